Background: an optimization exercise with open tools, aiming at small area. Do not read the settings as production practice.
Only simulation tests tie the RTL to the original design; equivalence was not proved.
Runs are listed by start time; runs that overlapped did not see each other's results, and the first one shown may already differ from the original design.
The series may have gaps, and a smaller design here may also do less where the tests do not look.
Power figures rest on the tool's default switching activity, not on a simulated workload.

`design.v`:
```
`timescale 1ns / 1ps
module fifo_top(
input clk, rst, en, clr, push_in, pop_in,
input [7:0] din,
output [7:0] dout,
output empty, full,
output ge4, ge8, ge14
);
reg [7:0] mem [0:15];
reg [3:0] idx;
reg       e;
assign empty = e;
assign full  = ~e & (~en | (idx == 4'd15));  
wire push = push_in & ~full;
wire pop  = pop_in  & ~e;
assign dout = mem[idx];
always @(posedge clk, posedge rst)
begin
if (rst)
  begin
  idx <= 4'd15;
  e   <= 1'b1;
  end
else if (clr)
  begin
  idx <= 4'd15;
  e   <= 1'b1;
  end
else if (push & ~pop)
  begin
  idx <= idx + 4'd1;
  e   <= 1'b0;
  end
else if (pop & ~push)
  begin
  idx <= idx - 4'd1;
  e   <= (idx == 4'd0);
  end
end
integer i;
always @(posedge clk)
begin
if (push)
  begin
  mem[0] <= din;
  for (i = 1; i < 16; i = i + 1)
    mem[i] <= mem[i-1];
  end
end
assign ge4  = ~e & (idx >= 4'd3);
assign ge8  = ~e & (idx >= 4'd7);
assign ge14 = ~e & (idx >= 4'd13);
endmodule
module all_mod(
input clk, rst, wr, rd,
input rx,
input [2:0] addr,
input [7:0] din,
output tx,
output [7:0] dout
    );
reg [7:0] lcr;
wire dlab = lcr[7];
wire [1:0] wls = lcr[1:0];
wire stb = lcr[2];
wire pen = lcr[3];
wire eps = lcr[4];
wire sticky_parity = lcr[5];
wire set_break = lcr[6];
wire a0 = (addr == 3'd0);
wire a1 = (addr == 3'd1);
reg [7:0] dlsb, dmsb;
wire [15:0] dl = {dmsb, dlsb};
always @(posedge clk, posedge rst)
  if (rst) dlsb <= 8'h00;
  else if (wr & a0 & dlab) dlsb <= din;
always @(posedge clk, posedge rst)
  if (rst) dmsb <= 8'h00;
  else if (wr & a1 & dlab) dmsb <= din;
reg update_baud;
reg [15:0] baud_cnt;
reg baud_pulse;
always @(posedge clk, posedge rst)
  if (rst) update_baud <= 1'b0;
  else     update_baud <= wr & dlab & (a0 | a1);
always @(posedge clk, posedge rst)
  if (rst) baud_cnt <= 16'h0;
  else if (update_baud || baud_cnt == 16'h0000) baud_cnt <= dl;
  else baud_cnt <= baud_cnt - 16'd1;
always @(posedge clk, posedge rst)
  if (rst) baud_pulse <= 1'b0;
  else     baud_pulse <= |dl & ~|baud_cnt;
reg [3:0] ier;
always @(posedge clk, posedge rst)
  if (rst) ier <= 4'h0;
  else if (wr & a1 & ~dlab) ier <= din[3:0];
reg [1:0] rx_trigger;
reg       fcr_ena, fcr_tx_rst, fcr_rx_rst;
wire      wr_fcr = wr & (addr == 3'd2);
always @(posedge clk, posedge rst)
  if (rst)
    begin
    rx_trigger <= 2'b00;
    fcr_ena    <= 1'b0;
    end
  else if (wr_fcr)
    begin
    rx_trigger <= din[7:6];
    fcr_ena    <= din[0];
    end
always @(posedge clk, posedge rst)
  if (rst)
    begin
    fcr_tx_rst <= 1'b0;
    fcr_rx_rst <= 1'b0;
    end
  else
    begin
    fcr_tx_rst <= wr_fcr & din[2];
    fcr_rx_rst <= wr_fcr & din[1];
    end
always @(posedge clk, posedge rst)
  if (rst) lcr <= 8'h00;
  else if (wr & (addr == 3'd3)) lcr <= din;
reg [4:0] mcr;
always @(posedge clk, posedge rst)
  if (rst) mcr <= 5'h00;
  else if (wr & (addr == 3'd4)) mcr <= din[4:0];
wire loop = mcr[4];
reg [7:0] scr;
always @(posedge clk, posedge rst)
  if (rst) scr <= 8'h00;
  else if (wr & (addr == 3'd7)) scr <= din;
wire tx_fifo_push = wr & a0 & ~dlab;
wire rx_fifo_pop  = rd & a0 & ~dlab;
reg  tx_pop;
wire [7:0] tx_fifo_out, rx_fifo_out;
wire tx_fifo_empty, rx_fifo_empty, rx_fifo_full;
wire rx_ge4, rx_ge8, rx_ge14;
reg  rx_push;
reg  [7:0] rsr;
fifo_top tx_fifo_inst (
    .clk (clk), .rst (rst), .en (fcr_ena), .clr (fcr_tx_rst),
    .push_in (tx_fifo_push), .pop_in (tx_pop), .din (din),
    .dout (tx_fifo_out), .empty (tx_fifo_empty), .full (),
    .ge4 (), .ge8 (), .ge14 ()
);
fifo_top rx_fifo_inst (
    .clk (clk), .rst (rst), .en (fcr_ena), .clr (fcr_rx_rst),
    .push_in (rx_push), .pop_in (rx_fifo_pop), .din (rsr),
    .dout (rx_fifo_out), .empty (rx_fifo_empty), .full (rx_fifo_full),
    .ge4 (rx_ge4), .ge8 (rx_ge8), .ge14 (rx_ge14)
);
wire rx_oe = rx_push & rx_fifo_full;
reg rx_thre;
always @*
  if (~fcr_ena) rx_thre = ~rx_fifo_empty;
  else
    case (rx_trigger)
    2'b00:   rx_thre = ~rx_fifo_empty;
    2'b01:   rx_thre = rx_ge4;
    2'b10:   rx_thre = rx_ge8;
    default: rx_thre = rx_ge14;
    endcase
localparam [1:0] T_IDLE = 2'd0, T_START = 2'd1, T_SEND = 2'd2, T_PARITY = 2'd3;
reg [1:0] tstate;
reg [4:0] tcount;
reg [2:0] tbitcnt;
reg [7:0] tsr;
reg       parity_out;
reg       tx_q;
wire thre = tx_fifo_empty;
wire tcz  = (tcount == 5'd0);
wire [4:0] stop_count = ~stb ? 5'd15 : (wls == 2'b00) ? 5'd23 : 5'd31;
wire sreg_empty = ~(tstate == T_START) & ~(tstate == T_SEND);
wire tpar = ^tsr[4:0] ^ (tsr[5] & |tbitcnt[1:0]) ^ (tsr[6] & tbitcnt[1])
            ^ (tsr[7] & &tbitcnt[1:0]);
reg tx_data;
always @*
  case (tstate)
  T_IDLE:   tx_data = 1'b1;
  T_START:  tx_data = 1'b0;
  T_SEND:   tx_data = tsr[0];
  default:  tx_data = parity_out;
  endcase
wire tload = baud_pulse & (tstate == T_IDLE) & ~thre & tcz;
always @(posedge clk, posedge rst)
  if (rst) tx_pop <= 1'b0;
  else     tx_pop <= tload;
always @(posedge clk)
  if (tload) tsr <= tx_fifo_out;
  else if (baud_pulse & (tstate == T_SEND) & tcz & (tbitcnt != 3'd0)) tsr <= tsr >> 1;
always @(posedge clk)
  if (baud_pulse & (tstate == T_START))
    parity_out <= sticky_parity ? ~eps : (tpar ^ ~eps);
always @(posedge clk, posedge rst)
  if (rst)
    begin
    tstate  <= T_IDLE;
    tcount  <= 5'd15;
    tbitcnt <= 3'd0;
    end
  else if (baud_pulse)
    case (tstate)
    T_IDLE:
      if (~thre)
        begin
        if (~tcz) tcount <= tcount - 5'd1;
        else
          begin
          tcount  <= 5'd15;
          tstate  <= T_START;
          tbitcnt <= {1'b1, wls};
          end
        end
    T_START:
      if (~tcz) tcount <= tcount - 5'd1;
      else
        begin
        tcount <= 5'd15;
        tstate <= T_SEND;
        end
    T_SEND:
      if (~tcz) tcount <= tcount - 5'd1;
      else if (tbitcnt != 3'd0)
        begin
        tcount  <= 5'd15;
        tbitcnt <= tbitcnt - 3'd1;
        end
      else if (pen)
        begin
        tcount <= 5'd15;
        tstate <= T_PARITY;
        end
      else
        begin
        tcount <= stop_count;
        tstate <= T_IDLE;
        end
    default:
      if (~tcz) tcount <= tcount - 5'd1;
      else
        begin
        tcount <= stop_count;
        tstate <= T_IDLE;
        end
    endcase
always @(posedge clk, posedge rst)
  if (rst) tx_q <= 1'b1;
  else     tx_q <= tx_data & ~set_break;
assign tx = loop | tx_q;
wire rx_in = loop ? tx_q : rx;
localparam [2:0] R_IDLE = 3'd0, R_START = 3'd1, R_READ = 3'd2, R_PARITY = 3'd3, R_STOP = 3'd4;
reg [2:0] rstate;
reg [3:0] rcount;
reg [2:0] rbitcnt;
reg       rx_reg;
reg       par_bit, pe, fe, bi;
always @(posedge clk, posedge rst)
  if (rst) rx_reg <= 1'b1;
  else     rx_reg <= rx_in;
wire r7 = (rcount == 4'd7);
wire r0 = (rcount == 4'd0);
always @(posedge clk)
  if (baud_pulse)
    rcount <= (rstate == R_IDLE) ? 4'd15 : rcount - 4'd1;
always @(posedge clk, posedge rst)
  if (rst) rstate <= R_IDLE;
  else if (baud_pulse)
    case (rstate)
    R_IDLE:   if (~rx_reg) rstate <= R_START;
    R_START:  if (r7 & rx_in) rstate <= R_IDLE;
              else if (r0) rstate <= R_READ;
    R_READ:   if (r0 & (rbitcnt == 3'd0)) rstate <= pen ? R_PARITY : R_STOP;
    R_PARITY: if (r0) rstate <= R_STOP;
    default:  if (r0) rstate <= R_IDLE;
    endcase
always @(posedge clk)
  if (baud_pulse & r0)
    begin
    if (rstate == R_START) rbitcnt <= {1'b1, wls};
    else if (rstate == R_READ) rbitcnt <= rbitcnt - 3'd1;
    end
always @(posedge clk, posedge rst)
  if (rst) rsr <= 8'h00;
  else if (baud_pulse & (rstate == R_READ) & r7)
    case (wls)
    2'b00: rsr <= {3'b000, rx_in, rsr[4:1]};
    2'b01: rsr <= {2'b00 , rx_in, rsr[5:1]};
    2'b10: rsr <= {1'b0  , rx_in, rsr[6:1]};
    2'b11: rsr <= {        rx_in, rsr[7:1]};
    endcase
always @(posedge clk)
  if (baud_pulse & (rstate == R_READ) & r0 & (rbitcnt == 3'd0))
    begin
    pe      <= 1'b0;
    par_bit <= 1'b0;
    end
  else if (baud_pulse & (rstate == R_PARITY) & r7)
    begin
    par_bit <= rx_in;
    pe      <= sticky_parity ? (rx_in ^ ~eps) : ~(^{rx_in, rsr, eps});
    end
wire stop_sample = baud_pulse & (rstate == R_STOP) & r7;
always @(posedge clk, posedge rst)
  if (rst) rx_push <= 1'b0;
  else     rx_push <= stop_sample;
always @(posedge clk)
  begin
  fe <= ~rx_in;
  bi <= ~rx_in & ~|rsr & ~par_bit;
  end
wire read_lsr = rd & (addr == 3'd5);
reg oe_s, pe_s, fe_s, bi_s;
always @(posedge clk, posedge rst)
  if (rst)
    begin
    oe_s <= 1'b0;
    pe_s <= 1'b0;
    fe_s <= 1'b0;
    bi_s <= 1'b0;
    end
  else
    begin
    oe_s <= (oe_s & ~read_lsr) | rx_oe;
    pe_s <= (pe_s & ~read_lsr) | (rx_push & pe);
    fe_s <= (fe_s & ~read_lsr) | (rx_push & fe);
    bi_s <= (bi_s & ~read_lsr) | (rx_push & bi);
    end
wire temt = thre & sreg_empty;
wire [7:0] lsr = {1'b0, temt, thre, bi_s, fe_s, pe_s, oe_s, ~rx_fifo_empty};
reg [3:0] iir_id;
always @*
  if (ier[2] & (oe_s | pe_s | fe_s | bi_s)) iir_id = 4'b0110;
  else if (ier[0] & rx_thre)                iir_id = 4'b0100;
  else if (ier[1] & thre)                   iir_id = 4'b0010;
  else                                      iir_id = 4'b0001;
reg [7:0] dout_r;
always @(posedge clk, posedge rst)
  if (rst) dout_r <= 8'h00;
  else if (rd)
    case (addr)
    3'd0: dout_r <= dlab ? dlsb : (rx_fifo_empty ? 8'h00 : rx_fifo_out);
    3'd1: dout_r <= dlab ? dmsb : {4'h0, ier};
    3'd2: dout_r <= {fcr_ena, fcr_ena, 2'b00, iir_id};
    3'd3: dout_r <= lcr;
    3'd4: dout_r <= {3'b000, mcr};
    3'd5: dout_r <= lsr;
    3'd6: dout_r <= 8'h00;
    default: dout_r <= scr;
    endcase
assign dout = dout_r;
endmodule
```
`run.sh`:
```
#!/bin/bash
# synth_recipe.tcl (not shown) runs the flow's synth.tcl, then flattens the netlist and writes it again
# the make line also repeats each setting of config.mk as NAME=value (left out here)
make -C /OpenROAD-flow-scripts/flow DESIGN_CONFIG=/design/flow/config.mk WORK_HOME=/design/flow/orfs CLKGATE_MAP_FILE= SYNTH_SCRIPT=/design/flow/synth_recipe.tcl finish
```
`config.mk`:
```
export PLATFORM = sky130hd
export DESIGN_NAME = all_mod
export DESIGN_NICKNAME = all_mod
export VERILOG_FILES = /design/flow/design.v
export SDC_FILE = /design/flow/constraint.sdc
export NUM_CORES = 4
export LEC_CHECK = 0
export CAP_MARGIN = 20
export CORE_MARGIN = 2
export CORE_UTILIZATION = 40
export PLACE_DENSITY = 0.6
export SLEW_MARGIN = 20
```
`constraint.sdc`:
```
create_clock -name core_clock -period 10.0 [get_ports {clk}]
set_input_delay 2.0000 -clock core_clock [delete_from_list [all_inputs] [get_ports {clk}]]
set_output_delay 2.0000 -clock core_clock [all_outputs]
set_load 0.01 [all_outputs]
```
==> results of run 1 <==
## layer usage
metal | vias to the layer above | track usage
met5 | - | 0
met3 | 58 | 0.02672
met4 | 0 | 0.04515
met2 | 304 | 0.2636
li1 | 4892 | -
met1 | 5388 | 0.2676
## kinds of logic (layout without fill, tap and decap cells)
| kind of cell | count (synthesis) | in the layout |
|---|---|---|
| compound gates | 315 | 315 |
| mux | 70 | 70 |
| flops | 387 | 387 |
| xor+xnor | 38 | 38 |
| buf+inv | 111 | 153 |
| fa+ha+maj | 28 | 28 |
| simple gates | 331 | 331 |
| other cells | 0 | 2 |
## path summary, 6_finish.rpt
check / start / end / slack (ns) / depth (start not counted)
max reg2reg: tx_fifo_inst.idx[2] / tsr[0] / 6.83 / 5
min in group asynchronous: rst / tcount[4] / 1.92 / 2
max in group asynchronous: rst / rsr[0] / 6.83 / 3
min: tx_fifo_inst.mem[9][4] / tx_fifo_inst.mem[10][4] / 0.44 / 0
min reg2reg: tx_fifo_inst.mem[9][4] / tx_fifo_inst.mem[10][4] / 0.44 / 0
max: addr[1] / tx_fifo_inst.idx[2] / 4.82 / 8
## where the power goes
part           switching, mW  internal, mW
Sequential             0.161          1.84
Clock                  0.619         0.905
Combinational          0.596         0.383
## per-stage QoR
stage                     area [sq um]    util  worst slack [ns]  power (mW)
after global placement           17470  0.4258             4.134       2.996
final                            18830  0.4590             4.825       4.503
after global routing             18820  0.4589             4.536       4.719
after CTS                        18810  0.4585             4.567       4.533
after detailed placement         17470  0.4258             3.965       3.005
after floorplan                  16720       -             3.534       2.675
## cell type report
class	count	area [sq um]	share of cell area
sequential	387	11050	0.5867
multi-input combinational	782	5258	0.2792
clock buffer	57	1146	0.06087
tap	532	665.6	0.03535
timing repair buffer	40	364.1	0.01934
clock inverter	17	195.2	0.01037
inverter	39	148.9	0.007908
antenna	2	5.005	0.0002658
## layout by cell type (no fill, tap or decap), drive strengths merged, types with 17 or more instances in the layout
| cell | netlist | layout |
|---|---|---|
| o22ai | 17 | 17 |
| nor2 | 70 | 70 |
| nand2b | 19 | 19 |
| nand3 | 46 | 46 |
| clkbuf | 48 | 57 |
| nor3 | 23 | 23 |
| nand2 | 101 | 101 |
| mux2 | 57 | 57 |
| o21ai | 62 | 62 |
| a22oi | 30 | 30 |
| edfxtp | 272 | 272 |
| clkdlybuf4s50 | 0 | 24 |
| dfrtp | 95 | 95 |
| a21oi | 68 | 68 |
| xnor2 | 32 | 32 |
| inv | 39 | 41 |
| ha | 27 | 27 |
==> out/results.tsv, run 1 <==
metric	value	unit
outcome	timing/DRC/antenna clean	
xor-xnor portion of the synthesized cell area	0.01991	
number of synthesized flops with an enable pin	272	
Root Buffer	sky130_fd_sc_hd__clkbuf_16	
hold bufs inserted after CTS	0	
detailed-route via count	10640	
DR WL/cell	20.55	um
# placed instances	1780	
detailed-route wire length on metal 1	18150	um
routed vias/inst	5.734	
initial antenna violation count	1	
CTS-repair resized insts	0	
wire length of the first global-routing pass	60770	um
maximum buffer depth of the clock tree	3	
crit path launch type	input pin	
Pre-Repair DR Iteration Count	7	
Worst Skew	0.01837	ns
Num CTS Buffers	40	
leakage power summed over all cells	6.626	nW
Die Ht	208.4	um
largest cells by area after synthesis	sky130_fd_sc_hd__edfxtp_1, sky130_fd_sc_hd__dfrtp_1, sky130_fd_sc_hd__mux2_2, sky130_fd_sc_hd__dfstp_2, sky130_fd_sc_hd__nand2_1	
Synth Area in Adders	0.02081	
slowest stage delay, CP	0.91	ns
highest clock frequency the design can meet	0.1932	GHz
Peak supply drop	0.0001531	V
critical path data arrival time	5.64	ns
growth of design area from synthesis to finish	12.63	%
Worst setup EP type	flip-flop	
sequential area share after synthesis	0.6608	
met3 WL	2193	um
Final Net Count	1333	
routability congestion estimate from global placement	0.8831	
count of standard-cell rows	74	
Avg Synthesized Cell Area	13.06	sq um
core region area	41020	sq um
largest net degree at the start of global routing	90	
layout cells sized above 1	0.1172	
cells along the critical path	clkdlybuf4s50_1, or3_1, nor2_1, o21a_4, buf_6, mux2i_1, xnor2_1, nand2b_1	
maximum fanout encountered on the critical timing path	89	
total buffers and inverters traversed by the critical path	2	
fill cell total of the finished layout	3618	
endpoints failing hold	0	
Slowest-stage cell, CP	sky130_fd_sc_hd__clkdlybuf4s50_1	
post-synth cell types	77	
most frequently used flop master after synthesis	sky130_fd_sc_hd__edfxtp_1	
worst relative slew slack	0.3116	
Worst Max-Slew Pin Slew	1.033	ns
most frequent cell after synthesis	sky130_fd_sc_hd__edfxtp_1	
Overflow after GRT	0	
number of remaining DRC errors	0	
minimum hold slack	0.4412	ns
share of the synthesized area in the top cell type	0.4886	
Tmin final	5.175	ns
post-detailed-routing wire length	38140	um
combinational family with the most area after synthesis	compound AO/OA/AOI/OAI gates	
post-route clock period utilization	0.5175	
total global routing track utilization	0.1761	
met2 WL post-DR	17060	um
I/O pin total	25	
number of global-route vias before repair	10340	
DRC marker count from the first detailed-route iteration	1085	
ranking of synthesized cells by instance count	sky130_fd_sc_hd__edfxtp_1, sky130_fd_sc_hd__nand2_1, sky130_fd_sc_hd__dfrtp_1	
clock tree from TritonCTS	yes	
H-tree levels	2	
number of I/O port buffers	24	
post-synthesis register bit count	387	
Worst-Skew Late Latency	0.54	ns
unrepaired setup endpoints after global routing	no	
Die Area	43440	sq um
Critical Setup Path Class	in2reg	
required time of the critical path	10.46	ns
Highest Signal Layer	met4	
number of max-slew violations in the final report	0	
count of max-cap constraint violations	0	
final setup vio count	0	
Die X-Extent	208.4	um
power density cells	239.2	nW/um^2
share of synthesized registers carrying an async set or reset	0.2868	
syn nets	1323	
largest registers ranked by flip-flop count	rx_fifo_inst.mem (128), tx_fifo_inst.mem (128), baud_cnt (16)	
Setup TNS	0	ns
share of synthesized area spent on multiplexers	0.04716	
compound-gate portion of the synthesized area	0.1292	
family with the most delay on the worst path	buffers and inverters	
post-synthesis cell area	16720	sq um
gate count after technology mapping	1280	
clock-pin slew reported for the worst setup and hold paths after clock tree synthesis	0.06	ns
cell type contributing the most total cell area after synthesis	sky130_fd_sc_hd__edfxtp_1	
Clock Sinks	387	
effective utilization at floorplan	0.4075	
post-synthesis share of cell area spent on and, or, nand and nor gates	0.09603	
worst min-delay path class	reg2reg	
yosys synthesis warning count	3	
post-route ant nets	0	
Post-CTS Setup Repair Bufs	0	
half-perimeter wire length of the detailed placement result	23920	um
Cell Count, Final, Fillers Out	1856	
==> run 2, diff against run 1 <==
--- a/config.mk
+++ b/config.mk
@@ -8,5 +8,6 @@
 export CAP_MARGIN = 20
 export CORE_MARGIN = 2
 export CORE_UTILIZATION = 40
+export CTS_BUF_LIST = sky130_fd_sc_hd__clkbuf_4
 export PLACE_DENSITY = 0.6
 export SLEW_MARGIN = 20
==> out/results.tsv, run 2 <==
metric	value	unit	change
post-synthesis cell area	16720	sq um	unchanged
layout cells sized above 1	0.1771		was 0.1172
H-tree levels	3		was 2
Die Ht	208.4	um	unchanged
Pre-Repair DR Iteration Count	7		unchanged
required time of the critical path	10.71	ns	was 10.46 ns
post-synthesis share of cell area spent on and, or, nand and nor gates	0.09603		unchanged
hold bufs inserted after CTS	0		unchanged
maximum buffer depth of the clock tree	3		unchanged
count of standard-cell rows	74		unchanged
clock-pin slew reported for the worst setup and hold paths after clock tree synthesis	0.07	ns	was 0.06 ns
number of synthesized flops with an enable pin	272		unchanged
Root Buffer	sky130_fd_sc_hd__clkbuf_4		was sky130_fd_sc_hd__clkbuf_16
Worst Max-Slew Pin Slew	1.030	ns	was 1.033 ns
total global routing track utilization	0.1812		was 0.1761
wire length of the first global-routing pass	61900	um	was 60770 um
Clock Sinks	387		unchanged
compound-gate portion of the synthesized area	0.1292		unchanged
minimum hold slack	0.4212	ns	was 0.4412 ns
Tmin final	5.095	ns	was 5.175 ns
DRC marker count from the first detailed-route iteration	1042		was 1085
number of I/O port buffers	24		unchanged
Critical Setup Path Class	in2reg		unchanged
highest clock frequency the design can meet	0.1963	GHz	was 0.1932 GHz
post-detailed-routing wire length	38840	um	was 38140 um
most frequently used flop master after synthesis	sky130_fd_sc_hd__edfxtp_1		unchanged
Post-CTS Setup Repair Bufs	0		unchanged
sequential area share after synthesis	0.6608		unchanged
post-synthesis register bit count	387		unchanged
syn nets	1323		unchanged
combinational family with the most area after synthesis	compound AO/OA/AOI/OAI gates		unchanged
xor-xnor portion of the synthesized cell area	0.01991		unchanged
worst min-delay path class	reg2reg		unchanged
P_sw	1.393	mW	was 1.375 mW
largest cells by area after synthesis	sky130_fd_sc_hd__edfxtp_1, sky130_fd_sc_hd__dfrtp_1, sky130_fd_sc_hd__mux2_2, sky130_fd_sc_hd__dfstp_2, sky130_fd_sc_hd__nand2_1		unchanged
final setup vio count	0		unchanged
routability congestion estimate from global placement	0.8831		unchanged
proportion of power drawn by combinational gates	0.227		was 0.217
Die Area	43440	sq um	unchanged
number of remaining DRC errors	0		unchanged
placed standard-cell area	17470	sq um	unchanged
Final Net Count	1393		was 1333
half-perimeter wire length of the detailed placement result	23920	um	unchanged
ranking of synthesized cells by instance count	sky130_fd_sc_hd__edfxtp_1, sky130_fd_sc_hd__nand2_1, sky130_fd_sc_hd__dfrtp_1		unchanged
clock tree from TritonCTS	yes		unchanged
post-route clock period utilization	0.5095		was 0.5175
post-layout util	0.4565		was 0.4590
number of global-route vias before repair	10890		was 10340
leading cell types in the layout, fill and taps excluded	sky130_fd_sc_hd__edfxtp_1, sky130_fd_sc_hd__clkbuf_4, sky130_fd_sc_hd__nand2_1		was sky130_fd_sc_hd__edfxtp_1, sky130_fd_sc_hd__nand2_1, sky130_fd_sc_hd__dfrtp_1
I/O pin total	25		unchanged
routed vias/inst	5.639		was 5.734
Worst Skew	0.05521	ns	was 0.01837 ns
worst relative slew slack	0.3131		was 0.3116
share of synthesized registers carrying an async set or reset	0.2868		unchanged
outcome	timing/DRC/antenna clean		unchanged
Overflow after GRT	0		unchanged
final critical-path setup slack	4.905	ns	was 4.825 ns
dpl ws	3.965	ns	unchanged
leakage power summed over all cells	6.716	nW	was 6.626 nW
Cell Count, Final, Fillers Out	1957		was 1856
share of the synthesized area in the top cell type	0.4886		unchanged
detailed-route via count	11040		was 10640
yosys synthesis warning count	3		unchanged
Power Total	4.293	mW	was 4.503 mW
final std cell area, no fill	18720	sq um	was 18830 sq um
Synth Area in Adders	0.02081		unchanged
Die X-Extent	208.4	um	unchanged
core region area	41020	sq um	unchanged
power share of the sequential group	0.466		was 0.444
crit path launch type	input pin		unchanged
gate count after technology mapping	1280		unchanged
most frequent cell after synthesis	sky130_fd_sc_hd__edfxtp_1		unchanged
most frequent standard cell in the layout excluding fill and tap cells	sky130_fd_sc_hd__edfxtp_1		unchanged
Peak supply drop	0.0001272	V	was 0.0001531 V
effective utilization at floorplan	0.4075		unchanged
CTS-repair resized insts	0		unchanged
maximum fanout encountered on the critical timing path	48		was 89
Avg Synthesized Cell Area	13.06	sq um	unchanged
endpoints failing hold	0		unchanged
post-synth cell types	77		unchanged
critical path data arrival time	5.81	ns	was 5.64 ns
largest net degree at the start of global routing	90		unchanged
number of max-slew violations in the final report	0		unchanged
# placed instances	1780		unchanged
post-route ant nets	0		unchanged
unrepaired setup endpoints after global routing	no		unchanged
portion of total power attributed to the clock network	0.307		was 0.338
largest registers ranked by flip-flop count	rx_fifo_inst.mem (128), tx_fifo_inst.mem (128), baud_cnt (16)		unchanged
growth of design area from synthesis to finish	12.01	%	was 12.63%
cell type contributing the most total cell area after synthesis	sky130_fd_sc_hd__edfxtp_1		unchanged
Pint	2.900	mW	was 3.128 mW
Worst setup EP type	flip-flop		unchanged
DR WL/cell	19.85	um	was 20.55 um
count of max-cap constraint violations	0		unchanged
Setup TNS	0	ns	unchanged
power density cells	229.3	nW/um^2	was 239.2 nW/um^2
proportion of total power due to net switching	0.3245		was 0.3054
share of synthesized area spent on multiplexers	0.04716		unchanged
Worst-Skew Late Latency	0.80	ns	was 0.54 ns
initial antenna violation count	2		was 1
Num CTS Buffers	99		was 40
[run 2: layout make-up]
class,count,area (sq um)
clock inverter,25,101.3
timing repair buffer,41,380.4
clock buffer,149,1119
inverter,39,148.9
fill,3700,22290
sequential,387,11050
tap,532,665.6
antenna,2,5.005
multi-input combinational,782,5258
[run 2: worst max-delay path, stage by stage]
cell and delay (ns):
sky130_fd_sc_hd__clkdlybuf4s50_1 0.90, sky130_fd_sc_hd__or3_1 0.67, sky130_fd_sc_hd__nor2_1 0.26, sky130_fd_sc_hd__o21a_4 0.57
sky130_fd_sc_hd__buf_4 0.58, sky130_fd_sc_hd__buf_12 0.33, sky130_fd_sc_hd__mux2i_1 0.26, sky130_fd_sc_hd__xnor2_1 0.14
sky130_fd_sc_hd__nand2b_1 0.07
[run 2: cells by family (layout without fill, tap and decap cells)]
| logic type | Yosys count | in the layout |
|---|---|---|
| DFF | 387 | 387 |
| other | 0 | 2 |
| xor gates and xnor gates | 38 | 38 |
| buffers and inverters | 111 | 254 |
| AOI/OAI and AO/OA | 315 | 315 |
| and+or+nand+nor | 331 | 331 |
| adders and majority gates | 28 | 28 |
| muxes | 70 | 70 |
[run 2: power groups by stage]
| stage | Sequential (mW) | Combinational, mW | Clock [mW] |
|---|---|---|---|
| 2_1_floorplan | 1.95 | 0.728 | 0 |
| 4_1_cts | 2.00 | 0.975 | 1.36 |
| 6_report | 2.00 | 0.975 | 1.32 |
| 5_1_grt | 2.02 | 1.08 | 1.44 |
| 3_3_place_gp | 2.03 | 0.966 | 0 |
| 3_5_place_dp | 2.03 | 0.973 | 0 |
[run 2: worst paths after layout]
kind                                              start                       to  slack [ns]  cells past startpoint
worst max register to register                   lcr[7]      tx_fifo_inst.idx[2]        6.81                      8
worst max-delay path                            addr[1]      tx_fifo_inst.idx[2]        4.91                      9
worst min-delay path            tx_fifo_inst.mem[10][4]  tx_fifo_inst.mem[11][4]        0.42                      0
min in group asynchronous                           rst               tbitcnt[0]        1.68                      2
max in group asynchronous                           rst                   rsr[4]        7.03                      3
worst min register to register  tx_fifo_inst.mem[10][4]  tx_fifo_inst.mem[11][4]        0.42                      0
[run 2: per-layer routing]
layer | wire (um) | vias to the layer above | GRT usage | part of all wire
met5 | 0 | - | 0 | 0
met4 | 817 | 0 | 0.06648 | 0.021
met3 | 2431 | 59 | 0.03457 | 0.063
met2 | 17220 | 363 | 0.2658 | 0.44
met1 | 18370 | 5513 | 0.2672 | 0.47
li1 | - | 5100 | - | -
==> run 3, diff against run 2 <==
--- a/design.v
+++ b/design.v
@@ -1,55 +1,9 @@
 `timescale 1ns / 1ps
-module fifo_top(
-input clk, rst, en, clr, push_in, pop_in,
-input [7:0] din,
-output [7:0] dout,
-output empty, full,
-output ge4, ge8, ge14
+module aoi222(
+input a1, a2, b1, b2, c1, c2,
+output y
 );
-reg [7:0] mem [0:15];
-reg [3:0] idx;
-reg       e;
-assign empty = e;
-assign full  = ~e & (~en | (idx == 4'd15));  
-wire push = push_in & ~full;
-wire pop  = pop_in  & ~e;
-assign dout = mem[idx];
-always @(posedge clk, posedge rst)
-begin
-if (rst)
-  begin
-  idx <= 4'd15;
-  e   <= 1'b1;
-  end
-else if (clr)
-  begin
-  idx <= 4'd15;
-  e   <= 1'b1;
-  end
-else if (push & ~pop)
-  begin
-  idx <= idx + 4'd1;
-  e   <= 1'b0;
-  end
-else if (pop & ~push)
-  begin
-  idx <= idx - 4'd1;
-  e   <= (idx == 4'd0);
-  end
-end
-integer i;
-always @(posedge clk)
-begin
-if (push)
-  begin
-  mem[0] <= din;
-  for (i = 1; i < 16; i = i + 1)
-    mem[i] <= mem[i-1];
-  end
-end
-assign ge4  = ~e & (idx >= 4'd3);
-assign ge8  = ~e & (idx >= 4'd7);
-assign ge14 = ~e & (idx >= 4'd13);
+assign y = ~((a1 & a2) | (b1 & b2) | (c1 & c2));
 endmodule
 module all_mod(
 input clk, rst, wr, rd,
@@ -71,12 +25,11 @@
 wire a1 = (addr == 3'd1);
 reg [7:0] dlsb, dmsb;
 wire [15:0] dl = {dmsb, dlsb};
-always @(posedge clk, posedge rst)
-  if (rst) dlsb <= 8'h00;
-  else if (wr & a0 & dlab) dlsb <= din;
-always @(posedge clk, posedge rst)
-  if (rst) dmsb <= 8'h00;
-  else if (wr & a1 & dlab) dmsb <= din;
+wire [7:0] din_c = rst ? 8'h00 : din;
+always @(posedge clk)
+  if (rst | (wr & a0 & dlab)) dlsb <= din_c;
+always @(posedge clk)
+  if (rst | (wr & a1 & dlab)) dmsb <= din_c;
 reg update_baud;
 reg [15:0] baud_cnt;
 reg baud_pulse;
@@ -91,22 +44,16 @@
   if (rst) baud_pulse <= 1'b0;
   else     baud_pulse <= |dl & ~|baud_cnt;
 reg [3:0] ier;
-always @(posedge clk, posedge rst)
-  if (rst) ier <= 4'h0;
-  else if (wr & a1 & ~dlab) ier <= din[3:0];
+always @(posedge clk)
+  if (rst | (wr & a1 & ~dlab)) ier <= din_c[3:0];
 reg [1:0] rx_trigger;
 reg       fcr_ena, fcr_tx_rst, fcr_rx_rst;
 wire      wr_fcr = wr & (addr == 3'd2);
-always @(posedge clk, posedge rst)
-  if (rst)
-    begin
-    rx_trigger <= 2'b00;
-    fcr_ena    <= 1'b0;
-    end
-  else if (wr_fcr)
+always @(posedge clk)
+  if (rst | wr_fcr)
     begin
-    rx_trigger <= din[7:6];
-    fcr_ena    <= din[0];
+    rx_trigger <= din_c[7:6];
+    fcr_ena    <= din_c[0];
     end
 always @(posedge clk, posedge rst)
   if (rst)
@@ -119,38 +66,141 @@
     fcr_tx_rst <= wr_fcr & din[2];
     fcr_rx_rst <= wr_fcr & din[1];
     end
-always @(posedge clk, posedge rst)
-  if (rst) lcr <= 8'h00;
-  else if (wr & (addr == 3'd3)) lcr <= din;
+always @(posedge clk)
+  if (rst | (wr & (addr == 3'd3))) lcr <= din_c;
 reg [4:0] mcr;
-always @(posedge clk, posedge rst)
-  if (rst) mcr <= 5'h00;
-  else if (wr & (addr == 3'd4)) mcr <= din[4:0];
+always @(posedge clk)
+  if (rst | (wr & (addr == 3'd4))) mcr <= din_c[4:0];
 wire loop = mcr[4];
 reg [7:0] scr;
-always @(posedge clk, posedge rst)
-  if (rst) scr <= 8'h00;
-  else if (wr & (addr == 3'd7)) scr <= din;
+always @(posedge clk)
+  if (rst | (wr & (addr == 3'd7))) scr <= din_c;
 wire tx_fifo_push = wr & a0 & ~dlab;
 wire rx_fifo_pop  = rd & a0 & ~dlab;
 reg  tx_pop;
-wire [7:0] tx_fifo_out, rx_fifo_out;
-wire tx_fifo_empty, rx_fifo_empty, rx_fifo_full;
-wire rx_ge4, rx_ge8, rx_ge14;
 reg  rx_push;
 reg  [7:0] rsr;
-fifo_top tx_fifo_inst (
-    .clk (clk), .rst (rst), .en (fcr_ena), .clr (fcr_tx_rst),
-    .push_in (tx_fifo_push), .pop_in (tx_pop), .din (din),
-    .dout (tx_fifo_out), .empty (tx_fifo_empty), .full (),
-    .ge4 (), .ge8 (), .ge14 ()
-);
-fifo_top rx_fifo_inst (
-    .clk (clk), .rst (rst), .en (fcr_ena), .clr (fcr_rx_rst),
-    .push_in (rx_push), .pop_in (rx_fifo_pop), .din (rsr),
-    .dout (rx_fifo_out), .empty (rx_fifo_empty), .full (rx_fifo_full),
-    .ge4 (rx_ge4), .ge8 (rx_ge8), .ge14 (rx_ge14)
-);
+integer i;
+reg [7:0] txf_mem [0:15];
+reg [3:0] txf_idx;
+reg       txf_e;
+wire      txf_full = ~txf_e & (~fcr_ena | (txf_idx == 4'd15));
+wire      txf_push = tx_fifo_push & ~txf_full;
+wire      txf_pop  = tx_pop & ~txf_e;
+always @(posedge clk, posedge rst)
+  if (rst)
+    begin
+    txf_idx <= 4'd15;
+    txf_e   <= 1'b1;
+    end
+  else if (fcr_tx_rst)
+    begin
+    txf_idx <= 4'd15;
+    txf_e   <= 1'b1;
+    end
+  else if (txf_push & ~txf_pop)
+    begin
+    txf_idx <= txf_idx + 4'd1;
+    txf_e   <= 1'b0;
+    end
+  else if (txf_pop & ~txf_push)
+    begin
+    txf_idx <= txf_idx - 4'd1;
+    txf_e   <= (txf_idx == 4'd0);
+    end
+always @(posedge clk)
+  if (txf_push)
+    begin
+    txf_mem[0] <= din;
+    for (i = 1; i < 16; i = i + 1)
+      txf_mem[i] <= txf_mem[i-1];
+    end
+wire [15:0] txf_sel;
+wire [7:0]  txf_out;
+genvar txf_k, txf_b;
+generate
+  for (txf_k = 0; txf_k < 16; txf_k = txf_k + 1) begin : txf_dec
+    assign txf_sel[txf_k] = ~txf_e & (txf_idx == txf_k);
+  end
+  for (txf_b = 0; txf_b < 8; txf_b = txf_b + 1) begin : txf_rd
+    wire [4:0] n;
+    aoi222 u0 (.a1(txf_sel[0]),  .a2(txf_mem[0][txf_b]),  .b1(txf_sel[1]),  .b2(txf_mem[1][txf_b]),
+               .c1(txf_sel[2]),  .c2(txf_mem[2][txf_b]),  .y(n[0]));
+    aoi222 u1 (.a1(txf_sel[3]),  .a2(txf_mem[3][txf_b]),  .b1(txf_sel[4]),  .b2(txf_mem[4][txf_b]),
+               .c1(txf_sel[5]),  .c2(txf_mem[5][txf_b]),  .y(n[1]));
+    aoi222 u2 (.a1(txf_sel[6]),  .a2(txf_mem[6][txf_b]),  .b1(txf_sel[7]),  .b2(txf_mem[7][txf_b]),
+               .c1(txf_sel[8]),  .c2(txf_mem[8][txf_b]),  .y(n[2]));
+    aoi222 u3 (.a1(txf_sel[9]),  .a2(txf_mem[9][txf_b]),  .b1(txf_sel[10]), .b2(txf_mem[10][txf_b]),
+               .c1(txf_sel[11]), .c2(txf_mem[11][txf_b]), .y(n[3]));
+    aoi222 u4 (.a1(txf_sel[12]), .a2(txf_mem[12][txf_b]), .b1(txf_sel[13]), .b2(txf_mem[13][txf_b]),
+               .c1(txf_sel[14]), .c2(txf_mem[14][txf_b]), .y(n[4]));
+    assign txf_out[txf_b] = ~&n | (txf_sel[15] & txf_mem[15][txf_b]);
+  end
+endgenerate
+reg [7:0] rxf_mem [0:15];
+reg [3:0] rxf_idx;
+reg       rxf_e;
+wire      rxf_full = ~rxf_e & (~fcr_ena | (rxf_idx == 4'd15));
+wire      rxf_push = rx_push & ~rxf_full;
+wire      rxf_pop  = rx_fifo_pop & ~rxf_e;
+always @(posedge clk, posedge rst)
+  if (rst)
+    begin
+    rxf_idx <= 4'd15;
+    rxf_e   <= 1'b1;
+    end
+  else if (fcr_rx_rst)
+    begin
+    rxf_idx <= 4'd15;
+    rxf_e   <= 1'b1;
+    end
+  else if (rxf_push & ~rxf_pop)
+    begin
+    rxf_idx <= rxf_idx + 4'd1;
+    rxf_e   <= 1'b0;
+    end
+  else if (rxf_pop & ~rxf_push)
+    begin
+    rxf_idx <= rxf_idx - 4'd1;
+    rxf_e   <= (rxf_idx == 4'd0);
+    end
+always @(posedge clk)
+  if (rxf_push)
+    begin
+    rxf_mem[0] <= rsr;
+    for (i = 1; i < 16; i = i + 1)
+      rxf_mem[i] <= rxf_mem[i-1];
+    end
+wire [15:0] rxf_sel;
+wire [7:0]  rxf_out;
+genvar rxf_k, rxf_b;
+generate
+  for (rxf_k = 0; rxf_k < 16; rxf_k = rxf_k + 1) begin : rxf_dec
+    assign rxf_sel[rxf_k] = ~rxf_e & (rxf_idx == rxf_k);
+  end
+  for (rxf_b = 0; rxf_b < 8; rxf_b = rxf_b + 1) begin : rxf_rd
+    wire [4:0] n;
+    aoi222 u0 (.a1(rxf_sel[0]),  .a2(rxf_mem[0][rxf_b]),  .b1(rxf_sel[1]),  .b2(rxf_mem[1][rxf_b]),
+               .c1(rxf_sel[2]),  .c2(rxf_mem[2][rxf_b]),  .y(n[0]));
+    aoi222 u1 (.a1(rxf_sel[3]),  .a2(rxf_mem[3][rxf_b]),  .b1(rxf_sel[4]),  .b2(rxf_mem[4][rxf_b]),
+               .c1(rxf_sel[5]),  .c2(rxf_mem[5][rxf_b]),  .y(n[1]));
+    aoi222 u2 (.a1(rxf_sel[6]),  .a2(rxf_mem[6][rxf_b]),  .b1(rxf_sel[7]),  .b2(rxf_mem[7][rxf_b]),
+               .c1(rxf_sel[8]),  .c2(rxf_mem[8][rxf_b]),  .y(n[2]));
+    aoi222 u3 (.a1(rxf_sel[9]),  .a2(rxf_mem[9][rxf_b]),  .b1(rxf_sel[10]), .b2(rxf_mem[10][rxf_b]),
+               .c1(rxf_sel[11]), .c2(rxf_mem[11][rxf_b]), .y(n[3]));
+    aoi222 u4 (.a1(rxf_sel[12]), .a2(rxf_mem[12][rxf_b]), .b1(rxf_sel[13]), .b2(rxf_mem[13][rxf_b]),
+               .c1(rxf_sel[14]), .c2(rxf_mem[14][rxf_b]), .y(n[4]));
+    assign rxf_out[rxf_b] = ~&n | (rxf_sel[15] & rxf_mem[15][rxf_b]);
+  end
+endgenerate
+wire tx_fifo_empty = txf_e;
+wire rx_fifo_empty = rxf_e;
+wire rx_fifo_full  = rxf_full;
+wire [7:0] tx_fifo_out = txf_out;
+wire [7:0] rx_fifo_out = rxf_out;
+wire rx_ge4  = ~rxf_e & (rxf_idx >= 4'd3);
+wire rx_ge8  = ~rxf_e & (rxf_idx >= 4'd7);
+wire rx_ge14 = ~rxf_e & (rxf_idx >= 4'd13);
 wire rx_oe = rx_push & rx_fifo_full;
 reg rx_thre;
 always @*
@@ -191,6 +241,9 @@
   if (tload) tsr <= tx_fifo_out;
   else if (baud_pulse & (tstate == T_SEND) & tcz & (tbitcnt != 3'd0)) tsr <= tsr >> 1;
 always @(posedge clk)
+  if (tload) tbitcnt <= {1'b1, wls};
+  else if (baud_pulse & (tstate == T_SEND) & tcz & (tbitcnt != 3'd0)) tbitcnt <= tbitcnt - 3'd1;
+always @(posedge clk)
   if (baud_pulse & (tstate == T_START))
     parity_out <= sticky_parity ? ~eps : (tpar ^ ~eps);
 always @(posedge clk, posedge rst)
@@ -198,7 +251,6 @@
     begin
     tstate  <= T_IDLE;
     tcount  <= 5'd15;
-    tbitcnt <= 3'd0;
     end
   else if (baud_pulse)
     case (tstate)
@@ -210,7 +262,6 @@
           begin
           tcount  <= 5'd15;
           tstate  <= T_START;
-          tbitcnt <= {1'b1, wls};
           end
         end
     T_START:
@@ -223,10 +274,7 @@
     T_SEND:
       if (~tcz) tcount <= tcount - 5'd1;
       else if (tbitcnt != 3'd0)
-        begin
         tcount  <= 5'd15;
-        tbitcnt <= tbitcnt - 3'd1;
-        end
       else if (pen)
         begin
         tcount <= 5'd15;
@@ -281,7 +329,7 @@
     if (rstate == R_START) rbitcnt <= {1'b1, wls};
     else if (rstate == R_READ) rbitcnt <= rbitcnt - 3'd1;
     end
-always @(posedge clk, posedge rst)
+always @(posedge clk)
   if (rst) rsr <= 8'h00;
   else if (baud_pulse & (rstate == R_READ) & r7)
     case (wls)
@@ -340,7 +388,7 @@
   if (rst) dout_r <= 8'h00;
   else if (rd)
     case (addr)
-    3'd0: dout_r <= dlab ? dlsb : (rx_fifo_empty ? 8'h00 : rx_fifo_out);
+    3'd0: dout_r <= dlab ? dlsb : rx_fifo_out;
     3'd1: dout_r <= dlab ? dmsb : {4'h0, ier};
     3'd2: dout_r <= {fcr_ena, fcr_ena, 2'b00, iir_id};
     3'd3: dout_r <= lcr;
--- a/config.mk
+++ b/config.mk
@@ -7,7 +7,8 @@
 export LEC_CHECK = 0
 export CAP_MARGIN = 20
 export CORE_MARGIN = 2
-export CORE_UTILIZATION = 40
-export CTS_BUF_LIST = sky130_fd_sc_hd__clkbuf_4
-export PLACE_DENSITY = 0.6
+export CORE_UTILIZATION = 65
+export PLACE_DENSITY = 0.8
 export SLEW_MARGIN = 20
+export SYNTH_HIERARCHICAL = 1
+export SYNTH_MINIMUM_KEEP_SIZE = 0
==> out/results.tsv, run 3 <==
metric	value	unit	change
worst relative slew slack	0.2670		was 0.3131
Die Area	25410	sq um	was 43440 sq um
hold bufs inserted after CTS	0		unchanged
routed vias/inst	6.752		was 5.639
gate count after technology mapping	1080		was 1280
power density cells	211.8	nW/um^2	was 229.3 nW/um^2
I/O pin total	25		unchanged
most frequently used flop master after synthesis	sky130_fd_sc_hd__edfxtp_1		unchanged
detailed-route via count	9926		was 11040
final critical-path setup slack	5.013	ns	was 4.905 ns
total global routing track utilization	0.2733		was 0.1812
initial antenna violation count	0		was 2
post-route clock period utilization	0.4987		was 0.5095
Critical Setup Path Class	in2reg		unchanged
effective utilization at floorplan	0.6650		was 0.4075
Overflow after GRT	0		unchanged
worst min-delay path class	reg2reg		unchanged
post-synthesis register bit count	387		unchanged
family with the most delay on the worst path	buffers and inverters		unchanged
syn nets	1123		was 1323
CTS-repair resized insts	0		unchanged
final std cell area, no fill	17560	sq um	was 18720 sq um
startpoint of the lowest-slack register-to-register path	rxf_idx[0]		was lcr[7]
number of global-route vias before repair	9576		was 10890
outcome	timing/DRC/antenna clean		unchanged
count of max-cap constraint violations	0		unchanged
post-detailed-routing wire length	34540	um	was 38840 um
number of synthesized flops with an enable pin	318		was 272
post-synth cell types	73		was 77
met3 WL	3122	um	was 2431 um
# placed instances	1398		was 1780
highest clock frequency the design can meet	0.2005	GHz	was 0.1963 GHz
placed standard-cell area	16280	sq um	was 17470 sq um
Critical R2R Capture	dout_r[2]		was tx_fifo_inst.idx[2]
ranking of synthesized cells by instance count	sky130_fd_sc_hd__edfxtp_1, sky130_fd_sc_hd__a222oi_1, sky130_fd_sc_hd__nand2_1		was sky130_fd_sc_hd__edfxtp_1, sky130_fd_sc_hd__nand2_1, sky130_fd_sc_hd__dfrtp_1
sequential area share after synthesis	0.7153		was 0.6608
cells along the critical path	clkdlybuf4s50_1, or3_1, nor4_4, buf_4, buf_6, a21oi_1, a21oi_1, o21ai_0		was clkdlybuf4s50_1, or3_1, nor2_1, o21a_4, buf_4, buf_12, mux2i_1, xnor2_1, nand2b_1
Worst setup EP type	flip-flop		unchanged
core region area	23610	sq um	was 41020 sq um
routability congestion estimate from global placement	0.9714		was 0.8831
post-route ant nets	0		unchanged
Final Net Count	1163		was 1393
DR WL/cell	23.50	um	was 19.85 um
clock-pin slew reported for the worst setup and hold paths after clock tree synthesis	0.06	ns	was 0.07 ns
Num CTS Buffers	39		was 99
slowest stage delay, CP	0.81	ns	was 0.90 ns
number of remaining DRC errors	0		unchanged
leakage power summed over all cells	6.056	nW	was 6.716 nW
hold path depth	1		was 0
cell type contributing the most total cell area after synthesis	sky130_fd_sc_hd__edfxtp_1		unchanged
growth of design area from synthesis to finish	11.85	%	was 12.01%
post-layout util	0.7437		was 0.4565
leading cell types in the layout, fill and taps excluded	sky130_fd_sc_hd__edfxtp_1, sky130_fd_sc_hd__a222oi_1, sky130_fd_sc_hd__nand2_1		was sky130_fd_sc_hd__edfxtp_1, sky130_fd_sc_hd__clkbuf_4, sky130_fd_sc_hd__nand2_1
H-tree levels	2		was 3
DRC marker count from the first detailed-route iteration	1567		was 1042
dpl ws	4.225	ns	was 3.965 ns
Worst Skew	0.01850	ns	was 0.05521 ns
wire length of the first global-routing pass	53830	um	was 61900 um
most frequent cell after synthesis	sky130_fd_sc_hd__edfxtp_1		unchanged
Highest Signal Layer	met4		unchanged
post-synthesis cell area	15700	sq um	was 16720 sq um
total buffers and inverters traversed by the critical path	3		unchanged
Root Buffer	sky130_fd_sc_hd__clkbuf_16		was sky130_fd_sc_hd__clkbuf_4
detailed-route wire length on metal 1	14120	um	was 18370 um
Avg Synthesized Cell Area	14.54	sq um	was 13.06 sq um
fill cell total of the finished layout	1438		was 3700
most frequent standard cell in the layout excluding fill and tap cells	sky130_fd_sc_hd__edfxtp_1		unchanged
yosys synthesis warning count	11		was 3
maximum fanout encountered on the critical timing path	100		was 48
crit path launch type	input pin		unchanged
share of synthesized registers carrying an async set or reset	0.1447		was 0.2868
Die Ht	159.4	um	was 208.4 um
final setup vio count	0		unchanged
number of max-slew violations in the final report	0		unchanged
largest cells by area after synthesis	sky130_fd_sc_hd__edfxtp_1, sky130_fd_sc_hd__dfrtp_1, sky130_fd_sc_hd__a222oi_1, sky130_fd_sc_hd__dfstp_2, sky130_fd_sc_hd__ha_1		was sky130_fd_sc_hd__edfxtp_1, sky130_fd_sc_hd__dfrtp_1, sky130_fd_sc_hd__mux2_2, sky130_fd_sc_hd__dfstp_2, sky130_fd_sc_hd__nand2_1
Cell Count, Final, Fillers Out	1470		was 1957
Worst Reg2Reg Path Length in Cells	9		was 8
Post-CTS Setup Repair Bufs	0		unchanged
Power Total	3.720	mW	was 4.293 mW
met2 WL post-DR	16230	um	was 17220 um
Endpoint, Worst Hold	tx_q		was tx_fifo_inst.mem[11][4]
Pre-Repair DR Iteration Count	7		unchanged
startpoint of the worst hold path	lcr[6]		was tx_fifo_inst.mem[10][4]
maximum buffer depth of the clock tree	3		unchanged
unrepaired setup endpoints after global routing	no		unchanged
share of the synthesized area in the top cell type	0.6082		was 0.4886
number of I/O port buffers	24		unchanged
Peak supply drop	0.0001683	V	was 0.0001272 V
Worst-Skew Late Latency	0.53	ns	was 0.80 ns
largest registers ranked by flip-flop count	rxf_mem (128), txf_mem (128), baud_cnt (16)		was rx_fifo_inst.mem (128), tx_fifo_inst.mem (128), baud_cnt (16)
critical path data arrival time	5.44	ns	was 5.81 ns
Tmin final	4.987	ns	was 5.095 ns
endpoints failing hold	0		unchanged
Slowest-stage cell, CP	sky130_fd_sc_hd__clkdlybuf4s50_1		unchanged
clock tree from TritonCTS	yes		unchanged
count of standard-cell rows	56		was 74
layout cells sized above 1	0.07993		was 0.1771
Worst Max-Slew Pin Slew	1.091	ns	was 1.030 ns
most common cell type on the critical path	sky130_fd_sc_hd__a21oi_1		
Clock Sinks	387		unchanged
minimum hold slack	0.4000	ns	was 0.4212 ns
flop-to-flop setup slack	6.25	ns	was 6.81 ns
Die X-Extent	159.4	um	was 208.4 um
Setup TNS	0	ns	unchanged
half-perimeter wire length of the detailed placement result	22710	um	was 23920 um
antenna cell count	0		was 2
required time of the critical path	10.46	ns	was 10.71 ns
largest net degree at the start of global routing	101		was 90
-- run 3: cell count changes after synthesis, moves of 12 or more --
cell and delta:
sky130_fd_sc_hd__a222oi_1 +66, sky130_fd_sc_hd__and3_1 +14, sky130_fd_sc_hd__mux2_2 -41, sky130_fd_sc_hd__edfxtp_1 +46, sky130_fd_sc_hd__inv_1 +12, sky130_fd_sc_hd__clkbuf_1 -24
sky130_fd_sc_hd__a21oi_1 -30, sky130_fd_sc_hd__nand3_1 -26, sky130_fd_sc_hd__a22oi_1 -28, sky130_fd_sc_hd__nand2_1 -27, sky130_fd_sc_hd__dfrtp_1 -55, sky130_fd_sc_hd__o21ai_1 -16
sky130_fd_sc_hd__mux2_1 -15, sky130_fd_sc_hd__o22ai_1 -13
-- run 3: power breakdown --
part	internal (mW)	switching (mW)	total, mW
clock network	0.844	0.588	1.43
registers	1.82	0.0847	1.90
logic	0.151	0.236	0.387
total	2.81	0.909	3.72
-- run 3: metal layers --
metal,vias up,GRT usage
li1,4376,-
met5,-,0
met2,565,0.4318
met4,0,0.08554
met1,4905,0.3981
met3,80,0.04402
-- run 3: kinds of logic (layout without fill, tap and decap cells) --
logic type / after synthesis / in the layout / share of synthesized area
flip-flops: 387 / 387 / 0.7153
AND/OR/NAND/NOR: 295 / 295 / 0.09746
AO/OA/AOI/OAI: 246 / 246 / 0.1192
buffers and inverters: 77 / 148 / 0.01897
XOR/XNOR: 39 / 39 / 0.02175
adder cells (fa/ha/maj): 27 / 27 / 0.02152
multiplexers: 9 / 9 / 0.005817
-- run 3: how the worst max path moves through the flow --
| stage | start | endpoint | slack (ns) | cells past startpoint |
|---|---|---|---|---|
| detailed placement | addr[2] | txf_idx[1] | 4.22 | 8 |
| floorplan | rxf_idx[0] | rxf_idx[2] | 2.19 | 8 |
| global route | addr[2] | txf_idx[1] | 4.79 | 8 |
| finish | addr[2] | txf_idx[1] | 5.01 | 8 |
| CTS | addr[2] | txf_idx[1] | 4.81 | 8 |
| global placement | addr[2] | txf_idx[1] | 4.31 | 8 |
-- run 3: area by class of cell --
class | instances | area (sq um) | share of cell area
tap | 319 | 399.1 | 0.02273
sequential | 387 | 11230 | 0.6395
clock buffer | 60 | 1146 | 0.06526
clock inverter | 12 | 118.9 | 0.006768
multi-input combinational | 616 | 4198 | 0.2390
timing repair buffer | 31 | 300.3 | 0.01710
inverter | 45 | 168.9 | 0.009618
-- run 3: Yosys stat by module (local to each module, per instance) --
module   cells  cell area, sq um
all_mod   1000             14900
aoi222       1             10.01
==> run 4, diff against run 3 <==
==> flow/run.sh (new file) <==
#!/bin/bash
set -euo pipefail
export CTS_ARGS="-sink_clustering_enable -repair_clock_nets -dont_use_dummy_load -buf_list sky130_fd_sc_hd__clkbuf_8 -sink_clustering_size 16 -sink_clustering_max_diameter 50"
export BUFFER_PORTS_ARGS="-buffer_cell sky130_fd_sc_hd__buf_1"
bash standard.sh > flow.log 2>&1
==> standard.sh (new file) <==
#!/bin/bash
# synth_recipe.tcl (not shown) runs the flow's synth.tcl, then flattens the netlist and writes it again
# the make line also repeats each setting of config.mk as NAME=value (left out here)
make -C /OpenROAD-flow-scripts/flow DESIGN_CONFIG=/design/flow/config.mk WORK_HOME=/design/flow/orfs CLKGATE_MAP_FILE= SYNTH_SCRIPT=/design/flow/synth_recipe.tcl "${@:-finish}"
removed: run.sh
==> out/results.tsv, run 4 <==
metric	value	unit	change
post-detailed-routing wire length	33460	um	was 34540 um
most frequent standard cell in the layout excluding fill and tap cells	sky130_fd_sc_hd__edfxtp_1		unchanged
number of remaining DRC errors	0		unchanged
detailed-route via count	9645		was 9926
Die Ht	159.4	um	unchanged
post-route clock period utilization	0.4435		was 0.4987
family with the most delay on the worst path	buffers and inverters		unchanged
Clock Sinks	387		unchanged
layout cells sized above 1	0.06535		was 0.07993
Post-CTS Setup Repair Bufs	0		unchanged
count of standard-cell rows	56		unchanged
post-layout util	0.7049		was 0.7437
initial antenna violation count	0		unchanged
Final Net Count	1162		was 1163
unrepaired setup endpoints after global routing	no		unchanged
Worst-Skew Late Latency	0.56	ns	was 0.53 ns
routability congestion estimate from global placement	0.9310		was 0.9714
Peak supply drop	0.0001136	V	was 0.0001683 V
effective utilization at floorplan	0.6650		unchanged
gate count after technology mapping	1080		unchanged
Setup TNS	0	ns	unchanged
CTS-repair resized insts	0		unchanged
total global routing track utilization	0.2644		was 0.2733
endpoints failing hold	0		unchanged
Num CTS Buffers	35		was 39
total buffers and inverters traversed by the critical path	3		unchanged
core region area	23610	sq um	unchanged
routed vias/inst	6.717		was 6.752
leading cell types in the layout, fill and taps excluded	sky130_fd_sc_hd__edfxtp_1, sky130_fd_sc_hd__a222oi_1, sky130_fd_sc_hd__nand2_1		unchanged
Slowest-stage cell, CP	sky130_fd_sc_hd__buf_6		was sky130_fd_sc_hd__clkdlybuf4s50_1
clock tree from TritonCTS	yes		unchanged
largest registers ranked by flip-flop count	rxf_mem (128), txf_mem (128), baud_cnt (16)		unchanged
number of global-route vias before repair	9217		was 9576
largest cells by area after synthesis	sky130_fd_sc_hd__edfxtp_1, sky130_fd_sc_hd__dfrtp_1, sky130_fd_sc_hd__a222oi_1, sky130_fd_sc_hd__dfstp_2, sky130_fd_sc_hd__ha_1		unchanged
antenna cell count	0		unchanged
slowest stage delay, CP	0.70	ns	was 0.81 ns
most frequently used flop master after synthesis	sky130_fd_sc_hd__edfxtp_1		unchanged
wire length of the first global-routing pass	51950	um	was 53830 um
minimum hold slack	0.4011	ns	was 0.4000 ns
critical path data arrival time	4.93	ns	was 5.44 ns
Worst Skew	0.06443	ns	was 0.01850 ns
half-perimeter wire length of the detailed placement result	22700	um	was 22710 um
placed standard-cell area	16150	sq um	was 16280 sq um
worst relative slew slack	0.2112		was 0.2670
Tmin final	4.435	ns	was 4.987 ns
flop-to-flop setup slack	6.33	ns	was 6.25 ns
most frequent cell after synthesis	sky130_fd_sc_hd__edfxtp_1		unchanged
cells along the critical path	buf_1, or3_1, nor4_4, buf_4, buf_6, o21ai_0, a21oi_1, o21ai_0		was clkdlybuf4s50_1, or3_1, nor4_4, buf_4, buf_6, a21oi_1, a21oi_1, o21ai_0
number of max-slew violations in the final report	0		unchanged
sequential area share after synthesis	0.7153		unchanged
leakage power summed over all cells	5.635	nW	was 6.056 nW
I/O pin total	25		unchanged
maximum fanout encountered on the critical timing path	95		was 100
Overflow after GRT	0		unchanged
crit path launch type	input pin		unchanged
post-synth cell types	73		unchanged
number of synthesized flops with an enable pin	318		unchanged
most common cell type on the critical path	sky130_fd_sc_hd__o21ai_0		was sky130_fd_sc_hd__a21oi_1
highest clock frequency the design can meet	0.2255	GHz	was 0.2005 GHz
Root Buffer	sky130_fd_sc_hd__clkbuf_8		was sky130_fd_sc_hd__clkbuf_16
Worst Max-Slew Pin Slew	1.153	ns	was 1.091 ns
syn nets	1123		unchanged
Pre-Repair DR Iteration Count	9		was 7
share of the synthesized area in the top cell type	0.6082		unchanged
Avg Synthesized Cell Area	14.54	sq um	unchanged
ranking of synthesized cells by instance count	sky130_fd_sc_hd__edfxtp_1, sky130_fd_sc_hd__a222oi_1, sky130_fd_sc_hd__nand2_1		unchanged
post-route ant nets	0		unchanged
growth of design area from synthesis to finish	6.001	%	was 11.85%
final std cell area, no fill	16640	sq um	was 17560 sq um
DR WL/cell	23.30	um	was 23.50 um
clock-pin slew reported for the worst setup and hold paths after clock tree synthesis	0.09	ns	was 0.06 ns
share of synthesized registers carrying an async set or reset	0.1447		unchanged
outcome	timing/DRC/antenna clean		unchanged
Die Area	25410	sq um	unchanged
power density cells	184.1	nW/um^2	was 211.8 nW/um^2
cell type contributing the most total cell area after synthesis	sky130_fd_sc_hd__edfxtp_1		unchanged
largest net degree at the start of global routing	96		was 101
DRC marker count from the first detailed-route iteration	1597		was 1567
Die X-Extent	159.4	um	unchanged
fill cell total of the finished layout	1553		was 1438
post-synthesis register bit count	387		unchanged
final setup vio count	0		unchanged
count of max-cap constraint violations	0		unchanged
maximum buffer depth of the clock tree	3		unchanged
H-tree levels	2		unchanged
Worst setup EP type	flip-flop		unchanged
worst min-delay path class	reg2reg		unchanged
number of I/O port buffers	24		unchanged
hold bufs inserted after CTS	0		unchanged
required time of the critical path	10.49	ns	was 10.46 ns
yosys synthesis warning count	11		unchanged
Critical Setup Path Class	in2reg		unchanged
post-synthesis cell area	15700	sq um	unchanged
run 4: Yosys stat by module (local to each module, per instance):
module | flip-flops and latches | times used
all_mod | 387 | 1
aoi222 | 0 | 80
run 4: path summary, 6_finish.rpt:
kind,startpoint,endpoint,depth (start not counted)
setup reg to reg,rxf_idx[0],dout_r[4],9
hold reg to reg,lcr[6],tx_q,1
hold / removal,lcr[6],tx_q,1
setup / recovery,addr[0],txf_idx[1],8
max in group asynchronous,rst,txf_idx[3],3
min in group asynchronous,rst,rx_push,2
run 4: layout make-up:
| class | count | area, sq um | area share |
|---|---|---|---|
| clock buffers | 35 | 481.7 | 0.02894 |
| inverters | 45 | 168.9 | 0.01015 |
| repair buffers | 34 | 166.4 | 0.009998 |
| flip-flops and latches | 387 | 11230 | 0.6748 |
| multi-input cells | 616 | 4197 | 0.2521 |
| well taps | 319 | 399.1 | 0.02398 |
run 4: routing by layer:
layer / wire, um / track usage / vias up
li1: - / - / 4328
met4: 839 / 0.08306 / 0
met2: 15520 / 0.4087 / 554
met1: 13840 / 0.3898 / 4703
met5: 0 / 0 / -
met3: 3258 / 0.04845 / 60
run 4: cell families after synthesis:
| group | after synthesis | synth area share |
|---|---|---|
| muxes | 9 | 0.005817 |
| AOI/OAI and AO/OA | 246 | 0.1192 |
| buffers and inverters | 77 | 0.01897 |
| adders and majority gates | 27 | 0.02152 |
| DFF | 387 | 0.7153 |
| and+or+nand+nor | 295 | 0.09746 |
| xor gates and xnor gates | 39 | 0.02175 |
run 4: report_power, final:
part           switching, mW  internal [mW]  leakage [nW]
Combinational          0.234          0.141          1.71
Clock                  0.476          0.314         0.252
Sequential            0.0844           1.81          3.67
run 4: metrics by stage:
| stage | worst slack, ns | power, mW | instances |
|---|---|---|---|
| after floorplan | 2.186 | 2.159 | 1080 |
| after global placement | 4.745 | 2.285 | 1400 |
| after detailed placement | 4.676 | 2.299 | 1400 |
| after CTS | 5.304 | 3.065 | 1435 |
| after global routing | 5.274 | 3.174 | 1436 |
| final | 5.565 | 3.064 | 1436 |
==> run 5, diff against run 4 <==
==> flow/run.sh (replaced) <==
#!/bin/bash
set -euo pipefail
scr=$PWD/scripts_abc_area
rm -rf "$scr"
cp -r "$FLOW_HOME/scripts" "$scr"
cp flow/abc_area.script "$scr/abc_speed.script"
bash standard.sh SCRIPTS_DIR="$scr" synth > flow_synth.log 2>&1
export CTS_ARGS="-sink_clustering_enable -repair_clock_nets -dont_use_dummy_load -buf_list sky130_fd_sc_hd__clkbuf_16 -sink_clustering_size 30 -sink_clustering_max_diameter 60"
export BUFFER_PORTS_ARGS="-buffer_cell sky130_fd_sc_hd__buf_1"
bash standard.sh > flow.log 2>&1
==> flow/abc_area.script (new file) <==
&get -n
&st
&dc2
&dch -f
&nf -a
&st
&dc2
&dch -f
&nf -a
&put
==> out/results.tsv, run 5 <==
metric	value	unit	change
outcome	timing/DRC/antenna clean		unchanged
Worst Reg2Reg Path Length in Cells	10		was 9
Peak supply drop	0.0001604	V	was 0.0001136 V
post-synthesis register bit count	387		unchanged
ranking of synthesized cells by instance count	sky130_fd_sc_hd__edfxtp_1, sky130_fd_sc_hd__a222oi_1, sky130_fd_sc_hd__nand2_1		unchanged
Critical Setup Path Class	in2reg		unchanged
number of I/O port buffers	24		unchanged
startpoint of the worst hold path	rxf_mem[2][4]		was lcr[6]
hold bufs inserted after CTS	0		unchanged
number of max-slew violations in the final report	0		unchanged
DRC marker count from the first detailed-route iteration	1824		was 1597
most frequent cell after synthesis	sky130_fd_sc_hd__edfxtp_1		unchanged
Overflow after GRT	0		unchanged
largest net degree at the start of global routing	89		was 96
Avg Synthesized Cell Area	14.93	sq um	was 14.54 sq um
detailed-route via count	9613		was 9645
H-tree levels	1		was 2
effective utilization at floorplan	0.6565		was 0.6650
endpoints failing hold	0		unchanged
Tmin final	5.308	ns	was 4.435 ns
I/O pin total	25		unchanged
Clock Sinks	387		unchanged
Endpoint, Worst Hold	rxf_mem[3][4]		was tx_q
Num CTS Buffers	24		was 35
maximum buffer depth of the clock tree	3		unchanged
Worst Skew	0.05517	ns	was 0.06443 ns
wire length of the first global-routing pass	50650	um	was 51950 um
startpoint of the lowest-slack register-to-register path	txf_idx[0]		was rxf_idx[0]
highest clock frequency the design can meet	0.1884	GHz	was 0.2255 GHz
growth of design area from synthesis to finish	7.735	%	was 6.001%
critical path data arrival time	5.75	ns	was 4.93 ns
antenna cell count	0		unchanged
number of remaining DRC errors	0		unchanged
post-route clock period utilization	0.5308		was 0.4435
crit path launch type	input pin		unchanged
leakage power summed over all cells	5.424	nW	was 5.635 nW
Die Area	24810	sq um	was 25410 sq um
Worst-Skew Late Latency	0.55	ns	was 0.56 ns
clock-pin slew reported for the worst setup and hold paths after clock tree synthesis	0.10	ns	was 0.09 ns
post-route ant nets	0		unchanged
post-synth cell types	55		was 73
Power Total	3.143	mW	was 3.064 mW
total global routing track utilization	0.2697		was 0.2644
required time of the critical path	10.44	ns	was 10.49 ns
largest registers ranked by flip-flop count	rxf_mem (128), txf_mem (128), baud_cnt (16)		unchanged
Worst Max-Slew Pin Slew	1.111	ns	was 1.153 ns
routability congestion estimate from global placement	0.8969		was 0.9310
worst min-delay path class	reg2reg		unchanged
worst relative slew slack	0.2513		was 0.2112
core region area	23330	sq um	was 23610 sq um
largest cells by area after synthesis	sky130_fd_sc_hd__edfxtp_1, sky130_fd_sc_hd__dfrtp_1, sky130_fd_sc_hd__a222oi_1, sky130_fd_sc_hd__dfstp_2, sky130_fd_sc_hd__ha_1		unchanged
post-synthesis cell area	15320	sq um	was 15700 sq um
routed vias/inst	6.862		was 6.717
Pre-Repair DR Iteration Count	11		was 9
Worst setup EP type	flip-flop		unchanged
hold path depth	0		was 1
Setup TNS	0	ns	unchanged
flop-to-flop setup slack	5.80	ns	was 6.33 ns
Critical R2R Capture	txf_idx[3]		was dout_r[4]
most frequently used flop master after synthesis	sky130_fd_sc_hd__edfxtp_1		unchanged
Die Ht	157.5	um	was 159.4 um
gate count after technology mapping	1026		was 1080
Die X-Extent	157.5	um	was 159.4 um
initial antenna violation count	0		unchanged
number of synthesized flops with an enable pin	318		unchanged
power density cells	190.4	nW/um^2	was 184.1 nW/um^2
number of global-route vias before repair	8888		was 9217
yosys synthesis warning count	11		unchanged
count of standard-cell rows	56		unchanged
Post-CTS Setup Repair Bufs	0		unchanged
maximum fanout encountered on the critical timing path	70		was 95
layout cells sized above 1	0.04991		was 0.06535
final setup vio count	0		unchanged
unrepaired setup endpoints after global routing	no		unchanged
DR WL/cell	23.64	um	was 23.30 um
sequential area share after synthesis	0.7332		was 0.7153
Final Net Count	1127		was 1162
clock tree from TritonCTS	yes		unchanged
syn nets	1069		was 1123
share of synthesized registers carrying an async set or reset	0.1447		unchanged
Root Buffer	sky130_fd_sc_hd__clkbuf_16		was sky130_fd_sc_hd__clkbuf_8
most frequent standard cell in the layout excluding fill and tap cells	sky130_fd_sc_hd__edfxtp_1		unchanged
post-detailed-routing wire length	33120	um	was 33460 um
share of the synthesized area in the top cell type	0.6234		was 0.6082
CTS-repair resized insts	0		unchanged
half-perimeter wire length of the detailed placement result	22600	um	was 22700 um
cell type contributing the most total cell area after synthesis	sky130_fd_sc_hd__edfxtp_1		unchanged
count of max-cap constraint violations	0		unchanged
leading cell types in the layout, fill and taps excluded	sky130_fd_sc_hd__edfxtp_1, sky130_fd_sc_hd__a222oi_1, sky130_fd_sc_hd__nand2_1		unchanged
-- run 5: cell types whose count changed after synthesis, sizes merged, moves of 7 or more --
| cell | change |
|---|---|
| and2 | -11 |
| nand2b | -10 |
| clkbuf | -25 |
| buf | -7 |
| xnor2 | -13 |
| nor2 | +13 |
| inv | -45 |
| a21oi | +16 |
| clkinv | +38 |
| a211oi | -7 |
-- run 5: stage by stage --
step	setup slack [ns]	hold WS [ns]	std cells	cell area (sq um)	utilization
final	4.692	0.4285	1401	16500	0.7073
after global routing	4.311	0.4301	1401	16500	0.7073
after CTS	4.727	0.4261	1401	16490	0.7068
after detailed placement	4.174	0.4325	1377	15890	0.6810
after global placement	4.282	0.4263	1377	15890	0.6808
after floorplan	1.078	0.3614	1026	15320	-
-- run 5: metal layers --
layer | global-route usage | up-vias | part of all wire
li1 | - | 4257 | -
met1 | 0.4225 | 4751 | 0.42
met2 | 0.4065 | 562 | 0.45
met3 | 0.04846 | 43 | 0.11
met4 | 0.04978 | 0 | 0.018
met5 | 0 | - | 0
-- run 5: cell type report --
class	instances	area, sq um
Clock buffer	24	600.6
Fill cell	1513	6829
Timing Repair Buffer	32	150.1
Multi-Input combinational cell	601	3978
Tap cell	319	399.1
Sequential cell	387	11230
Inverter	38	145.1
-- run 5: per-module statistics from Yosys, one instance, submodules excluded --
module	area (sq um)	flip-flops and latches
all_mod	14520	387
aoi222	10.01	0
-- run 5: critical path, stage by stage --
cell                     delay, ns
sky130_fd_sc_hd__buf_1        0.25
sky130_fd_sc_hd__or3_1        0.67
sky130_fd_sc_hd__nor3_4       0.25
sky130_fd_sc_hd__buf_4        0.61
sky130_fd_sc_hd__buf_4        0.80
sky130_fd_sc_hd__nor2_1       0.16
sky130_fd_sc_hd__nor3_1       0.46
sky130_fd_sc_hd__nor3_1       0.10
sky130_fd_sc_hd__or3b_1       0.36
-- run 5: power breakdown --
group	internal (mW)	leakage (nW)	switching [mW]
Sequential	1.81	3.76	0.0866
Clock	0.425	0.296	0.474
Combinational	0.127	1.37	0.218
Total	2.36	5.42	0.778
-- run 5: worst max-delay path by stage --
stage             from          to  slack [ns]  cells after the start
2_1_floorplan  addr[2]  txf_idx[2]        1.08                      6
4_1_cts        addr[2]  txf_idx[3]        4.73                      9
3_3_place_gp   addr[2]  txf_idx[3]        4.28                      9
5_1_grt        addr[2]  txf_idx[3]        4.31                      9
3_5_place_dp   addr[2]  txf_idx[3]        4.17                      9
6_report       addr[2]  txf_idx[3]        4.69                      9
-- run 5: logic make-up (layout without fill, tap and decap cells) --
family	after synthesis	count (layout)	synth area share
DFF	387	387	0.7332
and+or+nand+nor	281	281	0.08928
AOI/OAI and AO/OA	255	255	0.1232
buffers and inverters	38	94	0.009312
adders and majority gates	27	27	0.02205
xor gates and xnor gates	27	27	0.01544
muxes	11	11	0.007596
==> run 6, diff against run 5 <==
==> flow/run.sh (replaced) <==
#!/bin/bash
set -euo pipefail
scr=$PWD/scripts_abc_area
rm -rf "$scr"
cp -r "$FLOW_HOME/scripts" "$scr"
cp flow/abc_area.script "$scr/abc_speed.script"
bash standard.sh SCRIPTS_DIR="$scr" synth > flow_synth.log 2>&1
export CTS_ARGS="-sink_clustering_enable -repair_clock_nets -dont_use_dummy_load -buf_list sky130_fd_sc_hd__clkbuf_8 -sink_clustering_size 18 -sink_clustering_max_diameter 50"
export BUFFER_PORTS_ARGS="-buffer_cell sky130_fd_sc_hd__buf_1"
bash standard.sh > flow.log 2>&1
==> out/results.tsv, run 6 <==
metric	value	unit	change
post-synth cell types	55		unchanged
Worst Reg2Reg Path Length in Cells	10		unchanged
most frequent standard cell in the layout excluding fill and tap cells	sky130_fd_sc_hd__edfxtp_1		unchanged
ranking of synthesized cells by instance count	sky130_fd_sc_hd__edfxtp_1, sky130_fd_sc_hd__a222oi_1, sky130_fd_sc_hd__nand2_1		unchanged
Post-CTS Setup Repair Bufs	0		unchanged
antenna cell count	0		unchanged
post-layout util	0.7014		was 0.7073
hold bufs inserted after CTS	0		unchanged
endpoints failing hold	0		unchanged
Overflow after GRT	0		unchanged
Pint	2.245	mW	was 2.365 mW
CTS-repair resized insts	0		unchanged
largest registers ranked by flip-flop count	rxf_mem (128), txf_mem (128), baud_cnt (16)		unchanged
placed standard-cell area	15890	sq um	unchanged
required time of the critical path	10.43	ns	was 10.44 ns
total global routing track utilization	0.2723		was 0.2697
number of global-route vias before repair	8931		was 8888
# placed instances	1377		unchanged
Slowest-stage cell, CP	sky130_fd_sc_hd__buf_4		unchanged
unrepaired setup endpoints after global routing	no		unchanged
post-synthesis cell area	15320	sq um	unchanged
Worst Skew	0.07571	ns	was 0.05517 ns
worst relative slew slack	0.2233		was 0.2513
Critical Setup Path Class	in2reg		unchanged
post-route clock period utilization	0.5330		was 0.5308
critical path data arrival time	5.76	ns	was 5.75 ns
outcome	timing/DRC/antenna clean		unchanged
number of I/O port buffers	24		unchanged
Worst-Skew Late Latency	0.56	ns	was 0.55 ns
DRC marker count from the first detailed-route iteration	1483		was 1824
flop-to-flop setup slack	5.78	ns	was 5.80 ns
leakage power summed over all cells	5.371	nW	was 5.424 nW
number of synthesized flops with an enable pin	318		unchanged
Pre-Repair DR Iteration Count	9		was 11
most frequently used flop master after synthesis	sky130_fd_sc_hd__edfxtp_1		unchanged
maximum fanout encountered on the critical timing path	70		unchanged
half-perimeter wire length of the detailed placement result	22600	um	unchanged
post-synthesis register bit count	387		unchanged
growth of design area from synthesis to finish	6.837	%	was 7.735%
proportion of total power due to net switching	0.2561		was 0.2476
yosys synthesis warning count	11		unchanged
Root Buffer	sky130_fd_sc_hd__clkbuf_8		was sky130_fd_sc_hd__clkbuf_16
clock-pin slew reported for the worst setup and hold paths after clock tree synthesis	0.08	ns	was 0.10 ns
leading cell types in the layout, fill and taps excluded	sky130_fd_sc_hd__edfxtp_1, sky130_fd_sc_hd__a222oi_1, sky130_fd_sc_hd__nand2_1		unchanged
crit path launch	addr[2]		unchanged
Die X-Extent	157.5	um	unchanged
crit path launch type	input pin		unchanged
DR WL/cell	23.41	um	was 23.64 um
power share of the sequential group	0.629		was 0.604
proportion of power drawn by combinational gates	0.114		was 0.110
syn nets	1069		unchanged
worst min-delay path class	reg2reg		unchanged
power density cells	184.4	nW/um^2	was 190.4 nW/um^2
final setup vio count	0		unchanged
cells along the critical path	buf_1, or3_1, nor3_4, buf_4, buf_4, nor2_1, nor3_1, nor3_1, or3b_1		unchanged
core region area	23330	sq um	unchanged
layout cells sized above 1	0.05769		was 0.04991
capture point of the critical path	txf_idx[3]		unchanged
maximum buffer depth of the clock tree	3		unchanged
Die Area	24810	sq um	unchanged
startpoint of the lowest-slack register-to-register path	txf_idx[0]		unchanged
Avg Synthesized Cell Area	14.93	sq um	unchanged
highest clock frequency the design can meet	0.1876	GHz	was 0.1884 GHz
share of synthesized registers carrying an async set or reset	0.1447		unchanged
fill cell total of the finished layout	1555		was 1513
most frequent cell after synthesis	sky130_fd_sc_hd__edfxtp_1		unchanged
Final Net Count	1137		was 1127
final std cell area, no fill	16370	sq um	was 16500 sq um
routability congestion estimate from global placement	0.8969		unchanged
post-route ant nets	0		unchanged
routed vias/inst	6.791		was 6.862
wire length of the first global-routing pass	50900	um	was 50650 um
Worst setup EP type	flip-flop		unchanged
largest cells by area after synthesis	sky130_fd_sc_hd__edfxtp_1, sky130_fd_sc_hd__dfrtp_1, sky130_fd_sc_hd__a222oi_1, sky130_fd_sc_hd__dfstp_2, sky130_fd_sc_hd__ha_1		unchanged
portion of total power attributed to the clock network	0.257		was 0.286
Tmin final	5.330	ns	was 5.308 ns
Setup TNS	0	ns	unchanged
total stage count of the critical path	9		unchanged
effective utilization at floorplan	0.6565		unchanged
Clock Sinks	387		unchanged
largest net degree at the start of global routing	89		unchanged
Worst Max-Slew Pin Slew	1.153	ns	was 1.111 ns
family with the most delay on the worst path	simple AND/OR/NAND/NOR gates		unchanged
P_sw	0.7729	mW	was 0.7780 mW
multi-input gate area in the final layout	3973	sq um	was 3978 sq um
cell type contributing the most total cell area after synthesis	sky130_fd_sc_hd__edfxtp_1		unchanged
number of remaining DRC errors	0		unchanged
Die Ht	157.5	um	unchanged
count of max-cap constraint violations	0		unchanged
I/O pin total	25		unchanged
Peak supply drop	0.0001432	V	was 0.0001604 V
gate count after technology mapping	1026		unchanged
sequential area share after synthesis	0.7332		unchanged
initial antenna violation count	0		unchanged
slowest stage delay, CP	0.80	ns	about the same
post-detailed-routing wire length	33030	um	was 33120 um
H-tree levels	2		was 1
sequential cell area in the final layout	11230	sq um	unchanged
detailed-route via count	9582		was 9613
count of standard-cell rows	56		unchanged
share of the synthesized area in the top cell type	0.6234		unchanged
number of max-slew violations in the final report	0		unchanged
Critical R2R Capture	txf_idx[3]		unchanged
Num CTS Buffers	34		was 24
Cell Count, Final, Fillers Out	1411		was 1401
total buffers and inverters traversed by the critical path	3		unchanged
clock tree from TritonCTS	yes		unchanged
minimum hold slack	0.3991	ns	was 0.4285 ns
==> run 6: power groups by stage <==
stage	clock, mW	combinational (mW)	sequential, mW
after floorplan	0	0.233	1.91
after global placement	0	0.327	1.93
after detailed placement	0	0.338	1.93
after CTS	0.784	0.339	1.90
after global routing	0.841	0.379	1.91
final	0.774	0.345	1.90
==> run 6: cells by family after synthesis <==
group,share of synthesized area
flip-flops,0.7332
AND/OR/NAND/NOR,0.08928
AO/OA/AOI/OAI,0.1232
buffers and inverters,0.009312
XOR/XNOR,0.01544
adder cells (fa/ha/maj),0.02205
multiplexers,0.007596
==> run 6: cell type report <==
cell class | instances | share of cell area
inverters | 38 | 0.008868
repair buffers | 32 | 0.009174
flip-flops and latches | 387 | 0.6862
multi-input cells | 601 | 0.2427
clock buffers | 34 | 0.02859
well taps | 319 | 0.02439
==> run 6: routing by layer <==
layer	global-route usage	wire length (um)	up-vias
met5	0	0	-
met4	0.05801	505	0
met3	0.06195	3476	52
met2	0.4024	14820	538
met1	0.4216	14220	4724
li1	-	-	4268
==> run 6: metrics by stage <==
stage | setup WS (ns) | power, mW
6_report | 4.670 | 3.018
3_3_place_gp | 4.282 | 2.254
5_1_grt | 4.329 | 3.128
4_1_cts | 4.718 | 3.020
3_5_place_dp | 4.174 | 2.269
2_1_floorplan | 1.078 | 2.141
==> run 6: how the worst min path moves through the flow <==
stage / from / to / slack, ns / cells past startpoint
final: rxf_mem[10][6] / rxf_mem[11][6] / 0.40 / 0
after global routing: rxf_mem[10][6] / rxf_mem[11][6] / 0.42 / 0
after CTS: txf_mem[7][2] / txf_mem[8][2] / 0.42 / 0
after detailed placement: txf_mem[1][1] / txf_mem[2][1] / 0.43 / 0
after global placement: txf_mem[12][5] / txf_mem[13][5] / 0.43 / 0
after floorplan: lcr[6] / tx_q / 0.36 / 1
==> run 6: worst register-to-register path, delay by kind of cell, from the launching register on <==
family | cells | cell delay, ns
flip-flops | 1 | 0.60
adder cells (fa/ha/maj) | 1 | 0.18
AND/OR/NAND/NOR | 7 | 2.40
buffers and inverters | 2 | 0.92
==> run 6: modules after synthesis, one instance, submodules excluded <==
module   area [sq um]  copies in the design  cells  flip-flops and latches
aoi222          10.01                    80      1                       0
all_mod         14520                     1    946                     387
==> run 7, diff against run 6 <==
==> flow/run.sh (replaced) <==
#!/bin/bash
set -euo pipefail
scr=$PWD/scripts_abc_area
rm -rf "$scr"
cp -r "$FLOW_HOME/scripts" "$scr"
cp flow/abc_area.script "$scr/abc_speed.script"
bash standard.sh SCRIPTS_DIR="$scr" synth > flow_synth.log 2>&1
export CTS_ARGS="-sink_clustering_enable -repair_clock_nets -dont_use_dummy_load -buf_list sky130_fd_sc_hd__clkbuf_8 -sink_clustering_size 20 -sink_clustering_max_diameter 100"
export BUFFER_PORTS_ARGS="-buffer_cell sky130_fd_sc_hd__buf_1"
bash standard.sh > flow.log 2>&1
==> out/results.tsv, run 7 <==
metric	value	unit	change
outcome	timing/DRC/antenna clean		unchanged
Root Buffer	sky130_fd_sc_hd__clkbuf_8		unchanged
count of max-cap constraint violations	0		unchanged
Tmin final	5.237	ns	was 5.330 ns
final std cell area, no fill	16220	sq um	was 16370 sq um
hold bufs inserted after CTS	0		unchanged
post-route clock period utilization	0.5237		was 0.5330
multi-input gate area in the final layout	3978	sq um	was 3973 sq um
post-route ant nets	0		unchanged
final setup vio count	0		unchanged
ranking of synthesized cells by instance count	sky130_fd_sc_hd__edfxtp_1, sky130_fd_sc_hd__a222oi_1, sky130_fd_sc_hd__nand2_1		unchanged
cells along the critical path	buf_1, or3_1, nor3_4, buf_4, buf_4, nor2_1, nor3_1, nor3_1, or3b_1		unchanged
number of global-route vias before repair	8880		was 8931
most frequent standard cell in the layout excluding fill and tap cells	sky130_fd_sc_hd__edfxtp_1		unchanged
routability congestion estimate from global placement	0.8969		unchanged
I/O pin total	25		unchanged
share of synthesized area spent on multiplexers	0.007596		unchanged
clock tree from TritonCTS	yes		unchanged
post-detailed-routing wire length	32780	um	was 33030 um
share of synthesized registers carrying an async set or reset	0.1447		unchanged
Num CTS Buffers	23		was 34
sequential area share after synthesis	0.7332		unchanged
DRC marker count from the first detailed-route iteration	1604		was 1483
required time of the critical path	10.52	ns	was 10.43 ns
number of remaining DRC errors	0		unchanged
leakage power summed over all cells	5.293	nW	was 5.371 nW
Pre-Repair DR Iteration Count	9		unchanged
Die Area	24810	sq um	unchanged
Setup TNS	0	ns	unchanged
largest cells by area after synthesis	sky130_fd_sc_hd__edfxtp_1, sky130_fd_sc_hd__dfrtp_1, sky130_fd_sc_hd__a222oi_1, sky130_fd_sc_hd__dfstp_2, sky130_fd_sc_hd__ha_1		unchanged
highest clock frequency the design can meet	0.1909	GHz	was 0.1876 GHz
xor-xnor portion of the synthesized cell area	0.01544		unchanged
number of I/O port buffers	24		unchanged
total global routing track utilization	0.2681		was 0.2723
proportion of total power due to net switching	0.2572		was 0.2561
leading cell types in the layout, fill and taps excluded	sky130_fd_sc_hd__edfxtp_1, sky130_fd_sc_hd__a222oi_1, sky130_fd_sc_hd__nand2_1		unchanged
slowest stage delay, CP	0.80	ns	about the same
most frequent cell after synthesis	sky130_fd_sc_hd__edfxtp_1		unchanged
worst relative slew slack	0.2115		was 0.2233
# placed instances	1377		unchanged
detailed-route via count	9444		was 9582
Peak supply drop	0.0001642	V	was 0.0001432 V
core region area	23330	sq um	unchanged
fill cell total of the finished layout	1564		was 1555
placed standard-cell area	15890	sq um	unchanged
Worst-Skew Late Latency	0.59	ns	was 0.56 ns
sequential cell area in the final layout	11230	sq um	unchanged
Post-CTS Setup Repair Bufs	0		unchanged
total buffers and inverters traversed by the critical path	3		unchanged
power density cells	178.2	nW/um^2	was 184.4 nW/um^2
Worst setup EP type	flip-flop		unchanged
H-tree levels	1		was 2
endpoints failing hold	0		unchanged
largest registers ranked by flip-flop count	rxf_mem (128), txf_mem (128), baud_cnt (16)		unchanged
DR WL/cell	23.41	um	about the same
proportion of power drawn by combinational gates	0.119		was 0.114
worst min-delay path class	reg2reg		unchanged
portion of total power attributed to the clock network	0.224		was 0.257
minimum hold slack	0.3921	ns	was 0.3991 ns
yosys synthesis warning count	11		unchanged
post-synthesis share of cell area spent on and, or, nand and nor gates	0.08928		unchanged
number of synthesized flops with an enable pin	318		unchanged
power share of the sequential group	0.657		was 0.629
routed vias/inst	6.746		was 6.791
share of the synthesized area in the top cell type	0.6234		unchanged
post-synthesis cell area	15320	sq um	unchanged
growth of design area from synthesis to finish	5.881	%	was 6.837%
Overflow after GRT	0		unchanged
compound-gate portion of the synthesized area	0.1232		unchanged
cell type contributing the most total cell area after synthesis	sky130_fd_sc_hd__edfxtp_1		unchanged
Avg Synthesized Cell Area	14.93	sq um	unchanged
P_sw	0.7434	mW	was 0.7729 mW
CTS-repair resized insts	0		unchanged
initial antenna violation count	0		unchanged
count of standard-cell rows	56		unchanged
clock-pin slew reported for the worst setup and hold paths after clock tree synthesis	0.12	ns	was 0.08 ns
wire length of the first global-routing pass	50370	um	was 50900 um
maximum buffer depth of the clock tree	3		unchanged
Slowest-stage cell, CP	sky130_fd_sc_hd__buf_4		unchanged
post-synthesis register bit count	387		unchanged
combinational family with the most area after synthesis	compound AO/OA/AOI/OAI gates		unchanged
number of max-slew violations in the final report	0		unchanged
Die Ht	157.5	um	unchanged
maximum fanout encountered on the critical timing path	70		unchanged
Worst Skew	0.05600	ns	was 0.07571 ns
Pint	2.147	mW	was 2.245 mW
critical path data arrival time	5.76	ns	about the same
effective utilization at floorplan	0.6565		unchanged
Die X-Extent	157.5	um	unchanged
antenna cell count	0		unchanged
post-synth cell types	55		unchanged
layout cells sized above 1	0.04903		was 0.05769
Final Net Count	1126		was 1137
half-perimeter wire length of the detailed placement result	22600	um	unchanged
syn nets	1069		unchanged
family with the most delay on the worst path	simple AND/OR/NAND/NOR gates		unchanged
largest net degree at the start of global routing	89		unchanged
Critical Setup Path Class	in2reg		unchanged
gate count after technology mapping	1026		unchanged
Worst Max-Slew Pin Slew	1.170	ns	was 1.153 ns
most frequently used flop master after synthesis	sky130_fd_sc_hd__edfxtp_1		unchanged
Clock Sinks	387		unchanged
Cell Count, Final, Fillers Out	1400		was 1411
crit path launch type	input pin		unchanged
Synth Area in Adders	0.02205		unchanged
unrepaired setup endpoints after global routing	no		unchanged
## run 7: cell counts after synthesis
No cell type changed its count.
## run 7: cell type report
| class | count | area share |
|---|---|---|
| flip-flops and latches | 387 | 0.6924 |
| multi-input cells | 601 | 0.2452 |
| well taps | 319 | 0.02461 |
| clock buffers | 23 | 0.01952 |
| repair buffers | 32 | 0.009257 |
| inverters | 38 | 0.008949 |
## run 7: per-module statistics from Yosys (local to each module, per instance)
module | cell area [sq um] | copies in the design | cells inside
all_mod | 14520 | 1 | 946
aoi222 | 10.01 | 80 | 1
## run 7: cells by family after synthesis
family	Yosys count
AO/OA/AOI/OAI	255
XOR/XNOR	27
adder cells (fa/ha/maj)	27
buffers and inverters	38
flip-flops	387
multiplexers	11
AND/OR/NAND/NOR	281
## run 7: worst paths after layout
path                       slack, ns     startpoint             to  depth (start not counted)
max                             4.76        addr[2]     txf_idx[3]                          9
min                             0.39  txf_mem[2][3]  txf_mem[3][3]                          0
max reg2reg                     5.81     txf_idx[1]     txf_idx[3]                         10
min reg2reg                     0.39  txf_mem[2][3]  txf_mem[3][3]                          0
max in group asynchronous       7.50            rst      tstate[1]                          4
min in group asynchronous       1.54            rst      dout_r[6]                          3
## run 7: per-layer routing
metal	vias to the layer above	wire, um	GRT usage
li1	4235	-	-
met1	4626	13980	0.4177
met5	-	0	0
met3	48	3430	0.05094
met4	0	618	0.05498
met2	535	14740	0.4020
## run 7: per-stage QoR
step	setup slack (ns)	util	total power [mW]
global placement	4.282	0.6808	2.254
finish	4.763	0.6951	2.891
floorplan	1.078	-	2.141
detailed placement	4.174	0.6810	2.269
global route	4.407	0.6951	2.997
CTS	4.810	0.6946	2.896
## run 7: power by group through the flow
stage	clock [mW]	combinational [mW]	sequential [mW]
finish	0.648	0.344	1.90
floorplan	0	0.233	1.91
detailed placement	0	0.338	1.93
global route	0.710	0.378	1.91
CTS	0.661	0.339	1.90
global placement	0	0.327	1.93
==> run 8, diff against run 7 <==
--- a/design.v
+++ b/design.v
@@ -33,9 +33,8 @@
 reg update_baud;
 reg [15:0] baud_cnt;
 reg baud_pulse;
-always @(posedge clk, posedge rst)
-  if (rst) update_baud <= 1'b0;
-  else     update_baud <= wr & dlab & (a0 | a1);
+always @(posedge clk)
+  update_baud <= wr & dlab & (a0 | a1);
 always @(posedge clk, posedge rst)
   if (rst) baud_cnt <= 16'h0;
   else if (update_baud || baud_cnt == 16'h0000) baud_cnt <= dl;
@@ -82,31 +81,33 @@
 reg  [7:0] rsr;
 integer i;
 reg [7:0] txf_mem [0:15];
-reg [3:0] txf_idx;
-reg       txf_e;
+reg [3:0] txf_nidx;    
+reg       txf_ne;      
+wire [3:0] txf_idx = ~txf_nidx;
+wire      txf_e   = ~txf_ne;
 wire      txf_full = ~txf_e & (~fcr_ena | (txf_idx == 4'd15));
 wire      txf_push = tx_fifo_push & ~txf_full;
 wire      txf_pop  = tx_pop & ~txf_e;
 always @(posedge clk, posedge rst)
   if (rst)
     begin
-    txf_idx <= 4'd15;
-    txf_e   <= 1'b1;
+    txf_nidx <= 4'd0;
+    txf_ne   <= 1'b0;
     end
   else if (fcr_tx_rst)
     begin
-    txf_idx <= 4'd15;
-    txf_e   <= 1'b1;
+    txf_nidx <= 4'd0;
+    txf_ne   <= 1'b0;
     end
   else if (txf_push & ~txf_pop)
     begin
-    txf_idx <= txf_idx + 4'd1;
-    txf_e   <= 1'b0;
+    txf_nidx <= txf_nidx - 4'd1;
+    txf_ne   <= 1'b1;
     end
   else if (txf_pop & ~txf_push)
     begin
-    txf_idx <= txf_idx - 4'd1;
-    txf_e   <= (txf_idx == 4'd0);
+    txf_nidx <= txf_nidx + 4'd1;
+    txf_ne   <= (txf_idx != 4'd0);
     end
 always @(posedge clk)
   if (txf_push)
@@ -138,31 +139,33 @@
   end
 endgenerate
 reg [7:0] rxf_mem [0:15];
-reg [3:0] rxf_idx;
-reg       rxf_e;
+reg [3:0] rxf_nidx;    
+reg       rxf_ne;      
+wire [3:0] rxf_idx = ~rxf_nidx;
+wire      rxf_e   = ~rxf_ne;
 wire      rxf_full = ~rxf_e & (~fcr_ena | (rxf_idx == 4'd15));
 wire      rxf_push = rx_push & ~rxf_full;
 wire      rxf_pop  = rx_fifo_pop & ~rxf_e;
 always @(posedge clk, posedge rst)
   if (rst)
     begin
-    rxf_idx <= 4'd15;
-    rxf_e   <= 1'b1;
+    rxf_nidx <= 4'd0;
+    rxf_ne   <= 1'b0;
     end
   else if (fcr_rx_rst)
     begin
-    rxf_idx <= 4'd15;
-    rxf_e   <= 1'b1;
+    rxf_nidx <= 4'd0;
+    rxf_ne   <= 1'b0;
     end
   else if (rxf_push & ~rxf_pop)
     begin
-    rxf_idx <= rxf_idx + 4'd1;
-    rxf_e   <= 1'b0;
+    rxf_nidx <= rxf_nidx - 4'd1;
+    rxf_ne   <= 1'b1;
     end
   else if (rxf_pop & ~rxf_push)
     begin
-    rxf_idx <= rxf_idx - 4'd1;
-    rxf_e   <= (rxf_idx == 4'd0);
+    rxf_nidx <= rxf_nidx + 4'd1;
+    rxf_ne   <= (rxf_idx != 4'd0);
     end
 always @(posedge clk)
   if (rxf_push)
@@ -214,7 +217,8 @@
     endcase
 localparam [1:0] T_IDLE = 2'd0, T_START = 2'd1, T_SEND = 2'd2, T_PARITY = 2'd3;
 reg [1:0] tstate;
-reg [4:0] tcount;
+reg [4:0] tcn;    
+wire [4:0] tcount = ~tcn;
 reg [2:0] tbitcnt;
 reg [7:0] tsr;
 reg       parity_out;
@@ -234,9 +238,8 @@
   default:  tx_data = parity_out;
   endcase
 wire tload = baud_pulse & (tstate == T_IDLE) & ~thre & tcz;
-always @(posedge clk, posedge rst)
-  if (rst) tx_pop <= 1'b0;
-  else     tx_pop <= tload;
+always @(posedge clk)
+  tx_pop <= tload;
 always @(posedge clk)
   if (tload) tsr <= tx_fifo_out;
   else if (baud_pulse & (tstate == T_SEND) & tcz & (tbitcnt != 3'd0)) tsr <= tsr >> 1;
@@ -250,46 +253,46 @@
   if (rst)
     begin
     tstate  <= T_IDLE;
-    tcount  <= 5'd15;
+    tcn  <= ~(5'd15);
     end
   else if (baud_pulse)
     case (tstate)
     T_IDLE:
       if (~thre)
         begin
-        if (~tcz) tcount <= tcount - 5'd1;
+        if (~tcz) tcn <= ~(tcount - 5'd1);
         else
           begin
-          tcount  <= 5'd15;
+          tcn  <= ~(5'd15);
           tstate  <= T_START;
           end
         end
     T_START:
-      if (~tcz) tcount <= tcount - 5'd1;
+      if (~tcz) tcn <= ~(tcount - 5'd1);
       else
         begin
-        tcount <= 5'd15;
+        tcn <= ~(5'd15);
         tstate <= T_SEND;
         end
     T_SEND:
-      if (~tcz) tcount <= tcount - 5'd1;
+      if (~tcz) tcn <= ~(tcount - 5'd1);
       else if (tbitcnt != 3'd0)
-        tcount  <= 5'd15;
+        tcn  <= ~(5'd15);
       else if (pen)
         begin
-        tcount <= 5'd15;
+        tcn <= ~(5'd15);
         tstate <= T_PARITY;
         end
       else
         begin
-        tcount <= stop_count;
+        tcn <= ~(stop_count);
         tstate <= T_IDLE;
         end
     default:
-      if (~tcz) tcount <= tcount - 5'd1;
+      if (~tcz) tcn <= ~(tcount - 5'd1);
       else
         begin
-        tcount <= stop_count;
+        tcn <= ~(stop_count);
         tstate <= T_IDLE;
         end
     endcase
@@ -350,9 +353,8 @@
     pe      <= sticky_parity ? (rx_in ^ ~eps) : ~(^{rx_in, rsr, eps});
     end
 wire stop_sample = baud_pulse & (rstate == R_STOP) & r7;
-always @(posedge clk, posedge rst)
-  if (rst) rx_push <= 1'b0;
-  else     rx_push <= stop_sample;
+always @(posedge clk)
+  rx_push <= stop_sample;
 always @(posedge clk)
   begin
   fe <= ~rx_in;
@@ -384,7 +386,7 @@
   else if (ier[1] & thre)                   iir_id = 4'b0010;
   else                                      iir_id = 4'b0001;
 reg [7:0] dout_r;
-always @(posedge clk, posedge rst)
+always @(posedge clk)
   if (rst) dout_r <= 8'h00;
   else if (rd)
     case (addr)
==> out/results.tsv, run 8 <==
metric	value	unit	change
Num CTS Buffers	23		unchanged
post-synth cell types	55		unchanged
most frequently used flop master after synthesis	sky130_fd_sc_hd__edfxtp_1		unchanged
count of max-cap constraint violations	0		unchanged
power density cells	185.3	nW/um^2	was 178.2 nW/um^2
layout cells sized above 1	0.03952		was 0.04903
count of standard-cell rows	56		unchanged
clock tree from TritonCTS	yes		unchanged
number of global-route vias before repair	8682		was 8880
half-perimeter wire length of the detailed placement result	21580	um	was 22600 um
DR WL/cell	22.57	um	was 23.41 um
unrepaired setup endpoints after global routing	no		unchanged
Clock Sinks	387		unchanged
endpoints failing hold	0		unchanged
clock-pin slew reported for the worst setup and hold paths after clock tree synthesis	0.12	ns	about the same
gate count after technology mapping	1027		was 1026
worst min-delay path class	reg2reg		unchanged
share of the synthesized area in the top cell type	0.6257		was 0.6234
leakage power summed over all cells	5.291	nW	was 5.293 nW
leading cell types in the layout, fill and taps excluded	sky130_fd_sc_hd__edfxtp_1, sky130_fd_sc_hd__a222oi_1, sky130_fd_sc_hd__nand2_1		unchanged
total global routing track utilization	0.2569		was 0.2681
dpl ws	5.143	ns	was 4.174 ns
CTS-repair resized insts	0		unchanged
maximum buffer depth of the clock tree	3		unchanged
antenna cell count	0		unchanged
largest net degree at the start of global routing	89		unchanged
Post-CTS Setup Repair Bufs	0		unchanged
growth of design area from synthesis to finish	6.059	%	was 5.881%
most frequent cell after synthesis	sky130_fd_sc_hd__edfxtp_1		unchanged
effective utilization at floorplan	0.6560		was 0.6565
Pre-Repair DR Iteration Count	9		unchanged
largest cells by area after synthesis	sky130_fd_sc_hd__edfxtp_1, sky130_fd_sc_hd__dfrtp_1, sky130_fd_sc_hd__a222oi_1, sky130_fd_sc_hd__dfxtp_1, sky130_fd_sc_hd__a21oi_1		was sky130_fd_sc_hd__edfxtp_1, sky130_fd_sc_hd__dfrtp_1, sky130_fd_sc_hd__a222oi_1, sky130_fd_sc_hd__dfstp_2, sky130_fd_sc_hd__ha_1
Die Ht	157.2	um	was 157.5 um
Worst Skew	0.05768	ns	was 0.05600 ns
post-synthesis register bit count	387		unchanged
initial antenna violation count	0		unchanged
syn nets	1066		was 1069
I/O pin total	25		unchanged
most frequent standard cell in the layout excluding fill and tap cells	sky130_fd_sc_hd__edfxtp_1		unchanged
required time of the critical path	10.47	ns	was 10.52 ns
post-synthesis cell area	15260	sq um	was 15320 sq um
DRC marker count from the first detailed-route iteration	1220		was 1604
Final Net Count	1129		was 1126
number of I/O port buffers	24		unchanged
ranking of synthesized cells by instance count	sky130_fd_sc_hd__edfxtp_1, sky130_fd_sc_hd__a222oi_1, sky130_fd_sc_hd__nand2_1		unchanged
hold bufs inserted after CTS	0		unchanged
Worst setup EP type	flip-flop		unchanged
Setup TNS	0	ns	unchanged
number of synthesized flops with an enable pin	318		unchanged
sequential area share after synthesis	0.7312		was 0.7332
highest clock frequency the design can meet	0.2342	GHz	was 0.1909 GHz
detailed-route via count	9476		was 9444
post-route clock period utilization	0.4270		was 0.5237
post-route ant nets	0		unchanged
Overflow after GRT	0		unchanged
number of max-slew violations in the final report	0		unchanged
yosys synthesis warning count	11		unchanged
H-tree levels	1		unchanged
Worst Max-Slew Pin Slew	1.146	ns	was 1.170 ns
final critical-path setup slack	5.730	ns	was 4.763 ns
cell type contributing the most total cell area after synthesis	sky130_fd_sc_hd__edfxtp_1		unchanged
Critical Setup Path Class	in2reg		unchanged
Peak supply drop	0.0001238	V	was 0.0001642 V
critical path data arrival time	4.74	ns	was 5.76 ns
crit path launch type	input pin		unchanged
final setup vio count	0		unchanged
Avg Synthesized Cell Area	14.86	sq um	was 14.93 sq um
outcome	timing/DRC/antenna clean		unchanged
Tmin final	4.270	ns	was 5.237 ns
core region area	23260	sq um	was 23330 sq um
Die X-Extent	157.2	um	was 157.5 um
share of synthesized registers carrying an async set or reset	0.1163		was 0.1447
Worst-Skew Late Latency	0.58	ns	was 0.59 ns
Die Area	24720	sq um	was 24810 sq um
number of remaining DRC errors	0		unchanged
post-detailed-routing wire length	31760	um	was 32780 um
maximum fanout encountered on the critical timing path	42		was 70
largest registers ranked by flip-flop count	rxf_mem (128), txf_mem (128), baud_cnt (16)		unchanged
fill cell total of the finished layout	1613		was 1564
worst relative slew slack	0.2165		was 0.2115
wire length of the first global-routing pass	48510	um	was 50370 um
post-layout util	0.6958		was 0.6951
Root Buffer	sky130_fd_sc_hd__clkbuf_8		unchanged
routed vias/inst	6.735		was 6.746
routability congestion estimate from global placement	0.9699		was 0.8969
==> run 8: cell count changes after synthesis, sizes merged, moves of 6 or more <==
cell   previous run  this run
a21oi            54        62
ha               27        21
a41oi             6         0
nand3            16        23
dfstp            16         3
o21ai            51        39
dfxtp            13        24
==> run 8: logic make-up after synthesis <==
family                   after synthesis  synth area share
XOR/XNOR                              34           0.01951
adder cells (fa/ha/maj)               23           0.01984
AND/OR/NAND/NOR                      292           0.09306
buffers and inverters                 34          0.008363
flip-flops                           387            0.7312
multiplexers                           8          0.005493
AO/OA/AOI/OAI                        249            0.1225
==> run 8: stage by stage <==
| step | area, sq um | power, mW | hold WS [ns] | cells |
|---|---|---|---|---|
| floorplan | 15270 | 2.199 | 0.3785 | 1027 |
| global placement | 15870 | 2.357 | 0.4273 | 1384 |
| detailed placement | 15870 | 2.374 | 0.4312 | 1384 |
| CTS | 16190 | 3.007 | 0.4018 | 1407 |
| global route | 16190 | 3.113 | 0.4038 | 1407 |
| finish | 16190 | 2.999 | 0.3969 | 1407 |
==> run 8: area by class of cell <==
type,count,area [sq um],area share
well taps,319,399.1,0.02466
clock buffers,23,316.6,0.01956
multi-input cells,606,3985,0.2462
flip-flops and latches,387,11160,0.6895
repair buffers,38,195.2,0.01206
inverters,34,130.1,0.008040
==> run 8: path summary, 6_finish.rpt <==
path / depth (start not counted) / slack, ns / start / to
max: 12 / 5.73 / addr[2] / txf_nidx[3]
min: 0 / 0.40 / txf_mem[10][3] / txf_mem[11][3]
max reg2reg: 12 / 6.42 / txf_ne / txf_nidx[3]
min reg2reg: 0 / 0.40 / txf_mem[10][3] / txf_mem[11][3]
max in group asynchronous: 4 / 7.62 / rst / baud_cnt[0]
min in group asynchronous: 3 / 1.58 / rst / rstate[0]
==> run 8: per-layer routing <==
| layer | global-route usage | vias up | share of wire |
|---|---|---|---|
| met4 | 0.08701 | 0 | 0.036 |
| met2 | 0.3963 | 477 | 0.46 |
| li1 | - | 4259 | - |
| met5 | 0 | - | 0 |
| met3 | 0.03744 | 70 | 0.084 |
| met1 | 0.3826 | 4670 | 0.42 |
==> run 8: worst max-delay path, stage by stage <==
cell and delay (ns):
sky130_fd_sc_hd__buf_1 0.20, sky130_fd_sc_hd__or3_1 0.57, sky130_fd_sc_hd__nor3_4 0.20, sky130_fd_sc_hd__buf_4 0.46
sky130_fd_sc_hd__nand2_1 0.17, sky130_fd_sc_hd__clkinv_1 0.14, sky130_fd_sc_hd__ha_1 0.25, sky130_fd_sc_hd__a21o_1 0.19
sky130_fd_sc_hd__a21oi_1 0.17, sky130_fd_sc_hd__xnor2_1 0.15, sky130_fd_sc_hd__xnor2_1 0.14, sky130_fd_sc_hd__o21ai_0 0.09
==> run 8: per-module statistics from Yosys (local to each module, per instance) <==
module	flops+latches	times used	cells	area, sq um
aoi222	0	80	1	10.01
all_mod	387	1	947	14460
==> run 8: report_power, final <==
| part | leakage (nW) | internal, mW | total [mW] | switching (mW) |
|---|---|---|---|---|
| clock | 0.165 | 0.208 | 0.655 | 0.446 |
| combinational | 1.48 | 0.174 | 0.444 | 0.270 |
| sequential | 3.64 | 1.80 | 1.90 | 0.0972 |
==> run 9, diff against run 8 <==
==> flow/run.sh (replaced) <==
#!/bin/bash
set -euo pipefail
scr=$PWD/scripts_abc_area
rm -rf "$scr"
cp -r "$FLOW_HOME/scripts" "$scr"
cp flow/abc_area.script "$scr/abc_speed.script"
bash standard.sh SCRIPTS_DIR="$scr" synth > flow_synth.log 2>&1
export CTS_ARGS="-sink_clustering_enable -repair_clock_nets -dont_use_dummy_load -buf_list sky130_fd_sc_hd__clkbuf_8 -sink_clustering_size 19 -sink_clustering_max_diameter 90"
export BUFFER_PORTS_ARGS="-buffer_cell sky130_fd_sc_hd__buf_1"
bash standard.sh > flow.log 2>&1
--- a/config.mk
+++ b/config.mk
@@ -5,10 +5,10 @@
 export SDC_FILE = /design/flow/constraint.sdc
 export NUM_CORES = 4
 export LEC_CHECK = 0
-export CAP_MARGIN = 20
+export CAP_MARGIN = 5
 export CORE_MARGIN = 2
 export CORE_UTILIZATION = 65
 export PLACE_DENSITY = 0.8
-export SLEW_MARGIN = 20
+export SLEW_MARGIN = 5
 export SYNTH_HIERARCHICAL = 1
 export SYNTH_MINIMUM_KEEP_SIZE = 0
==> out/results.tsv, run 9 <==
metric	value	unit	change
number of I/O port buffers	24		unchanged
half-perimeter wire length of the detailed placement result	21580	um	unchanged
Power Total	3.013	mW	was 2.999 mW
number of synthesized flops with an enable pin	318		unchanged
critical path data arrival time	4.73	ns	was 4.74 ns
Worst setup EP type	flip-flop		unchanged
maximum buffer depth of the clock tree	3		unchanged
DRC marker count from the first detailed-route iteration	1393		was 1220
Pint	2.194	mW	was 2.185 mW
Num CTS Buffers	24		was 23
clock tree from TritonCTS	yes		unchanged
Worst-Skew Late Latency	0.58	ns	about the same
endpoints failing hold	0		unchanged
leading cell types in the layout, fill and taps excluded	sky130_fd_sc_hd__edfxtp_1, sky130_fd_sc_hd__a222oi_1, sky130_fd_sc_hd__nand2_1		unchanged
Overflow after GRT	0		unchanged
share of synthesized registers carrying an async set or reset	0.1163		unchanged
crit path launch type	input pin		unchanged
most frequent cell after synthesis	sky130_fd_sc_hd__edfxtp_1		unchanged
proportion of total power due to net switching	0.2718		was 0.2713
power share of the sequential group	0.631		was 0.634
Critical Setup Path Class	in2reg		unchanged
share of the synthesized area in the top cell type	0.6257		unchanged
Worst Max-Slew Pin Slew	1.088	ns	was 1.146 ns
routed vias/inst	6.707		was 6.735
Tmin final	4.270	ns	about the same
Post-CTS Setup Repair Bufs	0		unchanged
portion of total power attributed to the clock network	0.221		was 0.218
most frequently used flop master after synthesis	sky130_fd_sc_hd__edfxtp_1		unchanged
worst min-delay path class	reg2reg		unchanged
Avg Synthesized Cell Area	14.86	sq um	unchanged
final std cell area, no fill	16200	sq um	was 16190 sq um
sequential cell area in the final layout	11160	sq um	unchanged
placed standard-cell area	15870	sq um	unchanged
unrepaired setup endpoints after global routing	no		unchanged
effective utilization at floorplan	0.6560		unchanged
growth of design area from synthesis to finish	6.149	%	was 6.059%
Die X-Extent	157.2	um	unchanged
Peak supply drop	0.0001258	V	was 0.0001238 V
P_sw	0.8187	mW	was 0.8135 mW
Root Buffer	sky130_fd_sc_hd__clkbuf_8		unchanged
Worst Reg2Reg Path Length in Cells	12		unchanged
Die Ht	157.2	um	unchanged
ranking of synthesized cells by instance count	sky130_fd_sc_hd__edfxtp_1, sky130_fd_sc_hd__a222oi_1, sky130_fd_sc_hd__nand2_1		unchanged
H-tree levels	1		unchanged
most frequent standard cell in the layout excluding fill and tap cells	sky130_fd_sc_hd__edfxtp_1		unchanged
most common cell type on the critical path	sky130_fd_sc_hd__xnor2_1		unchanged
post-synthesis cell area	15260	sq um	unchanged
flop-to-flop setup slack	6.43	ns	was 6.42 ns
Die Area	24720	sq um	unchanged
Setup TNS	0	ns	unchanged
hold path depth	0		unchanged
CTS-repair resized insts	0		unchanged
largest cells by area after synthesis	sky130_fd_sc_hd__edfxtp_1, sky130_fd_sc_hd__dfrtp_1, sky130_fd_sc_hd__a222oi_1, sky130_fd_sc_hd__dfxtp_1, sky130_fd_sc_hd__a21oi_1		unchanged
largest registers ranked by flip-flop count	rxf_mem (128), txf_mem (128), baud_cnt (16)		unchanged
count of max-cap constraint violations	0		unchanged
multi-input gate area in the final layout	3985	sq um	unchanged
clock-pin slew reported for the worst setup and hold paths after clock tree synthesis	0.12	ns	about the same
post-synth cell types	55		unchanged
post-route ant nets	0		unchanged
Final Net Count	1130		was 1129
power density cells	186.0	nW/um^2	was 185.3 nW/um^2
total global routing track utilization	0.2592		was 0.2569
layout cells sized above 1	0.04040		was 0.03952
core region area	23260	sq um	unchanged
highest clock frequency the design can meet	0.2342	GHz	about the same
post-route clock period utilization	0.4270		about the same
cell type contributing the most total cell area after synthesis	sky130_fd_sc_hd__edfxtp_1		unchanged
gate count after technology mapping	1027		unchanged
fill cell total of the finished layout	1603		was 1613
Clock Sinks	387		unchanged
yosys synthesis warning count	11		unchanged
leakage power summed over all cells	5.298	nW	was 5.291 nW
detailed-route via count	9443		was 9476
DR WL/cell	22.80	um	was 22.57 um
count of standard-cell rows	56		unchanged
initial antenna violation count	0		unchanged
final setup vio count	0		unchanged
Worst Skew	0.04837	ns	was 0.05768 ns
number of global-route vias before repair	8688		was 8682
worst relative slew slack	0.2561		was 0.2165
largest net degree at the start of global routing	89		unchanged
post-detailed-routing wire length	32100	um	was 31760 um
outcome	timing/DRC/antenna clean		unchanged
slowest stage delay, CP	0.56	ns	was 0.57 ns
routability congestion estimate from global placement	0.9699		unchanged
hold bufs inserted after CTS	0		unchanged
sequential area share after synthesis	0.7312		unchanged
number of max-slew violations in the final report	0		unchanged
maximum fanout encountered on the critical timing path	42		unchanged
proportion of power drawn by combinational gates	0.148		about the same
number of remaining DRC errors	0		unchanged
Pre-Repair DR Iteration Count	7		was 9
antenna cell count	0		unchanged
Slowest-stage cell, CP	sky130_fd_sc_hd__or3_1		unchanged
I/O pin total	25		unchanged
wire length of the first global-routing pass	49000	um	was 48510 um
required time of the critical path	10.46	ns	was 10.47 ns
post-synthesis register bit count	387		unchanged
syn nets	1066		unchanged
cells along the critical path	buf_1, or3_1, nor3_4, buf_4, nand2_1, clkinv_1, ha_1, a21o_1, a21oi_1, xnor2_1, xnor2_1, o21ai_0		unchanged
run 9: Yosys stat by module (local to each module, per instance):
module | times used | flip-flops and latches | cells inside | cell area [sq um]
all_mod | 1 | 387 | 947 | 14460
aoi222 | 80 | 0 | 1 | 10.01
run 9: path summary, 6_finish.rpt:
path                                       end           start
max in group asynchronous          rxf_nidx[1]             rst
min in group asynchronous            rstate[0]             rst
worst min register to register  txf_mem[14][5]  txf_mem[13][5]
worst max register to register     txf_nidx[3]          txf_ne
worst min-delay path            txf_mem[14][5]  txf_mem[13][5]
worst max-delay path               txf_nidx[3]         addr[2]
run 9: worst max-delay path, delay by kind of cell:
family	cells	cell delay [ns]
adders and majority gates	1	0.25
and+or+nand+nor	3	0.92
AOI/OAI and AO/OA	3	0.45
buffers and inverters	3	0.80
xor gates and xnor gates	2	0.29
run 9: logic make-up after synthesis:
family,after synthesis,synth area share
DFF,387,0.7312
AOI/OAI and AO/OA,249,0.1225
adders and majority gates,23,0.01984
buffers and inverters,34,0.008363
and+or+nand+nor,292,0.09306
muxes,8,0.005493
xor gates and xnor gates,34,0.01951
run 9: stage by stage:
step	std cells	hold slack (ns)	setup slack, ns	util
2_1_floorplan	1027	0.3785	0.7655	-
3_3_place_gp	1384	0.4273	5.212	0.6822
3_5_place_dp	1384	0.4312	5.143	0.6822
4_1_cts	1408	0.4060	5.771	0.6964
5_1_grt	1408	0.4206	5.577	0.6964
6_report	1408	0.3999	5.730	0.6964
run 9: area by class of cell:
| type | instances | area share |
|---|---|---|
| well taps | 319 | 0.02464 |
| flip-flops and latches | 387 | 0.6889 |
| multi-input cells | 606 | 0.2460 |
| clock buffers | 24 | 0.02039 |
| inverters | 34 | 0.008033 |
| repair buffers | 38 | 0.01205 |
run 9: metal layers:
layer  track usage  wire (um)  part of all wire
met2        0.4022      14860              0.46
met1        0.3895      13560              0.42
met5             0          0                 0
met4       0.07446        950             0.030
met3       0.03827       2733             0.085
run 9: power by group through the flow:
stage               Clock, mW  Combinational [mW]  Sequential (mW)
CTS                     0.679               0.444             1.90
global route            0.731               0.488             1.91
detailed placement          0               0.443             1.93
finish                  0.666               0.446             1.90
global placement            0               0.428             1.93
floorplan                   0               0.295             1.90
==> run 10, diff against run 9 <==
==> config.mk (replaced) <==
export PLATFORM = sky130hd
export DESIGN_NAME = all_mod
export DESIGN_NICKNAME = all_mod
export VERILOG_FILES = /design/flow/design.v
export SDC_FILE = /design/flow/constraint.sdc
export NUM_CORES = 4
export LEC_CHECK = 0
export CAP_MARGIN = 20
export CORE_MARGIN = 2
export CORE_UTILIZATION = 75
export PLACE_DENSITY = 0.9
export SLEW_MARGIN = 20
export SYNTH_HIERARCHICAL = 1
export SYNTH_MINIMUM_KEEP_SIZE = 0
==> out/results.tsv, run 10 <==
metric	value	unit	change
Die Area	21500	sq um	was 24720 sq um
capture point of the critical path	txf_nidx[3]		unchanged
routed vias/inst	7.211		was 6.707
post-synthesis cell area	15260	sq um	unchanged
Die Ht	146.6	um	was 157.2 um
leakage power summed over all cells	5.295	nW	was 5.298 nW
clock tree from TritonCTS	yes		unchanged
total global routing track utilization	0.3129		was 0.2592
startpoint of the worst hold path	txf_mem[12][3]		was txf_mem[13][5]
power share of the sequential group	0.632		was 0.631
unrepaired setup endpoints after global routing	no		unchanged
Peak supply drop	0.0001846	V	was 0.0001258 V
required time of the critical path	10.49	ns	was 10.46 ns
post-synthesis share of cell area spent on and, or, nand and nor gates	0.09306		unchanged
number of max-slew violations in the final report	0		unchanged
worst min-delay path class	reg2reg		unchanged
endpoints failing hold	0		unchanged
largest cells by area after synthesis	sky130_fd_sc_hd__edfxtp_1, sky130_fd_sc_hd__dfrtp_1, sky130_fd_sc_hd__a222oi_1, sky130_fd_sc_hd__dfxtp_1, sky130_fd_sc_hd__a21oi_1		unchanged
cells along the critical path	buf_1, or3_1, nor3_4, buf_4, nand2_1, clkinv_1, ha_1, a21o_1, a21oi_1, xnor2_1, xnor2_1, o21ai_0		unchanged
cell type contributing the most total cell area after synthesis	sky130_fd_sc_hd__edfxtp_1		unchanged
proportion of total power due to net switching	0.2740		was 0.2718
Critical Setup Path Class	in2reg		unchanged
most frequent cell after synthesis	sky130_fd_sc_hd__edfxtp_1		unchanged
largest net degree at the start of global routing	97		was 89
detailed-route via count	9771		was 9443
share of the synthesized area in the top cell type	0.6257		unchanged
xor-xnor portion of the synthesized cell area	0.01951		unchanged
DRC marker count from the first detailed-route iteration	1716		was 1393
yosys synthesis warning count	11		unchanged
H-tree levels	1		unchanged
I/O pin total	25		unchanged
Pre-Repair DR Iteration Count	9		was 7
Worst Max-Slew Pin Slew	1.071	ns	was 1.088 ns
portion of total power attributed to the clock network	0.219		was 0.221
routability congestion estimate from global placement	0.9305		was 0.9699
fill cell total of the finished layout	1045		was 1603
Root Buffer	sky130_fd_sc_hd__clkbuf_8		unchanged
count of standard-cell rows	52		was 56
Worst-Skew Late Latency	0.60	ns	was 0.58 ns
leading cell types in the layout, fill and taps excluded	sky130_fd_sc_hd__edfxtp_1, sky130_fd_sc_hd__a222oi_1, sky130_fd_sc_hd__nand2_1		unchanged
worst relative slew slack	0.2781		was 0.2561
core region area	20100	sq um	was 23260 sq um
Pint	2.190	mW	was 2.194 mW
clock-pin slew reported for the worst setup and hold paths after clock tree synthesis	0.12	ns	about the same
Worst Reg2Reg Path Length in Cells	9		was 12
hold bufs inserted after CTS	0		unchanged
effective utilization at floorplan	0.7591		was 0.6560
compound-gate portion of the synthesized area	0.1225		unchanged
CTS-repair resized insts	0		unchanged
number of synthesized flops with an enable pin	318		unchanged
maximum buffer depth of the clock tree	3		unchanged
Final Net Count	1126		was 1130
most frequent standard cell in the layout excluding fill and tap cells	sky130_fd_sc_hd__edfxtp_1		unchanged
Die X-Extent	146.6	um	was 157.2 um
outcome	timing/DRC/antenna clean		unchanged
growth of design area from synthesis to finish	5.764	%	was 6.149%
critical path data arrival time	4.71	ns	was 4.73 ns
most common cell type on the critical path	sky130_fd_sc_hd__xnor2_1		unchanged
post-synthesis register bit count	387		unchanged
combinational family with the most area after synthesis	compound AO/OA/AOI/OAI gates		unchanged
post-detailed-routing wire length	33560	um	was 32100 um
share of synthesized area spent on multiplexers	0.005493		unchanged
power density cells	186.9	nW/um^2	was 186.0 nW/um^2
wire length of the first global-routing pass	52170	um	was 49000 um
Slowest-stage cell, CP	sky130_fd_sc_hd__or3_1		unchanged
Worst Skew	0.05813	ns	was 0.04837 ns
initial antenna violation count	0		unchanged
antenna cell count	0		unchanged
largest registers ranked by flip-flop count	rxf_mem (128), txf_mem (128), baud_cnt (16)		unchanged
final setup vio count	0		unchanged
post-layout util	0.8028		was 0.6964
Avg Synthesized Cell Area	14.86	sq um	unchanged
number of global-route vias before repair	9436		was 8688
layout cells sized above 1	0.04147		was 0.04040
number of remaining DRC errors	0		unchanged
crit path launch type	input pin		unchanged
P_sw	0.8265	mW	was 0.8187 mW
Synth Area in Adders	0.01984		unchanged
crit path launch	addr[2]		unchanged
Num CTS Buffers	24		unchanged
Clock Sinks	387		unchanged
Setup TNS	0	ns	unchanged
post-route ant nets	0		unchanged
Worst setup EP type	flip-flop		unchanged
Overflow after GRT	0		unchanged
count of max-cap constraint violations	0		unchanged
post-synth cell types	55		unchanged
sequential area share after synthesis	0.7312		unchanged
proportion of power drawn by combinational gates	0.149		was 0.148
Critical R2R Capture	rxf_nidx[3]		was txf_nidx[3]
syn nets	1066		unchanged
DR WL/cell	24.76	um	was 22.80 um
maximum fanout encountered on the critical timing path	35		was 42
Tmin final	4.225	ns	was 4.270 ns
Post-CTS Setup Repair Bufs	0		unchanged
startpoint of the lowest-slack register-to-register path	rxf_ne		was txf_ne
flop-to-flop setup slack	6.42	ns	was 6.43 ns
number of I/O port buffers	24		unchanged
most frequently used flop master after synthesis	sky130_fd_sc_hd__edfxtp_1		unchanged
share of synthesized registers carrying an async set or reset	0.1163		unchanged
half-perimeter wire length of the detailed placement result	22890	um	was 21580 um
highest clock frequency the design can meet	0.2367	GHz	was 0.2342 GHz
ranking of synthesized cells by instance count	sky130_fd_sc_hd__edfxtp_1, sky130_fd_sc_hd__a222oi_1, sky130_fd_sc_hd__nand2_1		unchanged
post-route clock period utilization	0.4225		was 0.4270
gate count after technology mapping	1027		unchanged
slowest stage delay, CP	0.56	ns	about the same
## run 10: cell counts after synthesis
Identical to the previous run, type by type.
## run 10: power groups by stage
| stage | sequential (mW) | combinational, mW | clock (mW) |
|---|---|---|---|
| after floorplan | 1.90 | 0.295 | 0 |
| after global placement | 1.93 | 0.411 | 0 |
| after detailed placement | 1.93 | 0.435 | 0 |
| after CTS | 1.90 | 0.439 | 0.665 |
| after global routing | 1.92 | 0.485 | 0.720 |
| final | 1.91 | 0.449 | 0.660 |
## run 10: per-stage QoR
stage                     cells  cell area (sq um)  setup WS [ns]  total power, mW  hold slack, ns
after floorplan            1027              15270         0.7655            2.199          0.3785
after global placement     1330              15770          5.308            2.338          0.4279
after detailed placement   1331              15780          5.198            2.369          0.4319
after CTS                  1355              16110          5.822            3.004          0.4157
after global routing       1355              16140          5.585            3.121          0.4319
final                      1355              16140          5.776            3.016          0.4060
## run 10: worst max-delay path: cells and delay by family
family / cells / cell delay, ns
xor gates and xnor gates: 2 / 0.30
AOI/OAI and AO/OA: 3 / 0.46
adders and majority gates: 1 / 0.24
buffers and inverters: 3 / 0.75
and+or+nand+nor: 3 / 0.92
## run 10: routing by layer
metal,up-vias,part of all wire,global-route usage
met5,-,0,0
li1,4252,-,-
met4,0,0.034,0.1044
met2,642,0.49,0.5127
met3,84,0.098,0.04406
met1,4793,0.38,0.4452
## run 10: worst min path at each step
stage                           endpoint  slack [ns]  cells past startpoint
after global placement    txf_mem[13][4]        0.43                      0
final                     txf_mem[13][3]        0.41                      0
after detailed placement   rxf_mem[8][5]        0.43                      0
after global routing      txf_mem[13][3]        0.43                      0
after CTS                 txf_mem[14][6]        0.42                      0
after floorplan                     tx_q        0.38                      1
## run 10: kinds of logic after synthesis
logic type	count (synthesis)
AOI/OAI and AO/OA	249
xor gates and xnor gates	34
adders and majority gates	23
buffers and inverters	34
DFF	387
muxes	8
and+or+nand+nor	292
## run 10: final cells by class
class	count	area, sq um	share of cell area
clock buffers	24	330.3	0.02047
multi-input cells	606	4010	0.2484
repair buffers	34	172.7	0.01070
inverters	34	130.1	0.008062
well taps	270	337.8	0.02093
flip-flops and latches	387	11160	0.6914
## run 10: modules after synthesis (local to each module, per instance)
module   flip-flops and latches  cells inside  cell area, sq um
all_mod                     387           947             14460
aoi222                        0             1             10.01
==> run 11, diff against run 10 <==
--- a/config.mk
+++ b/config.mk
@@ -7,8 +7,8 @@
 export LEC_CHECK = 0
 export CAP_MARGIN = 20
 export CORE_MARGIN = 2
-export CORE_UTILIZATION = 75
-export PLACE_DENSITY = 0.9
+export CORE_UTILIZATION = 65
+export PLACE_DENSITY = 0.8
 export SLEW_MARGIN = 20
 export SYNTH_HIERARCHICAL = 1
 export SYNTH_MINIMUM_KEEP_SIZE = 0
==> out/results.tsv, run 11 <==
metric	value	unit	change
most frequent cell after synthesis	sky130_fd_sc_hd__edfxtp_1		unchanged
post-synthesis share of cell area spent on and, or, nand and nor gates	0.09306		unchanged
proportion of total power due to net switching	0.2718		was 0.2740
number of max-slew violations in the final report	0		unchanged
Peak supply drop	0.0001258	V	was 0.0001846 V
highest clock frequency the design can meet	0.2342	GHz	was 0.2367 GHz
largest cells by area after synthesis	sky130_fd_sc_hd__edfxtp_1, sky130_fd_sc_hd__dfrtp_1, sky130_fd_sc_hd__a222oi_1, sky130_fd_sc_hd__dfxtp_1, sky130_fd_sc_hd__a21oi_1		unchanged
worst min-delay path class	reg2reg		unchanged
power density cells	186.0	nW/um^2	was 186.9 nW/um^2
Critical Setup Path Class	in2reg		unchanged
post-route ant nets	0		unchanged
number of synthesized flops with an enable pin	318		unchanged
final critical-path setup slack	5.730	ns	was 5.776 ns
H-tree levels	1		unchanged
Synth Area in Adders	0.01984		unchanged
post-route clock period utilization	0.4270		was 0.4225
Worst-Skew Late Latency	0.58	ns	was 0.60 ns
Clock Sinks	387		unchanged
number of I/O port buffers	24		unchanged
layout cells sized above 1	0.04040		was 0.04147
post-synth cell types	55		unchanged
count of standard-cell rows	56		was 52
power share of the sequential group	0.631		was 0.632
DR WL/cell	22.80	um	was 24.76 um
number of global-route vias before repair	8688		was 9436
Overflow after GRT	0		unchanged
wire length of the first global-routing pass	49000	um	was 52170 um
Final Net Count	1130		was 1126
leading cell types in the layout, fill and taps excluded	sky130_fd_sc_hd__edfxtp_1, sky130_fd_sc_hd__a222oi_1, sky130_fd_sc_hd__nand2_1		unchanged
antenna cell count	0		unchanged
number of remaining DRC errors	0		unchanged
core region area	23260	sq um	was 20100 sq um
initial antenna violation count	0		unchanged
combinational family with the most area after synthesis	compound AO/OA/AOI/OAI gates		unchanged
unrepaired setup endpoints after global routing	no		unchanged
DRC marker count from the first detailed-route iteration	1393		was 1716
routed vias/inst	6.707		was 7.211
xor-xnor portion of the synthesized cell area	0.01951		unchanged
crit path launch type	input pin		unchanged
hold bufs inserted after CTS	0		unchanged
yosys synthesis warning count	11		unchanged
compound-gate portion of the synthesized area	0.1225		unchanged
largest registers ranked by flip-flop count	rxf_mem (128), txf_mem (128), baud_cnt (16)		unchanged
sequential cell area in the final layout	11160	sq um	unchanged
fill cell total of the finished layout	1603		was 1045
minimum hold slack	0.3999	ns	was 0.4060 ns
Worst Max-Slew Pin Slew	1.088	ns	was 1.071 ns
I/O pin total	25		unchanged
Worst Skew	0.04837	ns	was 0.05813 ns
most frequent standard cell in the layout excluding fill and tap cells	sky130_fd_sc_hd__edfxtp_1		unchanged
most common cell type on the critical path	sky130_fd_sc_hd__xnor2_1		unchanged
post-synthesis register bit count	387		unchanged
P_sw	0.8187	mW	was 0.8265 mW
Die Area	24720	sq um	was 21500 sq um
total global routing track utilization	0.2592		was 0.3129
dpl ws	5.143	ns	was 5.198 ns
Die X-Extent	157.2	um	was 146.6 um
largest net degree at the start of global routing	89		was 97
Avg Synthesized Cell Area	14.86	sq um	unchanged
maximum fanout encountered on the critical timing path	42		was 35
outcome	timing/DRC/antenna clean		unchanged
cell type contributing the most total cell area after synthesis	sky130_fd_sc_hd__edfxtp_1		unchanged
routability congestion estimate from global placement	0.9699		was 0.9305
portion of total power attributed to the clock network	0.221		was 0.219
critical path data arrival time	4.73	ns	was 4.71 ns
maximum buffer depth of the clock tree	3		unchanged
CTS-repair resized insts	0		unchanged
required time of the critical path	10.46	ns	was 10.49 ns
clock tree from TritonCTS	yes		unchanged
cells along the critical path	buf_1, or3_1, nor3_4, buf_4, nand2_1, clkinv_1, ha_1, a21o_1, a21oi_1, xnor2_1, xnor2_1, o21ai_0		unchanged
worst relative slew slack	0.2561		was 0.2781
effective utilization at floorplan	0.6560		was 0.7591
gate count after technology mapping	1027		unchanged
share of synthesized area spent on multiplexers	0.005493		unchanged
share of the synthesized area in the top cell type	0.6257		unchanged
Pint	2.194	mW	was 2.190 mW
Slowest-stage cell, CP	sky130_fd_sc_hd__or3_1		unchanged
clock-pin slew reported for the worst setup and hold paths after clock tree synthesis	0.12	ns	about the same
count of max-cap constraint violations	0		unchanged
growth of design area from synthesis to finish	6.149	%	was 5.764%
half-perimeter wire length of the detailed placement result	21580	um	was 22890 um
ranking of synthesized cells by instance count	sky130_fd_sc_hd__edfxtp_1, sky130_fd_sc_hd__a222oi_1, sky130_fd_sc_hd__nand2_1		unchanged
proportion of power drawn by combinational gates	0.148		was 0.149
Num CTS Buffers	24		unchanged
detailed-route via count	9443		was 9771
sequential area share after synthesis	0.7312		unchanged
Die Ht	157.2	um	was 146.6 um
Worst setup EP type	flip-flop		unchanged
Setup TNS	0	ns	unchanged
leakage power summed over all cells	5.298	nW	was 5.295 nW
multi-input gate area in the final layout	3985	sq um	was 4010 sq um
slowest stage delay, CP	0.56	ns	about the same
Tmin final	4.270	ns	was 4.225 ns
syn nets	1066		unchanged
post-detailed-routing wire length	32100	um	was 33560 um
final setup vio count	0		unchanged
Pre-Repair DR Iteration Count	7		was 9
Post-CTS Setup Repair Bufs	0		unchanged
Root Buffer	sky130_fd_sc_hd__clkbuf_8		unchanged
share of synthesized registers carrying an async set or reset	0.1163		unchanged
post-synthesis cell area	15260	sq um	unchanged
most frequently used flop master after synthesis	sky130_fd_sc_hd__edfxtp_1		unchanged
endpoints failing hold	0		unchanged
Power Total	3.013	mW	was 3.016 mW
## run 11: cell counts after synthesis
Identical to the previous run, type by type.
## run 11: modules after synthesis, one instance, submodules excluded
module	cell area (sq um)	cells
all_mod	14460	947
aoi222	10.01	1
## run 11: routing by layer
layer | track usage | vias to the layer above | share of wire
met5 | 0 | - | 0
met4 | 0.07446 | 0 | 0.030
met3 | 0.03827 | 59 | 0.085
met2 | 0.4022 | 490 | 0.46
met1 | 0.3895 | 4639 | 0.42
li1 | - | 4255 | -
## run 11: worst paths after layout
check                                     from  slack (ns)  cells after the start        endpoint
worst max-delay path                   addr[2]        5.73                     12     txf_nidx[3]
worst min-delay path            txf_mem[13][5]        0.40                      0  txf_mem[14][5]
worst max register to register          txf_ne        6.43                     12     txf_nidx[3]
worst min register to register  txf_mem[13][5]        0.40                      0  txf_mem[14][5]
max in group asynchronous                  rst        7.61                      4     rxf_nidx[1]
min in group asynchronous                  rst        1.58                      3       rstate[0]
## run 11: final cells by class
type | instances | area share
clock buffer | 24 | 0.02039
inverter | 34 | 0.008033
multi-input combinational | 606 | 0.2460
sequential | 387 | 0.6889
tap | 319 | 0.02464
timing repair buffer | 38 | 0.01205
## run 11: cell families (layout without fill, tap and decap cells)
| kind of cell | count (synthesis) | after routing |
|---|---|---|
| buf+inv | 34 | 96 |
| compound gates | 249 | 249 |
| fa+ha+maj | 23 | 23 |
| simple gates | 292 | 292 |
| xor+xnor | 34 | 34 |
| mux | 8 | 8 |
| flops | 387 | 387 |
## run 11: worst max-delay path, delay by kind of cell
kind | cells | cell delay [ns]
AND/OR/NAND/NOR | 3 | 0.92
AO/OA/AOI/OAI | 3 | 0.45
XOR/XNOR | 2 | 0.29
adder cells (fa/ha/maj) | 1 | 0.25
buffers and inverters | 3 | 0.80
## run 11: per-stage QoR
stage                     area (sq um)    util  std cells
after detailed placement         15870  0.6822       1384
after global routing             16200  0.6964       1408
after global placement           15870  0.6822       1384
final                            16200  0.6964       1408
after CTS                        16200  0.6964       1408
after floorplan                  15270       -       1027
## run 11: power groups by stage
stage	Combinational [mW]	Clock, mW	Sequential, mW
after floorplan	0.295	0	1.90
after global placement	0.428	0	1.93
after detailed placement	0.443	0	1.93
after CTS	0.444	0.679	1.90
after global routing	0.488	0.731	1.91
final	0.446	0.666	1.90

what the ideal ports hide:
The results above use ideal ports. As a check the final layouts listed here were re-extracted and re-timed, cells and wires unchanged. Step 1 sets driving cells, clkbuf_16 on the clock port and buf_2 on the other inputs (assumed; they add their load-dependent delay and slew). Step 2, shift: input delay + t, output delay - t, t = (earliest + latest rising clock arrival at the registers) / 2. This alone moves slack from input paths to output paths. Slacks: ideal ports / drivers / drivers and shift; pairs: ideal ports / drivers.
run	shift t [ns]	setup WS [ns]	hold WS [ns]	worst setup path after step 2	worst data-port slew with drivers (ns)
run 1	0.589	4.825 / 4.849 / 4.260	0.441 / 0.441 / 0.441	input to register	0.12
run 2	0.816	4.905 / 4.925 / 4.110	0.421 / 0.421 / 0.421	input to register	0.12
run 3	0.575	5.013 / 5.037 / 4.461	0.400 / 0.400 / 0.400	input to register	0.06
run 4	0.579	5.565 / 5.584 / 5.006	0.401 / 0.401 / 0.401	input to register	0.03
run 5	0.577	4.692 / 4.719 / 4.143	0.429 / 0.429 / 0.429	input to register	0.05
run 6	0.570	4.670 / 4.694 / 4.124	0.399 / 0.399 / 0.399	input to register	0.05
run 7	0.604	4.763 / 4.786 / 4.182	0.392 / 0.392 / 0.392	input to register	0.05
run 8	0.593	5.730 / 5.753 / 5.160	0.397 / 0.397 / 0.397	input to register	0.04
run 9	0.598	5.730 / 5.753 / 5.155	0.400 / 0.400 / 0.400	input to register	0.04
run 10	0.611	5.776 / 5.793 / 5.182	0.406 / 0.406 / 0.406	input to register	0.04
run 11	0.598	5.730 / 5.753 / 5.155	0.400 / 0.400 / 0.400	input to register	0.04
After both steps every run listed still meets setup and hold. For run 2, which loses most, drivers alone change the setup slack by +0.020 ns; drivers and shift together by -0.795 ns.
